This design comes from an exercise in tuning for a short achievable clock period and few clock cycles on the open sky130 flow, not from production work.
Function was checked by simulation only, so behaviour that the tests miss may differ from the original.
The runs stand in the order in which they began. Some may have run side by side, so a run need not build on the results above it, and the first need not be the original design.
The series may have gaps, and a smaller design here may also do less where the tests do not look.
No activity file was given, so power comes from the tool's default toggle rates.

==> flow/design.v <==
package rv32i_types;
    typedef enum logic [6:0] {
        op_b_lui       = 7'b0110111,  
        op_b_auipc     = 7'b0010111,  
        op_b_jal       = 7'b1101111,  
        op_b_jalr      = 7'b1100111,  
        op_b_br        = 7'b1100011,  
        op_b_load      = 7'b0000011,  
        op_b_store     = 7'b0100011,  
        op_b_imm       = 7'b0010011,  
        op_b_reg       = 7'b0110011   
    } rv32i_opcode;
    typedef enum logic [2:0] {
        arith_f3_add   = 3'b000,  
        arith_f3_sll   = 3'b001,
        arith_f3_slt   = 3'b010,
        arith_f3_sltu  = 3'b011,
        arith_f3_xor   = 3'b100,
        arith_f3_sr    = 3'b101,  
        arith_f3_or    = 3'b110,
        arith_f3_and   = 3'b111
    } arith_f3_t;
    typedef enum logic [2:0] {
        load_f3_lb     = 3'b000,
        load_f3_lh     = 3'b001,
        load_f3_lw     = 3'b010,
        load_f3_lbu    = 3'b100,
        load_f3_lhu    = 3'b101
    } load_f3_t;
    typedef enum logic [2:0] {
        store_f3_sb    = 3'b000,
        store_f3_sh    = 3'b001,
        store_f3_sw    = 3'b010
    } store_f3_t;
    typedef enum logic [2:0] {
        branch_f3_beq  = 3'b000,
        branch_f3_bne  = 3'b001,
        branch_f3_blt  = 3'b100,
        branch_f3_bge  = 3'b101,
        branch_f3_bltu = 3'b110,
        branch_f3_bgeu = 3'b111
    } branch_f3_t;
    typedef enum logic [6:0] {
        base           = 7'b0000000,
        variant        = 7'b0100000
    } funct7_t;
    typedef enum logic [2:0] {
        alu_op_add     = 3'b000,
        alu_op_sll     = 3'b001,
        alu_op_sra     = 3'b010,
        alu_op_sub     = 3'b011,
        alu_op_xor     = 3'b100,
        alu_op_srl     = 3'b101,
        alu_op_or      = 3'b110,
        alu_op_and     = 3'b111
    } alu_ops;
endpackage
module regfile
(
    input   logic           clk,
    input   logic           rst,
    input   logic           regf_we,
    input   logic   [31:0]  rd_v,
    input   logic   [4:0]   rs1_s, rs2_s, rd_s,
    output  logic   [31:0]  rs1_v, rs2_v
);
            logic   [31:0]  data [32];
    always_ff @(posedge clk) begin
        if (rst) begin
            for (int i = 0; i < 32; i++) begin
                data[i] <= '0;
            end
        end else if (regf_we && (rd_s != 5'd0)) begin
            data[rd_s] <= rd_v;
        end
    end
    always_ff @(posedge clk) begin
        if (rst) begin
            rs1_v <= '0;
            rs2_v <= '0;
        end else begin
            rs1_v <= (rs1_s != 5'd0) ? data[rs1_s] : '0;
            rs2_v <= (rs2_s != 5'd0) ? data[rs2_s] : '0;
        end
    end
endmodule
import rv32i_types::*;
module cpu
(
    input   logic           clk,
    input   logic           rst,
    output  logic   [31:0]  mem_addr,
    output  logic   [3:0]   mem_rmask,
    output  logic   [3:0]   mem_wmask,
    input   logic   [31:0]  mem_rdata,
    output  logic   [31:0]  mem_wdata,
    input   logic           mem_resp
);
    enum int unsigned {
        s_reset,
        s_halt,
        s_fetch,
        s_decode,
        s_lui,
        s_aupic,
        s_jal,
        s_jalr,
        s_br,
        s_load,
        s_store,
        s_ri,
        s_rr
    } state, state_next;
            logic   [63:0]  order;
            logic           commit;
            logic   [31:0]  pc;
            logic   [31:0]  pc_next;
            logic           load_ir;
            logic   [31:0]  inst;
            logic   [2:0]   funct3;
            logic   [6:0]   funct7;
            logic   [6:0]   opcode;
            logic   [31:0]  i_imm;
            logic   [31:0]  s_imm;
            logic   [31:0]  b_imm;
            logic   [31:0]  u_imm;
            logic   [31:0]  j_imm;
            logic   [4:0]   rs1_s;
            logic   [4:0]   rs2_s;
            logic   [4:0]   rd_s;
            logic           regf_we;
            logic   [31:0]  rs1_v;
            logic   [31:0]  rs2_v;
            logic   [31:0]  rd_v;
            logic   [31:0]  a;
            logic   [31:0]  b;
            logic   [2:0]   aluop;
            logic   [2:0]   cmpop;
            logic   [31:0]  aluout;
            logic           br_en;
    assign funct3 = inst[14:12];
    assign funct7 = inst[31:25];
    assign opcode = inst[6:0];
    assign i_imm  = {{21{inst[31]}}, inst[30:20]};
    assign s_imm  = {{21{inst[31]}}, inst[30:25], inst[11:7]};
    assign b_imm  = {{20{inst[31]}}, inst[7], inst[30:25], inst[11:8], 1'b0};
    assign u_imm  = {inst[31:12], 12'h000};
    assign j_imm  = {{12{inst[31]}}, inst[19:12], inst[20], inst[30:21], 1'b0};
    assign rs1_s  = inst[19:15];
    assign rs2_s  = inst[24:20];
    assign rd_s   = inst[11:7];
    always_ff @(posedge clk) begin
        if (rst) begin
            inst <= '0;
        end else if (load_ir) begin
            inst <= mem_rdata;
        end
    end
    logic signed   [31:0] as;
    logic signed   [31:0] bs;
    logic unsigned [31:0] au;
    logic unsigned [31:0] bu;
    assign as =   signed'(a);
    assign bs =   signed'(b);
    assign au = unsigned'(a);
    assign bu = unsigned'(b);
    always_comb begin
        unique case (aluop)
            alu_op_add: aluout = au +   bu;
            alu_op_sll: aluout = au <<  bu[4:0];
            alu_op_sra: aluout = unsigned'(as >>> bu[4:0]);
            alu_op_sub: aluout = au -   bu;
            alu_op_xor: aluout = au ^   bu;
            alu_op_srl: aluout = au >>  bu[4:0];
            alu_op_or : aluout = au |   bu;
            alu_op_and: aluout = au &   bu;
            default   : aluout = '0;
        endcase
    end
    always_comb begin
        unique case (cmpop)
            branch_f3_beq : br_en = (au == bu);
            branch_f3_bne : br_en = (au != bu);
            branch_f3_blt : br_en = (as <  bs);
            branch_f3_bge : br_en = (as >=  bs);
            branch_f3_bltu: br_en = (au <  bu);
            branch_f3_bgeu: br_en = (au >=  bu);
            default       : br_en = 1'b0;
        endcase
    end
    regfile regfile(
        .*
    );
    always_ff @(posedge clk) begin
        if (rst) begin
            state <= s_reset;
            pc    <= 32'h1eceb000;
            order <= '0;
        end else begin
            state <= state_next;
            pc    <= pc_next;
            if (commit) begin
                order <= order + 'd1;
            end
        end
    end
    always_comb begin
        state_next = state;
        commit     = 1'b0;
        pc_next    = pc;
        mem_addr   = '0;
        mem_rmask  = '0;
        mem_wmask  = '0;     
        mem_wdata  = '0;
        rd_v       = '0;
        load_ir    = 1'b0;
        regf_we    = 1'b0;
        a          = '0;
        b          = '0;
        aluop      = '0;
        cmpop      = '0;
        unique case (state)
            s_halt: begin
                pc_next = pc;
                commit = 1'b1;
            end
            s_reset: begin
                state_next = s_fetch;
            end
            s_fetch: begin
                mem_addr = pc;
                mem_rmask = '1;
                if (mem_resp) begin
                   load_ir = 1'b1;
                   state_next = s_decode;
                end
            end
            s_decode: begin
                unique case (opcode)
                    op_b_lui  : state_next = s_lui;
                    op_b_auipc: state_next = s_aupic;
                    op_b_jal  : state_next = s_jal;
                    op_b_jalr : state_next = s_jalr;
                    op_b_br   : state_next = s_br;
                    op_b_load : state_next = s_load;
                    op_b_store: state_next = s_store;
                    op_b_imm  : state_next = s_ri;
                    op_b_reg  : state_next = s_rr;
                    default   : state_next = s_halt;
                endcase
            end
            s_lui: begin
                rd_v = u_imm;
                regf_we = 1'b1;
                pc_next = pc + 'd4;
                commit = 1'b1;
                state_next = s_fetch;
            end
            s_aupic: begin
                rd_v = pc + u_imm;
                regf_we = 1'b1;
                pc_next = pc + 'd4;
                commit = 1'b1;
                state_next = s_fetch;
            end
            s_jal: begin
                rd_v = pc + 'd4;
                regf_we = 1'b1;
                pc_next = pc + j_imm;
                commit = 1'b1;
                state_next = s_fetch;
            end
            s_jalr: begin
                rd_v = pc + 'd4;
                regf_we = 1'b1;
                pc_next = (rs1_v + i_imm) & 32'hfffffffe;
                commit = 1'b1;
                state_next = s_fetch;
            end
            s_br: begin
                cmpop = funct3;
                a = rs1_v;
                b = rs2_v;
                if (br_en) begin
                    pc_next = pc + b_imm;
                end else begin
                    pc_next = pc + 'd4;
                end
                commit = 1'b1;
                state_next = s_fetch;
            end
            s_load: begin
                mem_addr = rs1_v + i_imm;    
                unique case (funct3)
                    load_f3_lb, load_f3_lbu: mem_rmask = 4'b0001 << mem_addr[1:0];
                    load_f3_lh, load_f3_lhu: mem_rmask = 4'b0011 << mem_addr[1:0];
                    load_f3_lw             : mem_rmask = 4'b1111;
                    default                : mem_rmask = '0;
                endcase
                if (mem_resp) begin
                    regf_we = 1'b1;
                    unique case (funct3)
                        load_f3_lb : rd_v = {{24{mem_rdata[7 +8 *mem_addr[1:0]]}}, mem_rdata[8 *mem_addr[1:0] +: 8 ]};
                        load_f3_lbu: rd_v = {{24{1'b0}}                          , mem_rdata[8 *mem_addr[1:0] +: 8 ]};
                        load_f3_lh : rd_v = {{16{mem_rdata[15+16*mem_addr[1]  ]}}, mem_rdata[16*mem_addr[1]   +: 16]};
                        load_f3_lhu: rd_v = {{16{1'b0}}                          , mem_rdata[16*mem_addr[1]   +: 16]};
                        load_f3_lw : rd_v = mem_rdata;
                        default    : rd_v = '0;
                    endcase
                    pc_next = pc + 'd4;
                    commit = 1'b1;
                    state_next = s_fetch;
                end
                mem_addr[1:0] = 2'd0;
            end
            s_store: begin
                mem_addr = rs1_v + s_imm;
                unique case (funct3)
                    store_f3_sb: mem_wmask = 4'b0001 << mem_addr[1:0];
                    store_f3_sh: mem_wmask = 4'b0011 << mem_addr[1:0];
                    store_f3_sw: mem_wmask = 4'b1111;
                    default    : mem_wmask = '0;
                endcase
                unique case (funct3)
                    store_f3_sb: mem_wdata[8 *mem_addr[1:0] +: 8 ] = rs2_v[7 :0];
                    store_f3_sh: mem_wdata[16*mem_addr[1]   +: 16] = rs2_v[15:0];
                    store_f3_sw: mem_wdata = rs2_v;
                    default    : mem_wdata = '0;
                endcase
                if (mem_resp) begin
                    pc_next = pc + 'd4;
                    commit = 1'b1;
                    state_next = s_fetch;
                end
                mem_addr[1:0] = 2'd0;
            end
            s_ri: begin
                a = rs1_v;
                b = i_imm;
                unique case (funct3)
                    arith_f3_slt: begin
                        cmpop = branch_f3_blt;
                        rd_v = {31'd0, br_en};
                    end
                    arith_f3_sltu: begin
                        cmpop = branch_f3_bltu;
                        rd_v = {31'd0, br_en};
                    end
                    arith_f3_sr: begin
                        if (funct7[5]) begin
                            aluop = alu_op_sra;
                        end else begin
                            aluop = alu_op_srl;
                        end
                        rd_v = aluout;
                    end
                    default: begin
                        aluop = funct3;
                        rd_v = aluout;
                    end
                endcase
                regf_we = 1'b1;
                pc_next = pc + 'd4;
                commit = 1'b1;
                state_next = s_fetch;
            end
            s_rr: begin
                a = rs1_v;
                b = rs2_v;
                unique case (funct3)
                    arith_f3_slt: begin
                        cmpop = branch_f3_blt;
                        rd_v = {31'd0, br_en};
                    end
                    arith_f3_sltu: begin
                        cmpop = branch_f3_bltu;
                        rd_v = {31'd0, br_en};
                    end
                    arith_f3_sr: begin
                        if (funct7[5]) begin
                            aluop = alu_op_sra;
                        end else begin
                            aluop = alu_op_srl;
                        end
                        rd_v = aluout;
                    end
                    arith_f3_add: begin
                        if (funct7[5]) begin
                            aluop = alu_op_sub;
                        end else begin
                            aluop = alu_op_add;
                        end
                        rd_v = aluout;
                    end
                    default: begin
                        aluop = funct3;
                        rd_v = aluout;
                    end
                endcase
                regf_we = 1'b1;
                pc_next = pc + 'd4;
                commit = 1'b1;
                state_next = s_fetch;
            end
            default: begin
                state_next = s_halt;
            end
        endcase
    end
            logic           monitor_valid;
            logic   [63:0]  monitor_order;
            logic   [31:0]  monitor_inst;
            logic   [4:0]   monitor_rs1_addr;
            logic   [4:0]   monitor_rs2_addr;
            logic   [31:0]  monitor_rs1_rdata;
            logic   [31:0]  monitor_rs2_rdata;
            logic           monitor_regf_we;
            logic   [4:0]   monitor_rd_addr;
            logic   [31:0]  monitor_rd_wdata;
            logic   [31:0]  monitor_pc_rdata;
            logic   [31:0]  monitor_pc_wdata;
            logic   [31:0]  monitor_mem_addr;
            logic   [3:0]   monitor_mem_rmask;
            logic   [3:0]   monitor_mem_wmask;
            logic   [31:0]  monitor_mem_rdata;
            logic   [31:0]  monitor_mem_wdata;
    assign monitor_valid     = commit;
    assign monitor_order     = order;
    assign monitor_inst      = inst;
    assign monitor_rs1_addr  = rs1_s;
    assign monitor_rs2_addr  = rs2_s;
    assign monitor_rs1_rdata = rs1_v;
    assign monitor_rs2_rdata = rs2_v;
    assign monitor_rd_addr   = regf_we ? rd_s : 5'd0;
    assign monitor_rd_wdata  = rd_v;
    assign monitor_pc_rdata  = pc;
    assign monitor_pc_wdata  = pc_next;
    assign monitor_mem_addr  = mem_addr;
    assign monitor_mem_rmask = state != s_fetch ? mem_rmask : 4'd0;
    assign monitor_mem_wmask = mem_wmask;
    assign monitor_mem_rdata = mem_rdata;
    assign monitor_mem_wdata = mem_wdata;
endmodule
==> flow/run.sh <==
#!/bin/bash
# synth_recipe.tcl (not shown) runs the flow's synth.tcl, then flattens the netlist and writes it again
# the make line also repeats each setting of config.mk as NAME=value (left out here)
make -C /OpenROAD-flow-scripts/flow DESIGN_CONFIG=/design/flow/config.mk WORK_HOME=/design/flow/orfs CLKGATE_MAP_FILE= SYNTH_SCRIPT=/design/flow/synth_recipe.tcl finish
==> flow/config.mk <==
export PLATFORM = sky130hd
export DESIGN_NAME = cpu
export DESIGN_NICKNAME = cpu
export VERILOG_FILES = /design/flow/design.v
export SDC_FILE = /design/flow/constraint.sdc
export NUM_CORES = 4
export LEC_CHECK = 0
export CAP_MARGIN = 20
export CORE_MARGIN = 2
export CORE_UTILIZATION = 40
export SLEW_MARGIN = 20
==> flow/constraint.sdc <==
create_clock -name core_clock -period 8.0 [get_ports {clk}]
set_input_delay 1.6000 -clock core_clock [delete_from_list [all_inputs] [get_ports {clk}]]
set_output_delay 1.6000 -clock core_clock [all_outputs]
set_load 0.01 [all_outputs]
==> results of run 1 <==
[cells by family after synthesis]
| group | count (synthesis) | share of synthesized area |
|---|---|---|
| AOI/OAI and AO/OA | 1562 | 0.1393 |
| xor gates and xnor gates | 187 | 0.02175 |
| adders and majority gates | 195 | 0.03310 |
| buffers and inverters | 800 | 0.04169 |
| DFF | 1155 | 0.4432 |
| muxes | 860 | 0.1973 |
| other | 1 | 0.00004980 |
| and+or+nand+nor | 2189 | 0.1235 |
[metal layers]
metal	vias up	share of wire	track usage
met4	4	0.085	0.2552
met5	-	0.000096	0.0002481
met2	4889	0.43	0.5332
li1	26210	-	-
met3	1092	0.12	0.09231
met1	32430	0.36	0.4616
[cells in the mapped netlist, types with 27 or more instances]
cell      instances
nor2_1         1331
edfxtp_1       1024
mux4_2          491
clkbuf_1        468
nand2_1         401
a21oi_1         400
mux2i_1         285
o21ai_0         263
ha_1            188
inv_1           134
dfxtp_1         131
xnor2_1         122
nor3_1           99
buf_2            94
buf_1            93
mux2_2           84
a221oi_1         82
o22ai_1          82
o221ai_1         81
nand3_1          77
a211oi_1         73
xor2_1           65
a21o_1           62
o211ai_1         62
a22oi_1          57
nand4_1          46
a21boi_0         42
a31oi_1          42
a22o_1           31
and2_1           31
o21bai_1         31
and3_1           28
nor2b_1          27
[critical path, delay by kind of cell, from the launching register on]
kind	cells	cell delay (ns)
AND/OR/NAND/NOR	3	2.19
buffers and inverters	2	0.84
flip-flops	1	0.82
adder cells (fa/ha/maj)	2	0.76
AO/OA/AOI/OAI	2	0.22
[layout by cell type (no fill, tap or decap), drive strengths merged, types with 46 or more instances in the layout]
cell	count
ha	188
nand3	77
nor3	99
xor2	65
mux4	491
nor2	1331
a221oi	82
a211oi	74
o22ai	82
mux2i	285
nand4	46
nand2	401
clkbuf	169
clkinv	47
o211ai	62
edfxtp	1024
o221ai	81
mux2	84
buf	290
xnor2	122
a21o	62
dfxtp	131
o21ai	274
a21boi	46
a22oi	57
a21oi	400
inv	149
clkdlybuf4s50	104
[stage by stage]
stage / worst slack, ns / util / area (um2) / hold WS (ns) / cells
finish: 0.7352 / 0.4506 / 84440 / 0.5101 / 9459
global route: 0.7028 / 0.4505 / 84420 / 0.5385 / 9448
CTS: 1.012 / 0.4500 / 84340 / 0.5105 / 9445
detailed placement: 1.504 / 0.4264 / 79910 / 0.4996 / 9210
global placement: 1.342 / 0.4262 / 79880 / 0.4963 / 9208
floorplan: 2.632 / - / 75420 / 0.4591 / 6981
[power groups by stage]
stage / Combinational (mW) / Clock (mW) / Sequential, mW
3_5_place_dp: 1.75 / 0 / 7.12
3_3_place_gp: 1.73 / 0 / 7.10
6_report: 1.81 / 6.29 / 7.01
4_1_cts: 1.75 / 6.31 / 6.99
5_1_grt: 1.85 / 6.54 / 7.02
2_1_floorplan: 1.06 / 0 / 6.98
[how the worst max path moves through the flow]
stage	slack (ns)	to
finish	0.74	mem_wdata[2]
global placement	1.34	regfile.data[21][31]
CTS	1.01	mem_addr[28]
detailed placement	1.50	regfile.data[16][31]
floorplan	2.63	regfile.data[10][26]
global route	0.70	mem_wdata[2]
[sequential cells by signal, summed over array words and instances (netlist names)]
| signal | count |
|---|---|
| pc | 31 |
| regfile.rs2_v | 32 |
| regfile.data | 1024 |
| regfile.rs1_v | 32 |
| state | 4 |
| inst | 32 |
[layout make-up]
| class | count | share of cell area |
|---|---|---|
| Timing Repair Buffer | 395 | 0.03934 |
| Clock buffer | 168 | 0.04252 |
| Multi-Input combinational cell | 5026 | 0.4689 |
| Inverter | 142 | 0.006312 |
| Clock inverter | 67 | 0.009927 |
| Tap cell | 2495 | 0.03697 |
| Sequential cell | 1155 | 0.3957 |
| Antenna cell | 11 | 0.0003260 |
==> impl_metrics.tcl, run 1 <==
set metrics [dict create \
    crit_type "flip-flop to output port" \
    min_to "inst[3]" \
    netlist_instances 6949 \
    fmaxAchievable_ghz 0.1377 \
    dieWidth_um 437.9 \
    core_region_area_um2 187400 \
    p_int_mw 10.99 \
    ys_seq_elements 1155 \
    critPathMaxStageDelay_ns 0.95 \
    ctsResizeCount 0 \
    critPathCaptureType "output port" \
    crit_path_cell_trace "ha_1 > fa_1 > inv_1 > a21boi_0 > nor2_1 > a31oi_1 > nor2_1 > and2_1 > clkdlybuf4s50_1" \
    port_buffers 105 \
    hold_buffers 0 \
    drive_above_1_share 0.1758 \
    critPathSlowestCell "nor2_1" \
    num_rows 159 \
    syn2layout_area_growth_pct 12.15 \
    r2r_slack_ns 1.08 \
    synth-edff-count 1024 \
    hold_depth 2 \
    hold_path.class "flip-flop to flip-flop" \
    yosysUniqueCellTypes 94 \
    vias 64630 \
    maxSlewHeadroom 0.1512 \
    crit_required_ns 6.40 \
    clk_pin_slew_ns 0.07 \
    period_share 0.9081 \
    report.final.hold_viol_count 0 \
    comb_power_share 0.120 \
    worstMarginPinSlew_ns 1.264 \
    ir_worst_vdd_mv 0.2145 \
    synth_flop_cell "edfxtp_1" \
    start_util 0.4018 \
    grt_pass1_wl_mm 487.6 \
    avgRoutedWirePerCell_um 37.46 \
    antenna_found_initial 14 \
    cts_tree "done" \
    path_max_fanout 9 \
    synthArstFlopShare 0 \
    p_per_area_nw_per_um2 179.0 \
    ys_warn_count 2 \
    cpMostUsedCell "nor2_1" \
    cap_violations 0 \
    place_congestion 1.054 \
    die-area_um2 191700 \
    p_leak_nw 28.41 \
    nets 7080 \
    rsz0062_at_grt "no" \
    arrival_ns 5.66 \
    fin_crit_ns 7.265 \
    cp-start-kind "flip-flop" \
    gr-total-overflow 0 \
    p_switching_mw 4.124 \
    setup_tns_ns 0 \
    wirelength_mm 354.3 \
    grt_max_degree 109 \
    finClkSkew_ns 0.05520 \
    rr_startpoint "state[3]" \
    synth-seq-area-share 0.4432 \
    track_usage 0.3607 \
    die_h_um 437.9 \
    reg2reg_depth 16 \
    route.detailed.drc 0 \
    fillers 17370 \
    numCtsBuffers 130 \
    drv_slew 0 \
    register_area_um2 33410 \
    holdCritStartpoint "inst[3]" \
    detail-route-antenna-nets 0 \
    critical_path.startpoint "inst[7]" \
    syn_avg_cell_area_um2 10.84 \
    status "no timing/DRC/antenna violations" \
    clk_path_buf_depth 3 \
    htreeDepth 4 \
    clock-root-buffer "clkbuf_16" \
    setup_viol_count_final 0 \
    multi_input_area_um2 39600 \
    p_seq_frac 0.464 \
    sw_frac_of_total 0.2729 \
    pin_count 107 \
    yosysTopAreaCell "edfxtp_1" \
    yosys.area.top_type_share 0.4084 \
    r2r-end "pc[30]" \
    routed_via_density 6.833 \
    post_cts_buffers 0 \
    drtIter0Drc 10600 \
    grt_pass1_vias 61430 \
    dpl.hpwl_mm 239.7 \
    clock_latency_ns 0.82 \
    synthesis.area_um2 75300 \
    power_mw 15.11 \
    clock_sinks 1155 \
    pwr-share-clk 0.416 \
    synth_area_leaders "edfxtp_1 41%, mux4_2 15%, nor2_1 6.6%" \
    firstDrtPassIters 9 \
]
Testbench counts, summed over its fixed seeds: cycles 152,715.
==> run 2, diff against run 1 <==
==> flow/design.v (replaced) <==
package rv32i_types;
    typedef enum logic [6:0] {
        op_b_lui       = 7'b0110111,  
        op_b_auipc     = 7'b0010111,  
        op_b_jal       = 7'b1101111,  
        op_b_jalr      = 7'b1100111,  
        op_b_br        = 7'b1100011,  
        op_b_load      = 7'b0000011,  
        op_b_store     = 7'b0100011,  
        op_b_imm       = 7'b0010011,  
        op_b_reg       = 7'b0110011   
    } rv32i_opcode;
    typedef enum logic [2:0] {
        arith_f3_add   = 3'b000,  
        arith_f3_sll   = 3'b001,
        arith_f3_slt   = 3'b010,
        arith_f3_sltu  = 3'b011,
        arith_f3_xor   = 3'b100,
        arith_f3_sr    = 3'b101,  
        arith_f3_or    = 3'b110,
        arith_f3_and   = 3'b111
    } arith_f3_t;
    typedef enum logic [2:0] {
        load_f3_lb     = 3'b000,
        load_f3_lh     = 3'b001,
        load_f3_lw     = 3'b010,
        load_f3_lbu    = 3'b100,
        load_f3_lhu    = 3'b101
    } load_f3_t;
    typedef enum logic [2:0] {
        store_f3_sb    = 3'b000,
        store_f3_sh    = 3'b001,
        store_f3_sw    = 3'b010
    } store_f3_t;
    typedef enum logic [2:0] {
        branch_f3_beq  = 3'b000,
        branch_f3_bne  = 3'b001,
        branch_f3_blt  = 3'b100,
        branch_f3_bge  = 3'b101,
        branch_f3_bltu = 3'b110,
        branch_f3_bgeu = 3'b111
    } branch_f3_t;
    typedef enum logic [6:0] {
        base           = 7'b0000000,
        variant        = 7'b0100000
    } funct7_t;
    typedef enum logic [2:0] {
        alu_op_add     = 3'b000,
        alu_op_sll     = 3'b001,
        alu_op_sra     = 3'b010,
        alu_op_sub     = 3'b011,
        alu_op_xor     = 3'b100,
        alu_op_srl     = 3'b101,
        alu_op_or      = 3'b110,
        alu_op_and     = 3'b111
    } alu_ops;
endpackage
module regfile
(
    input   logic           clk,
    input   logic           rst,
    input   logic           regf_we,
    input   logic   [31:0]  rd_v,
    input   logic   [4:0]   rs1_s, rs2_s, rd_s,
    output  logic   [31:0]  rs1_v, rs2_v
);
            logic   [31:0]  data [32];
    always_ff @(posedge clk) begin
        if (rst) begin
            for (int i = 0; i < 32; i++) begin
                data[i] <= '0;
            end
        end else if (regf_we && (rd_s != 5'd0)) begin
            data[rd_s] <= rd_v;
        end
    end
    assign rs1_v = (rs1_s != 5'd0) ? data[rs1_s] : '0;
    assign rs2_v = (rs2_s != 5'd0) ? data[rs2_s] : '0;
endmodule
import rv32i_types::*;
module cpu
(
    input   logic           clk,
    input   logic           rst,
    output  logic   [31:0]  mem_addr,
    output  logic   [3:0]   mem_rmask,
    output  logic   [3:0]   mem_wmask,
    input   logic   [31:0]  mem_rdata,
    output  logic   [31:0]  mem_wdata,
    input   logic           mem_resp
);
    localparam logic [2:0] K_ALU  = 3'd0;
    localparam logic [2:0] K_LD   = 3'd1;
    localparam logic [2:0] K_ST   = 3'd2;
    localparam logic [2:0] K_BR   = 3'd3;
    localparam logic [2:0] K_JAL  = 3'd4;
    localparam logic [2:0] K_JALR = 3'd5;
    localparam logic [2:0] K_PRE  = 3'd6;
    localparam logic [2:0] K_NOP  = 3'd7;
            logic   [29:0]  q_addr;
            logic   [3:0]   q_rmask;
            logic   [3:0]   q_wmask;
            logic   [31:0]  q_wdata;
            logic           q_data;      
            logic   [29:0]  nfpc;        
    assign mem_addr  = {q_addr, 2'b00};
    assign mem_rmask = q_rmask;
    assign mem_wmask = q_wmask;
    assign mem_wdata = q_wdata;
            logic           ir_valid;
            logic   [31:0]  ir;
            logic   [29:0]  ir_pc;
            logic           ex_valid;
            logic   [2:0]   ex_kind;
            logic   [2:0]   ex_f3;
            logic           ex_alt;
            logic   [31:0]  ex_a;
            logic   [31:0]  ex_b;
            logic   [31:0]  ex_sd;
            logic   [31:0]  ex_pre;
            logic   [29:0]  ex_tgt;
            logic   [4:0]   ex_rd;
            logic           ex_wr;
            logic           wb_en;
            logic   [4:0]   wb_rd;
            logic   [31:0]  wb_raw;
            logic           wb_ld;
            logic   [2:0]   wb_f3;
            logic   [1:0]   wb_off;
            logic   [31:0]  wb_val;
            logic   [7:0]   wb_byte;
            logic   [15:0]  wb_half;
    always_comb begin
        unique case (wb_off)
            2'd0: wb_byte = wb_raw[7:0];
            2'd1: wb_byte = wb_raw[15:8];
            2'd2: wb_byte = wb_raw[23:16];
            default: wb_byte = wb_raw[31:24];
        endcase
        wb_half = wb_off[1] ? wb_raw[31:16] : wb_raw[15:0];
        if (!wb_ld) begin
            wb_val = wb_raw;
        end else begin
            unique case (wb_f3)
                load_f3_lb : wb_val = {{24{wb_byte[7]}}, wb_byte};
                load_f3_lbu: wb_val = {24'd0, wb_byte};
                load_f3_lh : wb_val = {{16{wb_half[15]}}, wb_half};
                load_f3_lhu: wb_val = {16'd0, wb_half};
                default    : wb_val = wb_raw;
            endcase
        end
    end
            logic   [6:0]   opcode;
            logic   [2:0]   funct3;
            logic   [4:0]   rs1_s, rs2_s, rd_s;
            logic   [31:0]  i_imm, s_imm, b_imm, u_imm, j_imm;
            logic   [31:0]  rf_rs1, rf_rs2, rs1_v, rs2_v;
            logic   [31:0]  pc_full, pc_imm, pc_sum, pc_4;
    assign opcode = ir[6:0];
    assign funct3 = ir[14:12];
    assign rs1_s  = ir[19:15];
    assign rs2_s  = ir[24:20];
    assign rd_s   = ir[11:7];
    assign i_imm  = {{21{ir[31]}}, ir[30:20]};
    assign s_imm  = {{21{ir[31]}}, ir[30:25], ir[11:7]};
    assign b_imm  = {{20{ir[31]}}, ir[7], ir[30:25], ir[11:8], 1'b0};
    assign u_imm  = {ir[31:12], 12'h000};
    assign j_imm  = {{12{ir[31]}}, ir[19:12], ir[20], ir[30:21], 1'b0};
    regfile regfile (
        .clk    (clk),
        .rst    (rst),
        .regf_we(wb_en),
        .rd_v   (wb_val),
        .rs1_s  (rs1_s),
        .rs2_s  (rs2_s),
        .rd_s   (wb_rd),
        .rs1_v  (rf_rs1),
        .rs2_v  (rf_rs2)
    );
    assign rs1_v = (wb_en && wb_rd == rs1_s) ? wb_val : rf_rs1;
    assign rs2_v = (wb_en && wb_rd == rs2_s) ? wb_val : rf_rs2;
    assign pc_full = {ir_pc, 2'b00};
    assign pc_imm  = (opcode == op_b_jal) ? j_imm : (opcode == op_b_br) ? b_imm : u_imm;
    assign pc_sum  = pc_full + pc_imm;
    assign pc_4    = pc_full + 32'd4;
            logic   [2:0]   d_kind;
            logic           d_alt;
            logic   [31:0]  d_b;
            logic   [31:0]  d_sd;
            logic   [31:0]  d_pre;
            logic           d_wr;
    always_comb begin
        d_kind = K_NOP;
        d_alt  = 1'b0;
        d_b    = i_imm;
        d_pre  = pc_4;
        d_wr   = 1'b0;
        unique case (opcode)
            op_b_lui  : begin d_kind = K_PRE;  d_pre = u_imm;  d_wr = 1'b1; end
            op_b_auipc: begin d_kind = K_PRE;  d_pre = pc_sum; d_wr = 1'b1; end
            op_b_jal  : begin d_kind = K_JAL;  d_wr = 1'b1; end
            op_b_jalr : begin d_kind = K_JALR; d_wr = 1'b1; end
            op_b_br   : begin d_kind = K_BR;   d_b = rs2_v; end
            op_b_load : begin d_kind = K_LD;   d_wr = 1'b1; end
            op_b_store: begin d_kind = K_ST;   d_b = s_imm; end
            op_b_imm  : begin
                d_kind = K_ALU; d_wr = 1'b1;
                d_alt  = (funct3 == arith_f3_sr) && ir[30];
            end
            op_b_reg  : begin
                d_kind = K_ALU; d_wr = 1'b1; d_b = rs2_v;
                d_alt  = ((funct3 == arith_f3_sr) || (funct3 == arith_f3_add)) && ir[30];
            end
            default   : ;
        endcase
        unique case (funct3)
            store_f3_sb: d_sd = {4{rs2_v[7:0]}};
            store_f3_sh: d_sd = {2{rs2_v[15:0]}};
            default    : d_sd = rs2_v;
        endcase
    end
            logic   [31:0]  sum;
            logic   [32:0]  diff;
            logic           eq, lt, ltu, taken;
            logic   [31:0]  alu, result;
            logic           redirect;
            logic   [29:0]  target;
            logic   [3:0]   st_mask;
    assign sum  = ex_a + ex_b;
    assign diff = {1'b0, ex_a} - {1'b0, ex_b};
    assign eq   = (ex_a == ex_b);
    assign ltu  = diff[32];
    assign lt   = (ex_a[31] ^ ex_b[31]) ? ex_a[31] : diff[31];
    always_comb begin
        unique case (ex_f3)
            arith_f3_add : alu = ex_alt ? diff[31:0] : sum;
            arith_f3_sll : alu = ex_a << ex_b[4:0];
            arith_f3_slt : alu = {31'd0, lt};
            arith_f3_sltu: alu = {31'd0, ltu};
            arith_f3_xor : alu = ex_a ^ ex_b;
            arith_f3_sr  : alu = ex_alt ? unsigned'(signed'(ex_a) >>> ex_b[4:0]) : ex_a >> ex_b[4:0];
            arith_f3_or  : alu = ex_a | ex_b;
            default      : alu = ex_a & ex_b;
        endcase
        unique case (ex_f3)
            branch_f3_beq : taken = eq;
            branch_f3_bne : taken = !eq;
            branch_f3_blt : taken = lt;
            branch_f3_bge : taken = !lt;
            branch_f3_bltu: taken = ltu;
            branch_f3_bgeu: taken = !ltu;
            default       : taken = 1'b0;
        endcase
        unique case (ex_f3)
            store_f3_sb: st_mask = 4'b0001 << sum[1:0];
            store_f3_sh: st_mask = sum[1] ? 4'b1100 : 4'b0011;
            default    : st_mask = 4'b1111;
        endcase
    end
    assign result   = (ex_kind == K_ALU) ? alu : ex_pre;
    assign redirect = (ex_kind == K_JAL) || (ex_kind == K_JALR) || ((ex_kind == K_BR) && taken);
    assign target   = (ex_kind == K_JALR) ? sum[31:2] : ex_tgt;
            logic           ex_mem;
    assign ex_mem = (ex_kind == K_LD) || (ex_kind == K_ST);
    always_ff @(posedge clk) begin
        if (rst) begin
            q_addr   <= 30'h1eceb000 >> 2;
            q_rmask  <= 4'b1111;
            q_wmask  <= 4'b0000;
            q_wdata  <= '0;
            q_data   <= 1'b0;
            nfpc     <= '0;
            ir_valid <= 1'b0;
            ir       <= '0;
            ir_pc    <= '0;
            ex_valid <= 1'b0;
            ex_kind  <= K_NOP;
            ex_f3    <= '0;
            ex_alt   <= 1'b0;
            ex_a     <= '0;
            ex_b     <= '0;
            ex_sd    <= '0;
            ex_pre   <= '0;
            ex_tgt   <= '0;
            ex_rd    <= '0;
            ex_wr    <= 1'b0;
            wb_en    <= 1'b0;
            wb_rd    <= '0;
            wb_raw   <= '0;
            wb_ld    <= 1'b0;
            wb_f3    <= '0;
            wb_off   <= '0;
        end else begin
            if (ir_valid && !ex_valid) begin
                ir_valid <= 1'b0;
                ex_valid <= 1'b1;
                ex_kind  <= d_kind;
                ex_f3    <= funct3;
                ex_alt   <= d_alt;
                ex_a     <= rs1_v;
                ex_b     <= d_b;
                ex_sd    <= d_sd;
                ex_pre   <= d_pre;
                ex_tgt   <= pc_sum[31:2];
                ex_rd    <= rd_s;
                ex_wr    <= d_wr && (rd_s != 5'd0);
            end
            if (mem_resp) begin
                if (q_data) begin
                    ex_valid <= 1'b0;
                    if ((ex_kind == K_LD) && ex_wr) begin
                        wb_en  <= 1'b1;
                        wb_rd  <= ex_rd;
                        wb_raw <= mem_rdata;
                        wb_ld  <= 1'b1;
                        wb_f3  <= ex_f3;
                        wb_off <= sum[1:0];
                    end
                    q_addr  <= nfpc;
                    q_rmask <= 4'b1111;
                    q_wmask <= 4'b0000;
                    q_data  <= 1'b0;
                end else if (ex_valid && ex_mem) begin
                    ir       <= mem_rdata;
                    ir_valid <= 1'b1;
                    ir_pc    <= q_addr;
                    nfpc     <= q_addr + 30'd1;
                    q_addr   <= sum[31:2];
                    q_rmask  <= (ex_kind == K_LD) ? 4'b1111 : 4'b0000;
                    q_wmask  <= (ex_kind == K_ST) ? st_mask : 4'b0000;
                    q_wdata  <= ex_sd;
                    q_data   <= 1'b1;
                end else begin
                    ex_valid <= 1'b0;
                    if (ex_valid && ex_wr) begin
                        wb_en  <= 1'b1;
                        wb_rd  <= ex_rd;
                        wb_raw <= result;
                        wb_ld  <= 1'b0;
                    end
                    if (ex_valid && redirect) begin
                        ir_valid <= 1'b0;
                        q_addr   <= target;
                    end else begin
                        ir       <= mem_rdata;
                        ir_valid <= 1'b1;
                        ir_pc    <= q_addr;
                        q_addr   <= q_addr + 30'd1;
                    end
                    q_rmask <= 4'b1111;
                    q_wmask <= 4'b0000;
                    q_data  <= 1'b0;
                end
            end
        end
    end
endmodule
==> run 2 against run 1 <==
Sequential share of layout area grew 3.6 points. Final area grew 5.8%. Setup slack gained 0.97 ns. Core utilization shrank 0.24 points. Non-clock buffer count shrank 104. Cell count grew 1.8%. Largest cell class unchanged. Register-to-register slack gained 0.63 ns. First-iteration DRC count shrank 2.1%.
==> impl_metrics.tcl, run 2 <==
set metrics [dict create \
    status "no timing/DRC/antenna violations" \
    yosysTopAreaCell "edfxtp_1" \
    cp-start-kind "flip-flop" \
    die_h_um 451.3 \
    track_usage 0.3222 \
    setup_tns_ns 0 \
    ctsResizeCount 0 \
    drv_slew 0 \
    htreeDepth 4 \
    rsz0062_at_grt "no" \
    firstDrtPassIters 6 \
    vias 64070 \
    report.final.hold_viol_count 0 \
    cpMostUsedCell "o21ai_0" \
    pin_count 107 \
    dieWidth_um 451.3 \
    top_register "regfile.data" \
    clk_path_buf_depth 3 \
    synth-seq-area-share 0.4807 \
    placed_cell_area_um2 84060 \
    crit_path_cell_trace "inv_1 > ha_1 > o21ba_2 > o41a_1 > nand4_1 > and4_1 > or2_2 > o21ai_0 > o21ai_0 > o21ai_0 > a21oi_1 > nor2_1 > fa_1 > nand2_1 > a21o_1 > a21oi_1 > nor2_1 > a31oi_4 > buf_4 > and2_1 > a22oi_1 > o221ai_1" \
    avgRoutedWirePerCell_um 34.75 \
    grt_pass1_vias 60860 \
    gr-total-overflow 0 \
    final_cell_mix "1336 x nor2_1, 1024 x edfxtp_1, 688 x mux4_2" \
    wirelength_mm 334.7 \
    fin_crit_ns 6.290 \
    fillers 18150 \
    maxSlewHeadroom 0.1790 \
    clock-root-buffer "clkbuf_16" \
    path_max_fanout 39 \
    ys_warn_count 2 \
    antenna_found_initial 8 \
    synth_area_leaders "edfxtp_1 38%, mux4_2 19%, dfxtp_1 9.7%" \
    comb_power_share 0.141 \
    routed_via_density 6.653 \
    drtIter0Drc 10380 \
    ir_worst_vdd_mv 0.2422 \
    yosysUniqueCellTypes 93 \
    setup_viol_count_final 0 \
    synthesis.area_um2 80040 \
    p_leak_nw 28.77 \
    worstMarginPinSlew_ns 1.231 \
    detail-route-antenna-nets 0 \
    grt_max_degree 126 \
    sw_frac_of_total 0.2809 \
    layout.cells.non_filler 9630 \
    netlist_instances 7037 \
    p_seq_frac 0.453 \
    cts_tree "done" \
    crit_required_ns 8.68 \
    critPathSlowestCell "dfxtp_4" \
    largest_reg_flops 1024 \
    core_region_area_um2 199200 \
    grt_pass1_wl_mm 468.0 \
    synth_flop_cell "edfxtp_1" \
    design_area_um2 89310 \
    syn2layout_area_growth_pct 11.58 \
    route.detailed.drc 0 \
    pre_cts_slack_ns 1.984 \
    critPathMaxStageDelay_ns 0.60 \
    hold_buffers 0 \
    critPathCaptureType "flip-flop" \
    path_buf_inv 2 \
    p_int_mw 13.19 \
    place_congestion 1.028 \
    crit_type "flip-flop to flip-flop" \
    whs_ns 0.4533 \
    power_mw 18.34 \
    die-area_um2 203700 \
    final_core_util 0.4482 \
    clock_latency_ns 0.85 \
    numCtsBuffers 158 \
    port_buffers 104 \
    final_common_cell "nor2_1" \
    post_cts_buffers 0 \
    start_util 0.4017 \
    synth.most_common_cell "nor2_1" \
    arrival_ns 6.97 \
    timing.final.ws_setup_ns 1.710 \
    hold_path.class "flip-flop to flip-flop" \
    yosys.area.top_type_share 0.3842 \
    synth_common_cells "1340 x nor2_1, 1024 x edfxtp_1, 688 x mux4_2" \
    p_switching_mw 5.153 \
    nets 7013 \
    cap_violations 0 \
    ys_seq_elements 1410 \
    synthArstFlopShare 0 \
    clk_pin_slew_ns 0.06 \
    syn_avg_cell_area_um2 11.37 \
    fmaxAchievable_ghz 0.1590 \
    critPathTopFamily "compound AO/OA/AOI/OAI gates" \
    p_per_area_nw_per_um2 205.4 \
    finClkSkew_ns 0.06961 \
    dp_cells 9341 \
    num_rows 164 \
    clock_sinks 1410 \
    dpl.hpwl_mm 212.3 \
    period_share 0.7863 \
    synth-edff-count 1024 \
    pwr-share-clk 0.406 \
    drive_above_1_share 0.1865 \
]
-- run 2: power by group through the flow --
stage,logic (mW),clock network (mW),registers [mW]
final,2.58,7.45,8.31
after global routing,2.65,7.78,8.33
after CTS,2.48,7.48,8.30
after detailed placement,2.47,0,8.45
after global placement,2.47,0,8.43
after floorplan,1.56,0,8.33
-- run 2: area by class of cell --
type | instances | area, um2 | area share
Multi-Input combinational cell | 4864 | 39200 | 0.4389
Sequential cell | 1410 | 38520 | 0.4313
Clock buffer | 196 | 4293 | 0.04807
Tap cell | 2656 | 3323 | 0.03721
Timing Repair Buffer | 291 | 2608 | 0.02920
Clock inverter | 89 | 900.9 | 0.01009
Inverter | 121 | 455.4 | 0.005100
Antenna cell | 3 | 7.507 | 0.00008406
-- run 2: worst paths after layout --
| kind | to | slack [ns] | start | cells past startpoint |
|---|---|---|---|---|
| worst min register to register | ex_sd[11] | 0.45 | ex_sd[11] | 2 |
| worst min-delay path | ex_sd[11] | 0.45 | ex_sd[11] | 2 |
| worst max register to register | q_addr[5] | 1.71 | ex_b[1] | 22 |
| worst max-delay path | q_addr[5] | 1.71 | ex_b[1] | 22 |
-- run 2: cells by family (layout without fill, tap and decap cells) --
logic type      count (synthesis)  after routing  share of synthesized area
fa+ha+maj                     132            132                    0.02101
xor+xnor                      144            144                    0.01576
mux                           835            835                     0.2123
flops                        1410           1410                     0.4807
simple gates                 2380           2380                     0.1242
buf+inv                       796            697                    0.03877
other cells                     1             37                 0.00004685
compound gates               1339           1339                     0.1071
-- run 2: metal layers --
metal / up-vias / part of all wire / track usage
met5: - / 0.00032 / 0
met4: 6 / 0.061 / 0.1656
met3: 875 / 0.13 / 0.09738
met2: 4828 / 0.44 / 0.4827
met1: 32400 / 0.36 / 0.4225
li1: 25970 / - / -
-- run 2: tightest hold or removal path, cell delays in order, from the launching register on --
cell	delay, ns
dfxtp_1	0.31
nand2_1	0.05
a21oi_1	0.05
Testbench counts for the RTL of run 2, summed over its fixed seeds: cycles 101,496.
==> run 3, diff against run 2 <==
==> flow/design.v (replaced) <==
package rv32i_types;
    typedef enum logic [6:0] {
        op_b_lui       = 7'b0110111,  
        op_b_auipc     = 7'b0010111,  
        op_b_jal       = 7'b1101111,  
        op_b_jalr      = 7'b1100111,  
        op_b_br        = 7'b1100011,  
        op_b_load      = 7'b0000011,  
        op_b_store     = 7'b0100011,  
        op_b_imm       = 7'b0010011,  
        op_b_reg       = 7'b0110011   
    } rv32i_opcode;
    typedef enum logic [2:0] {
        arith_f3_add   = 3'b000,  
        arith_f3_sll   = 3'b001,
        arith_f3_slt   = 3'b010,
        arith_f3_sltu  = 3'b011,
        arith_f3_xor   = 3'b100,
        arith_f3_sr    = 3'b101,  
        arith_f3_or    = 3'b110,
        arith_f3_and   = 3'b111
    } arith_f3_t;
    typedef enum logic [2:0] {
        load_f3_lb     = 3'b000,
        load_f3_lh     = 3'b001,
        load_f3_lw     = 3'b010,
        load_f3_lbu    = 3'b100,
        load_f3_lhu    = 3'b101
    } load_f3_t;
    typedef enum logic [2:0] {
        store_f3_sb    = 3'b000,
        store_f3_sh    = 3'b001,
        store_f3_sw    = 3'b010
    } store_f3_t;
    typedef enum logic [2:0] {
        branch_f3_beq  = 3'b000,
        branch_f3_bne  = 3'b001,
        branch_f3_blt  = 3'b100,
        branch_f3_bge  = 3'b101,
        branch_f3_bltu = 3'b110,
        branch_f3_bgeu = 3'b111
    } branch_f3_t;
    typedef enum logic [6:0] {
        base           = 7'b0000000,
        variant        = 7'b0100000
    } funct7_t;
    typedef enum logic [2:0] {
        alu_op_add     = 3'b000,
        alu_op_sll     = 3'b001,
        alu_op_sra     = 3'b010,
        alu_op_sub     = 3'b011,
        alu_op_xor     = 3'b100,
        alu_op_srl     = 3'b101,
        alu_op_or      = 3'b110,
        alu_op_and     = 3'b111
    } alu_ops;
endpackage
module regfile
(
    input   logic           clk,
    input   logic           rst,
    input   logic           we_a,
    input   logic   [4:0]   wa_a,
    input   logic   [31:0]  wd_a,
    input   logic           we_b,
    input   logic   [4:0]   wa_b,
    input   logic   [31:0]  wd_b,
    input   logic   [4:0]   rs1_s, rs2_s,
    output  logic   [31:0]  rs1_v, rs2_v
);
            logic   [31:0]  data [32];
    always_ff @(posedge clk) begin
        if (rst) begin
            for (int i = 0; i < 32; i++) begin
                data[i] <= '0;
            end
        end else begin
            for (int i = 1; i < 32; i++) begin
                if (we_a && (wa_a == 5'(i))) begin
                    data[i] <= wd_a;
                end else if (we_b && (wa_b == 5'(i))) begin
                    data[i] <= wd_b;
                end
            end
        end
    end
    assign rs1_v = (rs1_s != 5'd0) ? data[rs1_s] : '0;
    assign rs2_v = (rs2_s != 5'd0) ? data[rs2_s] : '0;
endmodule
import rv32i_types::*;
module cpu
(
    input   logic           clk,
    input   logic           rst,
    output  logic   [31:0]  mem_addr,
    output  logic   [3:0]   mem_rmask,
    output  logic   [3:0]   mem_wmask,
    input   logic   [31:0]  mem_rdata,
    output  logic   [31:0]  mem_wdata,
    input   logic           mem_resp
);
    localparam logic [29:0] RESET_W = 30'h1eceb000 >> 2;
    localparam int          PF_AHEAD = 4;
    localparam int          CB = 4;
    localparam int          NL = 1 << CB;
    localparam logic [2:0] K_ALU  = 3'd0;
    localparam logic [2:0] K_LD   = 3'd1;
    localparam logic [2:0] K_ST   = 3'd2;
    localparam logic [2:0] K_BR   = 3'd3;
    localparam logic [2:0] K_JAL  = 3'd4;
    localparam logic [2:0] K_JALR = 3'd5;
    localparam logic [2:0] K_PRE  = 3'd6;
    localparam logic [2:0] K_NOP  = 3'd7;
    localparam logic [1:0] R_FETCH = 2'd0;
    localparam logic [1:0] R_LOAD  = 2'd1;
    localparam logic [1:0] R_STORE = 2'd2;
            logic           q_pend;
            logic   [29:0]  q_addr;
            logic   [3:0]   q_rmask;
            logic   [3:0]   q_wmask;
            logic   [31:0]  q_wdata;
            logic   [1:0]   q_kind;
            logic           nq_valid;
            logic   [29:0]  nq_addr;
            logic   [3:0]   nq_rmask;
            logic   [3:0]   nq_wmask;
            logic   [31:0]  nq_wdata;
            logic   [1:0]   nq_kind;
    assign mem_addr  = {q_addr, 2'b00};
    assign mem_rmask = q_rmask;
    assign mem_wmask = q_wmask;
    assign mem_wdata = q_wdata;
            logic           port_free;
    assign port_free = !q_pend || mem_resp;
            logic           c_valid [NL];
            logic   [13-CB:0] c_tag [NL];    
            logic   [15:0]  c_hi;                
            logic           f_hi_ok, p_hi_ok;
    assign f_hi_ok = (fpc[29:14] == c_hi);
    assign p_hi_ok = (ppc[29:14] == c_hi);
            logic   [31:0]  c_data  [NL];
            logic           c_pt    [NL];    
            logic   [29:0]  c_pn    [NL];    
            logic   [29:0]  fpc;
            logic   [29:0]  ppc;
            logic           ir_valid;
            logic           ir_fpred;    
            logic   [31:0]  ir;
            logic   [29:0]  ir_pc;
            logic           x_valid;
            logic   [2:0]   x_kind;
            logic   [2:0]   x_f3;
            logic           x_alt;
            logic           x_pred;
            logic   [31:0]  x_a;
            logic   [31:0]  x_b;
            logic   [31:0]  x_sd;
            logic   [31:0]  x_pre;
            logic   [29:0]  x_tgt;
            logic   [29:0]  x_pn;
            logic   [4:0]   x_rd;
            logic           x_wr;
            logic           x_fa, x_fb, x_fs;    
            logic           x_mark;              
            logic   [CB-1:0] x_idx;
            logic   [10:0]  x_sel;               
            logic           wb_en;
            logic   [4:0]   wb_rd;
            logic   [31:0]  wb_val;
            logic           lu_pend;
            logic           lu_wr;
            logic   [4:0]   lu_rd;
            logic   [2:0]   lu_f3;
            logic   [1:0]   lu_off;
            logic           ld_en;
            logic   [4:0]   ld_rd;
            logic   [31:0]  ld_raw;
            logic   [2:0]   ld_f3;
            logic   [1:0]   ld_off;
            logic   [31:0]  ld_val;
            logic   [7:0]   ld_byte;
            logic   [15:0]  ld_half;
    always_comb begin
        unique case (ld_off)
            2'd0: ld_byte = ld_raw[7:0];
            2'd1: ld_byte = ld_raw[15:8];
            2'd2: ld_byte = ld_raw[23:16];
            default: ld_byte = ld_raw[31:24];
        endcase
        ld_half = ld_off[1] ? ld_raw[31:16] : ld_raw[15:0];
        unique case (ld_f3)
            load_f3_lb : ld_val = {{24{ld_byte[7]}}, ld_byte};
            load_f3_lbu: ld_val = {24'd0, ld_byte};
            load_f3_lh : ld_val = {{16{ld_half[15]}}, ld_half};
            load_f3_lhu: ld_val = {16'd0, ld_half};
            default    : ld_val = ld_raw;
        endcase
    end
            logic   [31:0]  sum;
            logic   [32:0]  diff;
            logic           eq, lt, ltu, taken;
            logic   [31:0]  alu, x_res;
            logic   [3:0]   st_mask;
            logic           x_mem;
            logic           x_redir;
            logic           b_redir;     
            logic   [29:0]  b_target;
            logic   [31:0]  x_addr;      
            logic   [29:0]  x_target;
            logic           x_res_wr;    
            logic   [31:0]  xa, xb, xsd;
    assign xa   = x_fa ? wb_val : x_a;
    assign xb   = x_fb ? wb_val : x_b;
    always_comb begin
        if (!x_fs)                    xsd = x_sd;
        else if (x_f3 == store_f3_sb) xsd = {4{wb_val[7:0]}};
        else if (x_f3 == store_f3_sh) xsd = {2{wb_val[15:0]}};
        else                          xsd = wb_val;
    end
    assign sum  = xa + xb;
    assign diff = {1'b0, xa} - {1'b0, xb};
    assign eq   = (xa == xb);
    assign ltu  = diff[32];
    assign lt   = (xa[31] ^ xb[31]) ? xa[31] : diff[31];
    always_comb begin
        alu = ({32{x_sel[0]}}  & sum)
            | ({32{x_sel[1]}}  & diff[31:0])
            | ({32{x_sel[2]}}  & (xa << xb[4:0]))
            | ({32{x_sel[3]}}  & {31'd0, lt})
            | ({32{x_sel[4]}}  & {31'd0, ltu})
            | ({32{x_sel[5]}}  & (xa ^ xb))
            | ({32{x_sel[6]}}  & (xa >> xb[4:0]))
            | ({32{x_sel[7]}}  & unsigned'(signed'(xa) >>> xb[4:0]))
            | ({32{x_sel[8]}}  & (xa | xb))
            | ({32{x_sel[9]}}  & (xa & xb))
            | ({32{x_sel[10]}} & x_pre);
        unique case (x_f3)
            branch_f3_beq : taken = eq;
            branch_f3_bne : taken = !eq;
            branch_f3_blt : taken = lt;
            branch_f3_bge : taken = !lt;
            branch_f3_bltu: taken = ltu;
            branch_f3_bgeu: taken = !ltu;
            default       : taken = 1'b0;
        endcase
        unique case (x_f3)
            store_f3_sb: st_mask = 4'b0001 << x_addr[1:0];
            store_f3_sh: st_mask = x_addr[1] ? 4'b1100 : 4'b0011;
            default    : st_mask = 4'b1111;
        endcase
    end
    assign x_res    = alu;
    assign x_mem    = (x_kind == K_LD) || (x_kind == K_ST);
    assign x_res_wr = x_valid && x_wr && !x_mem && !b_redir;
    assign x_redir  = x_valid && !b_redir && ((x_kind == K_JALR) || ((x_kind == K_BR) && (taken != x_pred)));
    assign x_target = (x_kind == K_JALR) ? sum[31:2] : (taken ? x_tgt : x_pn);
            logic           xr_ok;
            logic           xr_valid;
            logic           x_done;
    assign xr_ok    = (!nq_valid || (nq_kind == R_FETCH)) && ((x_kind != K_LD) || !lu_pend);
    assign xr_valid = x_valid && x_mem && xr_ok && !b_redir;
    assign x_done   = !x_mem || xr_ok;
            logic   [6:0]   opcode;
            logic   [2:0]   funct3;
            logic   [4:0]   rs1_s, rs2_s, rd_s;
            logic   [31:0]  i_imm, s_imm, b_imm, u_imm, j_imm;
            logic   [31:0]  rf_rs1, rf_rs2, rs1_v, rs2_v;
            logic   [31:0]  pc_imm, pc_sum;
            logic   [29:0]  pc_n;
    assign opcode = ir[6:0];
    assign funct3 = ir[14:12];
    assign rs1_s  = ir[19:15];
    assign rs2_s  = ir[24:20];
    assign rd_s   = ir[11:7];
    assign i_imm  = {{21{ir[31]}}, ir[30:20]};
    assign s_imm  = {{21{ir[31]}}, ir[30:25], ir[11:7]};
    assign b_imm  = {{20{ir[31]}}, ir[7], ir[30:25], ir[11:8], 1'b0};
    assign u_imm  = {ir[31:12], 12'h000};
    assign j_imm  = {{12{ir[31]}}, ir[19:12], ir[20], ir[30:21], 1'b0};
    regfile regfile (
        .clk    (clk),
        .rst    (rst),
        .we_a   (wb_en),
        .wa_a   (wb_rd),
        .wd_a   (wb_val),
        .we_b   (ld_en),
        .wa_b   (ld_rd),
        .wd_b   (ld_val),
        .rs1_s  (rs1_s),
        .rs2_s  (rs2_s),
        .rs1_v  (rf_rs1),
        .rs2_v  (rf_rs2)
    );
    always_comb begin
        if (wb_en && (wb_rd == rs1_s))         rs1_v = wb_val;
        else if (ld_en && (ld_rd == rs1_s))    rs1_v = ld_val;
        else                                   rs1_v = rf_rs1;
        if (wb_en && (wb_rd == rs2_s))         rs2_v = wb_val;
        else if (ld_en && (ld_rd == rs2_s))    rs2_v = ld_val;
        else                                   rs2_v = rf_rs2;
    end
            logic   [31:0]  pc_j, pc_b, pc_u;
    assign pc_j   = {ir_pc, 2'b00} + j_imm;
    assign pc_b   = {ir_pc, 2'b00} + b_imm;
    assign pc_u   = {ir_pc, 2'b00} + u_imm;
    assign pc_sum = (opcode == op_b_jal) ? pc_j : pc_b;    
    assign pc_n   = ir_pc + 30'd1;
            logic   [2:0]   d_kind;
            logic           d_alt;
            logic   [31:0]  d_b;
            logic   [31:0]  d_sd;
            logic   [31:0]  d_pre;
            logic           d_wr;
            logic           d_use1, d_use2;
            logic           d_ptaken;
            logic   [10:0]  d_sel;
            logic           d_breg;
    always_comb begin
        d_kind = K_NOP;
        d_alt  = 1'b0;
        d_b    = i_imm;
        d_pre  = {pc_n, 2'b00};
        d_wr   = 1'b0;
        d_use1 = 1'b0;
        d_use2 = 1'b0;
        unique case (opcode)
            op_b_lui  : begin d_kind = K_PRE;  d_pre = u_imm;  d_wr = 1'b1; end
            op_b_auipc: begin d_kind = K_PRE;  d_pre = pc_u;   d_wr = 1'b1; end
            op_b_jal  : begin d_kind = K_JAL;  d_wr = 1'b1; end
            op_b_jalr : begin d_kind = K_JALR; d_wr = 1'b1; d_use1 = 1'b1; end
            op_b_br   : begin d_kind = K_BR;   d_b = rs2_v; d_use1 = 1'b1; d_use2 = 1'b1; end
            op_b_load : begin d_kind = K_LD;   d_wr = 1'b1; d_use1 = 1'b1; end
            op_b_store: begin d_kind = K_ST;   d_b = s_imm; d_use1 = 1'b1; d_use2 = 1'b1; end
            op_b_imm  : begin
                d_kind = K_ALU; d_wr = 1'b1; d_use1 = 1'b1;
                d_alt  = (funct3 == arith_f3_sr) && ir[30];
            end
            op_b_reg  : begin
                d_kind = K_ALU; d_wr = 1'b1; d_b = rs2_v; d_use1 = 1'b1; d_use2 = 1'b1;
                d_alt  = ((funct3 == arith_f3_sr) || (funct3 == arith_f3_add)) && ir[30];
            end
            default   : ;
        endcase
        unique case (funct3)
            store_f3_sb: d_sd = {4{rs2_v[7:0]}};
            store_f3_sh: d_sd = {2{rs2_v[15:0]}};
            default    : d_sd = rs2_v;
        endcase
        d_ptaken = (opcode == op_b_jal) || ((opcode == op_b_br) && ir[31]);
        d_breg   = (opcode == op_b_br) || (opcode == op_b_reg);
        d_sel    = '0;
        if (d_kind == K_ALU) begin
            unique case (funct3)
                arith_f3_add : d_sel[d_alt ? 1 : 0] = 1'b1;
                arith_f3_sll : d_sel[2] = 1'b1;
                arith_f3_slt : d_sel[3] = 1'b1;
                arith_f3_sltu: d_sel[4] = 1'b1;
                arith_f3_xor : d_sel[5] = 1'b1;
                arith_f3_sr  : d_sel[d_alt ? 7 : 6] = 1'b1;
                arith_f3_or  : d_sel[8] = 1'b1;
                default      : d_sel[9] = 1'b1;
            endcase
        end else begin
            d_sel[10] = 1'b1;
        end
    end
            logic           haz_x, haz_l, d_hazard;
    assign haz_x = x_valid && (x_kind == K_LD) && x_wr &&
                   ((d_use1 && (rs1_s == x_rd)) || (d_use2 && (rs2_s == x_rd)) || (d_wr && (rd_s == x_rd)));
    assign haz_l = lu_pend && lu_wr &&
                   ((d_use1 && (rs1_s == lu_rd)) || (d_use2 && (rs2_s == lu_rd)) || (d_wr && (rd_s == lu_rd)));
            logic           haz_a;
    assign haz_a = ((opcode == op_b_load) || (opcode == op_b_store)) && x_res_wr && (x_rd == rs1_s);
    assign d_hazard = haz_x || haz_l || haz_a;
            logic   [31:0]  d_addr;
    assign d_addr = rs1_v + ((opcode == op_b_store) ? s_imm : i_imm);
            logic           d_adv;
    assign d_adv = ir_valid && (!x_valid || x_done) && !d_hazard;
            logic   [CB-1:0] f_idx;
            logic           f_hit_c, f_hit_r, f_avail, f_adv;
            logic   [31:0]  f_inst;
            logic           f_inflight;
    assign f_idx   = fpc[CB-1:0];
    assign f_hit_c = c_valid[f_idx] && (c_tag[f_idx] == fpc[13:CB]) && f_hi_ok;
    assign f_hit_r = mem_resp && (q_kind == R_FETCH) && (q_addr == fpc);
    assign f_inst  = f_hit_r ? mem_rdata : c_data[f_idx];
            logic           f_pt;
    assign f_pt    = f_hit_c && c_pt[f_idx];
    assign f_avail = f_hit_c || f_hit_r;
    assign f_adv   = f_avail && (!ir_valid || d_adv);
    assign f_inflight = (q_pend && (q_kind == R_FETCH) && (q_addr == fpc)) ||
                        (nq_valid && (nq_kind == R_FETCH) && (nq_addr == fpc));
            logic   [29:0]  pdiff;
            logic           p_room, p_behind;
            logic   [CB-1:0] p_idx;
            logic           p_hit, p_inflight, pf_want, pf_valid;
            logic   [2:0]   pd;
    assign pd       = ppc[2:0] - fpc[2:0];
    assign pdiff    = '0;
    assign p_behind = (pd >= 3'd5);
    assign p_room   = (pd < 3'(PF_AHEAD));
    assign p_idx    = ppc[CB-1:0];
    assign p_hit    = c_valid[p_idx] && (c_tag[p_idx] == ppc[13:CB]) && p_hi_ok;
    assign p_inflight = (q_pend && (q_kind == R_FETCH) && (q_addr == ppc)) ||
                        (nq_valid && (nq_kind == R_FETCH) && (nq_addr == ppc));
    assign pf_want  = p_room && !p_hit && !p_inflight;
    assign pf_valid = pf_want && !nq_valid && !xr_valid;
            logic           new_valid;
            logic   [29:0]  new_addr;
            logic   [3:0]   new_rmask, new_wmask;
            logic   [31:0]  new_wdata;
            logic   [1:0]   new_kind;
    always_comb begin
        new_valid = xr_valid || pf_valid;
        if (xr_valid) begin
            new_addr  = x_addr[31:2];
            new_rmask = (x_kind == K_LD) ? 4'b1111 : 4'b0000;
            new_wmask = (x_kind == K_ST) ? st_mask : 4'b0000;
            new_wdata = xsd;
            new_kind  = (x_kind == K_LD) ? R_LOAD : R_STORE;
        end else begin
            new_addr  = ppc;
            new_rmask = 4'b1111;
            new_wmask = 4'b0000;
            new_wdata = xsd;
            new_kind  = R_FETCH;
        end
    end
            logic           pf_drop;
    assign pf_drop = nq_valid && xr_valid;
    always_ff @(posedge clk) begin
        if (rst) begin
            q_pend   <= 1'b0;
            q_addr   <= '0;
            q_rmask  <= '0;
            q_wmask  <= '0;
            q_wdata  <= '0;
            q_kind   <= R_FETCH;
            nq_valid <= 1'b0;
            nq_addr  <= '0;
            nq_rmask <= '0;
            nq_wmask <= '0;
            nq_wdata <= '0;
            nq_kind  <= R_FETCH;
            for (int i = 0; i < NL; i++) c_valid[i] <= 1'b0;
            c_hi     <= '0;
            fpc      <= RESET_W;
            ppc      <= RESET_W;
            ir_valid <= 1'b0;
            ir_fpred <= 1'b0;
            ir       <= '0;
            ir_pc    <= '0;
            x_valid  <= 1'b0;
            b_redir  <= 1'b0;
            b_target <= '0;
            x_addr   <= '0;
            x_kind   <= K_NOP;
            x_f3     <= '0;
            x_alt    <= 1'b0;
            x_pred   <= 1'b0;
            x_a      <= '0;
            x_b      <= '0;
            x_sd     <= '0;
            x_pre    <= '0;
            x_tgt    <= '0;
            x_pn     <= '0;
            x_rd     <= '0;
            x_wr     <= 1'b0;
            x_fa     <= 1'b0;
            x_fb     <= 1'b0;
            x_fs     <= 1'b0;
            x_sel    <= '0;
            x_mark   <= 1'b0;
            x_idx    <= '0;
            wb_en    <= 1'b0;
            wb_rd    <= '0;
            wb_val   <= '0;
            lu_pend  <= 1'b0;
            lu_wr    <= 1'b0;
            lu_rd    <= '0;
            lu_f3    <= '0;
            lu_off   <= '0;
            ld_en    <= 1'b0;
            ld_rd    <= '0;
            ld_raw   <= '0;
            ld_f3    <= '0;
            ld_off   <= '0;
        end else begin
            if (port_free) begin
                if (nq_valid) begin
                    q_pend   <= 1'b1;
                    q_addr   <= nq_addr;
                    q_rmask  <= nq_rmask;
                    q_wmask  <= nq_wmask;
                    q_wdata  <= nq_wdata;
                    q_kind   <= nq_kind;
                    nq_valid <= new_valid;
                end else if (new_valid) begin
                    q_pend   <= 1'b1;
                    q_addr   <= new_addr;
                    q_rmask  <= new_rmask;
                    q_wmask  <= new_wmask;
                    q_wdata  <= new_wdata;
                    q_kind   <= new_kind;
                end else begin
                    q_pend   <= 1'b0;
                    q_rmask  <= 4'b0000;
                    q_wmask  <= 4'b0000;
                end
            end else if (new_valid) begin
                nq_valid <= 1'b1;
            end
            if (new_valid && (nq_valid || !port_free)) begin
                nq_addr  <= new_addr;
                nq_rmask <= new_rmask;
                nq_wmask <= new_wmask;
                nq_wdata <= new_wdata;
                nq_kind  <= new_kind;
            end
            ld_en <= 1'b0;
            if (mem_resp && (q_kind == R_FETCH)) begin
                if (q_addr[29:14] != c_hi) begin
                    for (int i = 0; i < NL; i++) c_valid[i] <= 1'b0;
                    c_hi <= q_addr[29:14];
                end
                c_valid[q_addr[CB-1:0]] <= 1'b1;
                c_tag[q_addr[CB-1:0]]   <= q_addr[13:CB];
                c_data[q_addr[CB-1:0]]  <= mem_rdata;
                c_pt[q_addr[CB-1:0]]    <= 1'b0;
            end
            if (x_valid && x_mark && !b_redir && !(mem_resp && (q_kind == R_FETCH) && (q_addr[CB-1:0] == x_idx))) begin
                c_pt[x_idx]          <= 1'b1;
                c_pn[x_idx]          <= x_tgt;
            end
            if (mem_resp && (q_kind == R_LOAD)) begin
                lu_pend <= 1'b0;
                ld_en   <= lu_wr;
                ld_rd   <= lu_rd;
                ld_raw  <= mem_rdata;
                ld_f3   <= lu_f3;
                ld_off  <= lu_off;
            end
            wb_en  <= x_res_wr;
            if (x_res_wr) begin
                wb_rd  <= x_rd;
                wb_val <= x_res;
            end
            if (xr_valid && (x_kind == K_LD)) begin
                lu_pend <= 1'b1;
                lu_wr   <= x_wr;
                lu_rd   <= x_rd;
                lu_f3   <= x_f3;
                lu_off  <= x_addr[1:0];
            end
            if (d_adv) begin
                x_valid  <= !b_redir;
                x_addr   <= d_addr;
                x_kind   <= d_kind;
                x_sel    <= d_sel;
                x_idx    <= ir_pc[CB-1:0];
                x_mark   <= d_ptaken && !ir_fpred && c_valid[ir_pc[CB-1:0]] && (c_tag[ir_pc[CB-1:0]] == ir_pc[13:CB]) && (ir_pc[29:14] == c_hi) &&
                            !(mem_resp && (q_kind == R_FETCH) && (q_addr[CB-1:0] == ir_pc[CB-1:0]));
                x_fa     <= x_res_wr && (x_rd == rs1_s);
                x_fb     <= x_res_wr && (x_rd == rs2_s) && d_breg;
                x_fs     <= x_res_wr && (x_rd == rs2_s) && (opcode == op_b_store);
                x_f3     <= funct3;
                x_alt    <= d_alt;
                x_pred   <= d_ptaken;
                x_a      <= rs1_v;
                x_b      <= d_b;
                x_sd     <= d_sd;
                x_pre    <= d_pre;
                x_tgt    <= pc_sum[31:2];
                x_pn     <= pc_n;
                x_rd     <= rd_s;
                x_wr     <= d_wr && (rd_s != 5'd0);
            end else if (x_done || b_redir) begin
                x_valid  <= 1'b0;
            end
            if (!ir_valid || d_adv) begin
                ir       <= f_inst;
                ir_pc    <= fpc;
                ir_fpred <= f_pt;
            end
            b_redir  <= x_redir;
            b_target <= x_target;
            if (b_redir) begin
                fpc      <= b_target;
                ppc      <= b_target;
                ir_valid <= 1'b0;
            end else if (d_adv && d_ptaken && !ir_fpred) begin
                fpc      <= pc_sum[31:2];
                ppc      <= pc_sum[31:2];
                ir_valid <= 1'b0;
            end else begin
                if (f_adv) begin
                    ir_valid <= 1'b1;
                    fpc      <= f_pt ? c_pn[f_idx] : fpc + 30'd1;
                end else if (d_adv) begin
                    ir_valid <= 1'b0;
                end
                if (f_adv && f_pt) begin
                    ppc <= c_pn[f_idx];
                end else if (pf_drop) begin
                    ppc <= nq_addr;
                end else if ((p_behind || (!f_hit_c && !f_inflight)) && (ppc != fpc)) begin
                    ppc <= fpc;
                end else if (p_room && (p_hit || p_inflight || pf_valid)) begin
                    ppc <= ppc + 30'd1;
                end
            end
        end
    end
endmodule
==> flow/flow/run.sh (new file) <==
#!/bin/bash
set -euo pipefail
bash standard.sh ADDER_MAP_FILE= synth > synth.log 2>&1
bash standard.sh ADDER_MAP_FILE= finish > layout.log 2>&1
==> flow/standard.sh (new file) <==
#!/bin/bash
# synth_recipe.tcl (not shown) runs the flow's synth.tcl, then flattens the netlist and writes it again
# the make line also repeats each setting of config.mk as NAME=value (left out here)
make -C /OpenROAD-flow-scripts/flow DESIGN_CONFIG=/design/flow/config.mk WORK_HOME=/design/flow/orfs CLKGATE_MAP_FILE= SYNTH_SCRIPT=/design/flow/synth_recipe.tcl "${@:-finish}"
--- a/flow/config.mk
+++ b/flow/config.mk
@@ -5,7 +5,12 @@
 export SDC_FILE = /design/flow/constraint.sdc
 export NUM_CORES = 4
 export LEC_CHECK = 0
+export ABC_CLOCK_PERIOD_IN_PS = 2500
 export CAP_MARGIN = 20
 export CORE_MARGIN = 2
-export CORE_UTILIZATION = 40
+export CORE_UTILIZATION = 30
+export MIN_ROUTING_LAYER = met2
+export PLACE_DENSITY = 0.4
+export SETUP_SLACK_MARGIN = 3.8
 export SLEW_MARGIN = 20
+export TNS_END_PERCENT = 100
removed: flow/run.sh
==> run 3 against run 2 <==
Synthesized cell count increased by 130%. Synthesized area increased by 87%. The flow now stops in global routing.
==> impl_metrics.tcl, run 3 <==
set metrics [dict create \
    status "aborted with a tool error" \
    haltStage "global routing" \
    error "[ERROR GRT-0232] Routing congestion too high. Check the congestion heatmap in the GUI." \
    synth_area_leaders "edfxtp_1 23%, dfxtp_1 23%, mux4_2 7.1%" \
    die_h_um 711.1 \
    hold_buffers 0 \
    gr-total-overflow 4 \
    synth_flop_cell "dfxtp_1" \
    yosys.area.top_type_share 0.2306 \
    synth-seq-area-share 0.4564 \
    netlist_instances 16040 \
    dieWidth_um 711.1 \
    pre_cts_slack_ns 1.442 \
    clock-root-buffer "clkbuf_16" \
    synth-edff-count 1152 \
    dpl.hpwl_mm 644.1 \
    start_util 0.3013 \
    synth_common_cells "2617 x nor2_1, 1691 x dfxtp_1, 1439 x clkbuf_1" \
    synth-compound-area-share 0.2070 \
    clock_sinks 2843 \
    ys_seq_elements 2843 \
    synthSimpleGateAreaFrac 0.1469 \
    port_buffers 104 \
    ys_warn_count 3 \
    grt_max_degree 171 \
    pin_count 107 \
    placed_cell_area_um2 160600 \
    clk_path_buf_depth 4 \
    syn_avg_cell_area_um2 9.350 \
    track_usage 0.6120 \
    place_congestion 1.109 \
    synthMuxAreaShare 0.1047 \
    synth.most_common_cell "nor2_1" \
    synthesis.area_um2 150000 \
    numCtsBuffers 353 \
    yosysTopAreaCell "edfxtp_1" \
    synthXorXnorAreaFrac 0.03648 \
    htreeDepth 5 \
    yosysUniqueCellTypes 103 \
    synth_top_family_by_area "compound AO/OA/AOI/OAI gates" \
    synthArstFlopShare 0 \
    num_rows 259 \
    synth_adder_area_share 0.003746 \
]
## run 3: cell count changes after synthesis, sizes merged, moves of 318 or more
cell,previous run,this run
dfxtp,386,1691
nor2,1340,2617
a211oi,88,1130
clkbuf,526,1440
a21oi,458,1266
nand2,595,1255
a22oi,54,583
o21ai,238,567
xnor2,90,412
mux2i,124,442
## run 3: cell families after synthesis
logic type,after synthesis
xor gates and xnor gates,623
adders and majority gates,56
muxes,972
DFF,2843
and+or+nand+nor,5153
other,1
AOI/OAI and AO/OA,4644
buffers and inverters,1748
## run 3: per-stage QoR
step | hold slack [ns] | instances
CTS | 0.4556 | 22820
detailed placement | 0.4470 | 21810
global placement | 0.4386 | 21800
floorplan | 0.4227 | 16040
## run 3: repair_timing
action | in CTS
pin swaps | 206
cloned | 19
gates resized for setup | 732
buffers inserted | 344
endpoints found under the setup margin | 743
endpoints found under the hold margin | 0
## run 3: power by group through the flow
| stage | clock [mW] | sequential [mW] | combinational [mW] |
|---|---|---|---|
| after floorplan | 0 | 15.7 | 2.35 |
| after global placement | 0 | 16.0 | 3.82 |
| after detailed placement | 0 | 16.0 | 3.82 |
| after CTS | 16.9 | 15.7 | 4.08 |
## run 3: layer usage
layer	track usage	GRT overflow
met1	-	-
met2	0.6124	2
met3	0.7609	2
met4	0.3679	0
met5	0.5958	0
## run 3: worst max-delay path by stage
| stage | startpoint | endpoint | slack [ns] | cells past startpoint |
|---|---|---|---|---|
| 2_1_floorplan | mem_resp | c_data[12][0] | 3.12 | 4 |
| 3_3_place_gp | ir[16] | x_addr[27] | 1.32 | 19 |
| 4_1_cts | ir[17] | x_addr[26] | 2.98 | 18 |
| 3_5_place_dp | ir[18] | x_addr[27] | 1.44 | 15 |
Testbench counts for the RTL of run 3, summed over its fixed seeds: cycles 75,020.
==> run 4, diff against run 3 <==
--- a/flow/design.v
+++ b/flow/design.v
@@ -132,15 +132,15 @@
     assign mem_wdata = q_wdata;
             logic           port_free;
     assign port_free = !q_pend || mem_resp;
-            logic           c_valid [NL];
-            logic   [13-CB:0] c_tag [NL];    
+            logic   [NL-1:0]        c_valid;
+            logic   [NL-1:0][13-CB:0] c_tag;    
             logic   [15:0]  c_hi;                
             logic           f_hi_ok, p_hi_ok;
     assign f_hi_ok = (fpc[29:14] == c_hi);
     assign p_hi_ok = (ppc[29:14] == c_hi);
-            logic   [31:0]  c_data  [NL];
-            logic           c_pt    [NL];    
-            logic   [29:0]  c_pn    [NL];    
+            logic   [NL-1:0][31:0]  c_data;
+            logic   [NL-1:0]        c_pt;    
+            logic   [NL-1:0][9:0]   c_pn;    
             logic   [29:0]  fpc;
             logic   [29:0]  ppc;
             logic           ir_valid;
@@ -205,35 +205,41 @@
             logic           x_redir;
             logic           b_redir;     
             logic   [29:0]  b_target;
+            logic           b_jalr, b_taken;
+            logic   [29:0]  b_sum, b_tgt, b_pn;
+    assign b_target = b_jalr ? b_sum : (b_taken ? b_tgt : b_pn);
             logic   [31:0]  x_addr;      
+            logic   [12:0]  x_alo;       
+            logic   [19:0]  x_ahi;       
+            logic           x_aneg;      
+            logic   [19:0]  x_ahi_p, x_ahi_m;
             logic   [29:0]  x_target;
             logic           x_res_wr;    
-            logic   [31:0]  xa, xb, xsd;
-    assign xa   = x_fa ? wb_val : x_a;
-    assign xb   = x_fb ? wb_val : x_b;
+            logic   [31:0]  xsd;
     always_comb begin
         if (!x_fs)                    xsd = x_sd;
         else if (x_f3 == store_f3_sb) xsd = {4{wb_val[7:0]}};
         else if (x_f3 == store_f3_sh) xsd = {2{wb_val[15:0]}};
         else                          xsd = wb_val;
     end
-    assign sum  = xa + xb;
-    assign diff = {1'b0, xa} - {1'b0, xb};
-    assign eq   = (xa == xb);
-    assign ltu  = diff[32];
-    assign lt   = (xa[31] ^ xb[31]) ? xa[31] : diff[31];
+            logic   [31:0]  res_n, res_a, res_b, sum_n, sum_a, sum_b;
+            logic           eq_n, eq_a, eq_b, lt_n, lt_a, lt_b, ltu_n, ltu_a, ltu_b;
+    xalu alu_n (.a(x_a),    .b(x_b),    .pre(x_pre), .sel(x_sel), .res(res_n), .sum(sum_n), .eq(eq_n), .lt(lt_n), .ltu(ltu_n));
+    xalu alu_a (.a(wb_val), .b(x_b),    .pre(x_pre), .sel(x_sel), .res(res_a), .sum(sum_a), .eq(eq_a), .lt(lt_a), .ltu(ltu_a));
+    xalu alu_b (.a(x_a),    .b(wb_val), .pre(x_pre), .sel(x_sel), .res(res_b), .sum(sum_b), .eq(eq_b), .lt(lt_b), .ltu(ltu_b));
+    always_comb begin
+        if (x_fa && x_fb) begin
+            alu = res_a;  sum = sum_a;  eq = 1'b1; lt = 1'b0; ltu = 1'b0;
+        end else if (x_fa) begin
+            alu = res_a;  sum = sum_a;  eq = eq_a; lt = lt_a; ltu = ltu_a;
+        end else if (x_fb) begin
+            alu = res_b;  sum = sum_b;  eq = eq_b; lt = lt_b; ltu = ltu_b;
+        end else begin
+            alu = res_n;  sum = sum_n;  eq = eq_n; lt = lt_n; ltu = ltu_n;
+        end
+    end
+    assign diff = '0;
     always_comb begin
-        alu = ({32{x_sel[0]}}  & sum)
-            | ({32{x_sel[1]}}  & diff[31:0])
-            | ({32{x_sel[2]}}  & (xa << xb[4:0]))
-            | ({32{x_sel[3]}}  & {31'd0, lt})
-            | ({32{x_sel[4]}}  & {31'd0, ltu})
-            | ({32{x_sel[5]}}  & (xa ^ xb))
-            | ({32{x_sel[6]}}  & (xa >> xb[4:0]))
-            | ({32{x_sel[7]}}  & unsigned'(signed'(xa) >>> xb[4:0]))
-            | ({32{x_sel[8]}}  & (xa | xb))
-            | ({32{x_sel[9]}}  & (xa & xb))
-            | ({32{x_sel[10]}} & x_pre);
         unique case (x_f3)
             branch_f3_beq : taken = eq;
             branch_f3_bne : taken = !eq;
@@ -251,6 +257,14 @@
     end
     assign x_res    = alu;
     assign x_mem    = (x_kind == K_LD) || (x_kind == K_ST);
+    assign x_ahi_p = x_ahi + 20'd1;
+    assign x_ahi_m = x_ahi - 20'd1;
+    always_comb begin
+        x_addr[11:0] = x_alo[11:0];
+        if (x_alo[12] && !x_aneg)      x_addr[31:12] = x_ahi_p;
+        else if (!x_alo[12] && x_aneg) x_addr[31:12] = x_ahi_m;
+        else                           x_addr[31:12] = x_ahi;
+    end
     assign x_res_wr = x_valid && x_wr && !x_mem && !b_redir;
     assign x_redir  = x_valid && !b_redir && ((x_kind == K_JALR) || ((x_kind == K_BR) && (taken != x_pred)));
     assign x_target = (x_kind == K_JALR) ? sum[31:2] : (taken ? x_tgt : x_pn);
@@ -371,11 +385,15 @@
                    ((d_use1 && (rs1_s == lu_rd)) || (d_use2 && (rs2_s == lu_rd)) || (d_wr && (rd_s == lu_rd)));
             logic           haz_a;
     assign haz_a = ((opcode == op_b_load) || (opcode == op_b_store)) && x_res_wr && (x_rd == rs1_s);
-    assign d_hazard = haz_x || haz_l || haz_a;
+            logic           haz_f;
+    assign haz_f = (opcode == op_b_reg) && x_res_wr && (x_rd == rs1_s) && (x_rd == rs2_s);
+    assign d_hazard = haz_x || haz_l || haz_a || haz_f;
             logic   [31:0]  d_addr;
-    assign d_addr = rs1_v + ((opcode == op_b_store) ? s_imm : i_imm);
+    assign d_addr = (opcode == op_b_store) ? s_imm : i_imm;    
             logic           d_adv;
-    assign d_adv = ir_valid && (!x_valid || x_done) && !d_hazard;
+            logic           d_rq;
+            logic   [29:0]  d_rtgt;
+    assign d_adv = ir_valid && (!x_valid || x_done) && !d_hazard && !d_rq;
             logic   [CB-1:0] f_idx;
             logic           f_hit_c, f_hit_r, f_avail, f_adv;
             logic   [31:0]  f_inst;
@@ -404,7 +422,8 @@
     assign p_inflight = (q_pend && (q_kind == R_FETCH) && (q_addr == ppc)) ||
                         (nq_valid && (nq_kind == R_FETCH) && (nq_addr == ppc));
     assign pf_want  = p_room && !p_hit && !p_inflight;
-    assign pf_valid = pf_want && !nq_valid && !xr_valid;
+            logic           fp_q, stuck_q;
+    assign pf_valid = pf_want && !nq_valid && !xr_valid && !fp_q;
             logic           new_valid;
             logic   [29:0]  new_addr;
             logic   [3:0]   new_rmask, new_wmask;
@@ -442,7 +461,13 @@
             nq_wmask <= '0;
             nq_wdata <= '0;
             nq_kind  <= R_FETCH;
-            for (int i = 0; i < NL; i++) c_valid[i] <= 1'b0;
+            for (int i = 0; i < NL; i++) begin
+                c_valid[i] <= 1'b0;
+                c_tag[i]   <= '0;
+                c_data[i]  <= '0;
+                c_pt[i]    <= 1'b0;
+                c_pn[i]    <= '0;
+            end
             c_hi     <= '0;
             fpc      <= RESET_W;
             ppc      <= RESET_W;
@@ -452,8 +477,18 @@
             ir_pc    <= '0;
             x_valid  <= 1'b0;
             b_redir  <= 1'b0;
-            b_target <= '0;
-            x_addr   <= '0;
+            d_rq     <= 1'b0;
+            d_rtgt   <= '0;
+            fp_q     <= 1'b0;
+            stuck_q  <= 1'b0;
+            b_jalr   <= 1'b0;
+            b_taken  <= 1'b0;
+            b_sum    <= '0;
+            b_tgt    <= '0;
+            b_pn     <= '0;
+            x_alo    <= '0;
+            x_ahi    <= '0;
+            x_aneg   <= 1'b0;
             x_kind   <= K_NOP;
             x_f3     <= '0;
             x_alt    <= 1'b0;
@@ -495,22 +530,18 @@
                     q_wdata  <= nq_wdata;
                     q_kind   <= nq_kind;
                     nq_valid <= new_valid;
-                end else if (new_valid) begin
-                    q_pend   <= 1'b1;
+                end else begin
+                    q_pend   <= new_valid;
                     q_addr   <= new_addr;
-                    q_rmask  <= new_rmask;
-                    q_wmask  <= new_wmask;
+                    q_rmask  <= new_valid ? new_rmask : 4'b0000;
+                    q_wmask  <= new_valid ? new_wmask : 4'b0000;
                     q_wdata  <= new_wdata;
                     q_kind   <= new_kind;
-                end else begin
-                    q_pend   <= 1'b0;
-                    q_rmask  <= 4'b0000;
-                    q_wmask  <= 4'b0000;
                 end
             end else if (new_valid) begin
                 nq_valid <= 1'b1;
             end
-            if (new_valid && (nq_valid || !port_free)) begin
+            if ((nq_valid && xr_valid) || (!nq_valid && !port_free)) begin
                 nq_addr  <= new_addr;
                 nq_rmask <= new_rmask;
                 nq_wmask <= new_wmask;
@@ -530,7 +561,7 @@
             end
             if (x_valid && x_mark && !b_redir && !(mem_resp && (q_kind == R_FETCH) && (q_addr[CB-1:0] == x_idx))) begin
                 c_pt[x_idx]          <= 1'b1;
-                c_pn[x_idx]          <= x_tgt;
+                c_pn[x_idx]          <= x_tgt[9:0];
             end
             if (mem_resp && (q_kind == R_LOAD)) begin
                 lu_pend <= 1'b0;
@@ -554,11 +585,13 @@
             end
             if (d_adv) begin
                 x_valid  <= !b_redir;
-                x_addr   <= d_addr;
+                x_alo    <= {1'b0, rs1_v[11:0]} + {1'b0, d_addr[11:0]};
+                x_ahi    <= rs1_v[31:12];
+                x_aneg   <= d_addr[31];
                 x_kind   <= d_kind;
                 x_sel    <= d_sel;
                 x_idx    <= ir_pc[CB-1:0];
-                x_mark   <= d_ptaken && !ir_fpred && c_valid[ir_pc[CB-1:0]] && (c_tag[ir_pc[CB-1:0]] == ir_pc[13:CB]) && (ir_pc[29:14] == c_hi) &&
+                x_mark   <= d_ptaken && !ir_fpred && (pc_sum[31:12] == {ir_pc[29:10]}) && c_valid[ir_pc[CB-1:0]] && (c_tag[ir_pc[CB-1:0]] == ir_pc[13:CB]) && (ir_pc[29:14] == c_hi) &&
                             !(mem_resp && (q_kind == R_FETCH) && (q_addr[CB-1:0] == ir_pc[CB-1:0]));
                 x_fa     <= x_res_wr && (x_rd == rs1_s);
                 x_fb     <= x_res_wr && (x_rd == rs2_s) && d_breg;
@@ -577,33 +610,42 @@
             end else if (x_done || b_redir) begin
                 x_valid  <= 1'b0;
             end
+            fp_q    <= 1'b0;
+            stuck_q <= !f_hit_c && !f_inflight && (ppc != fpc);
             if (!ir_valid || d_adv) begin
                 ir       <= f_inst;
                 ir_pc    <= fpc;
                 ir_fpred <= f_pt;
             end
             b_redir  <= x_redir;
-            b_target <= x_target;
+            b_jalr   <= (x_kind == K_JALR);
+            b_taken  <= taken;
+            b_sum    <= sum[31:2];
+            b_tgt    <= x_tgt;
+            b_pn     <= x_pn;
+            d_rq     <= d_adv && d_ptaken && !ir_fpred && !b_redir;
+            d_rtgt   <= pc_sum[31:2];
             if (b_redir) begin
                 fpc      <= b_target;
                 ppc      <= b_target;
                 ir_valid <= 1'b0;
-            end else if (d_adv && d_ptaken && !ir_fpred) begin
-                fpc      <= pc_sum[31:2];
-                ppc      <= pc_sum[31:2];
+            end else if (d_rq) begin
+                fpc      <= d_rtgt;
+                ppc      <= d_rtgt;
                 ir_valid <= 1'b0;
             end else begin
                 if (f_adv) begin
+                    fp_q     <= f_pt;
                     ir_valid <= 1'b1;
-                    fpc      <= f_pt ? c_pn[f_idx] : fpc + 30'd1;
+                    fpc      <= f_pt ? {fpc[29:10], c_pn[f_idx]} : fpc + 30'd1;
                 end else if (d_adv) begin
                     ir_valid <= 1'b0;
                 end
-                if (f_adv && f_pt) begin
-                    ppc <= c_pn[f_idx];
+                if (fp_q) begin
+                    ppc <= fpc;
                 end else if (pf_drop) begin
                     ppc <= nq_addr;
-                end else if ((p_behind || (!f_hit_c && !f_inflight)) && (ppc != fpc)) begin
+                end else if ((p_behind || stuck_q) && (ppc != fpc)) begin
                     ppc <= fpc;
                 end else if (p_room && (p_hit || p_inflight || pf_valid)) begin
                     ppc <= ppc + 30'd1;
@@ -612,3 +654,35 @@
         end
     end
 endmodule
+module xalu
+(
+    input   logic   [31:0]  a,
+    input   logic   [31:0]  b,
+    input   logic   [31:0]  pre,
+    input   logic   [10:0]  sel,
+    output  logic   [31:0]  res,
+    output  logic   [31:0]  sum,
+    output  logic           eq,
+    output  logic           lt,
+    output  logic           ltu
+);
+            logic   [32:0]  diff;
+    assign sum  = a + b;
+    assign diff = {1'b0, a} - {1'b0, b};
+    assign eq   = (a == b);
+    assign ltu  = diff[32];
+    assign lt   = (a[31] ^ b[31]) ? a[31] : diff[31];
+    always_comb begin
+        res = ({32{sel[0]}}  & sum)
+            | ({32{sel[1]}}  & diff[31:0])
+            | ({32{sel[2]}}  & (a << b[4:0]))
+            | ({32{sel[3]}}  & {31'd0, lt})
+            | ({32{sel[4]}}  & {31'd0, ltu})
+            | ({32{sel[5]}}  & (a ^ b))
+            | ({32{sel[6]}}  & (a >> b[4:0]))
+            | ({32{sel[7]}}  & unsigned'(signed'(a) >>> b[4:0]))
+            | ({32{sel[8]}}  & (a | b))
+            | ({32{sel[9]}}  & (a & b))
+            | ({32{sel[10]}} & pre);
+    end
+endmodule
--- a/flow/config.mk
+++ b/flow/config.mk
@@ -9,8 +9,7 @@
 export CAP_MARGIN = 20
 export CORE_MARGIN = 2
 export CORE_UTILIZATION = 30
-export MIN_ROUTING_LAYER = met2
 export PLACE_DENSITY = 0.4
-export SETUP_SLACK_MARGIN = 3.8
+export SETUP_SLACK_MARGIN = 4.5
 export SLEW_MARGIN = 20
 export TNS_END_PERCENT = 100
==> run 4 against run 3 <==
Now clean on timing, DRC and antenna. Synthesized area increased by 5.6%. Synthesized cell count up 30%.
==> impl_metrics.tcl, run 4 <==
set metrics [dict create \
    drv_slew 0 \
    layout.cells.non_filler 27970 \
    ys_seq_elements 2588 \
    die-area_um2 533800 \
    clk_pin_slew_ns 0.07 \
    synth_area_leaders "dfxtp_1 33%, nor2_1 8.5%, a21oi_1 7.1%" \
    clock-root-buffer "clkbuf_16" \
    ir_worst_vdd_mv 0.1734 \
    top_regs "regfile.data: 992 flops, c_data: 512 flops" \
    antenna_found_initial 88 \
    path_max_fanout 14 \
    dp_cells 26280 \
    rsz0062_at_grt "yes" \
    crit_path_cell_trace "buf_12 > or3_4 > nor2_4 > buf_4 > buf_4 > a22oi_1 > nand4_1 > o31a_1 > o22ai_4 > buf_6 > a211oi_4 > or2_4 > buf_6 > inv_2 > maj3_2 > maj3_2 > xnor2_1 > a211oi_2" \
    status "no timing/DRC/antenna violations" \
    netlist_instances 20900 \
    fmaxAchievable_ghz 0.2367 \
    grt_pass1_wl_mm 1446 \
    arrival_ns 5.08 \
    final_core_util 0.3803 \
    yosysUniqueCellTypes 109 \
    drtIter0Drc 29280 \
    maxSlewHeadroom 0.1481 \
    htreeDepth 5 \
    setup_tns_ns 0 \
    top_register "regfile.data" \
    hold_path.class "flip-flop to flip-flop" \
    synth_flop_cell "dfxtp_1" \
    critPathSlowestCell "buf_4" \
    clk_path_buf_depth 4 \
    grt_max_degree 166 \
    critPathCaptureType "flip-flop" \
    crit_required_ns 8.85 \
    synth_common_cells "3591 x nor2_1, 2588 x dfxtp_1, 2407 x nand2_1" \
    ys_warn_count 4 \
    fin_crit_ns 4.226 \
    firstDrtPassIters 11 \
    placed_cell_area_um2 166600 \
    die_h_um 730.6 \
    vias 180500 \
    synth.most_common_cell "nor2_1" \
    dpl.hpwl_mm 684.3 \
    track_usage 0.3870 \
    synth-edff-count 0 \
    report.final.hold_viol_count 0 \
    avgRoutedWirePerCell_um 39.36 \
    numCtsBuffers 333 \
    final_cell_mix "3382 x nor2_1, 2380 x dfxtp_1, 2337 x nand2_1" \
    core_region_area_um2 525200 \
    hold_buffers 0 \
    place_congestion 1.048 \
    whs_ns 0.4343 \
    port_buffers 104 \
    period_share 0.5282 \
    syn_avg_cell_area_um2 7.579 \
    yosysTopAreaCell "dfxtp_1" \
    synthArstFlopShare 0 \
    design_area_um2 199700 \
    crit_type "flip-flop to flip-flop" \
    start_util 0.3016 \
    cts_tree "done" \
    detail-route-antenna-nets 0 \
    syn2layout_area_growth_pct 26.10 \
    critPathMaxStageDelay_ns 0.49 \
    routed_via_density 6.453 \
    cap_violations 0 \
    synth-seq-area-share 0.3271 \
    setup_viol_count_final 0 \
    yosys.area.top_type_share 0.3271 \
    largest_reg_flops 992 \
    clock_latency_ns 1.04 \
    dieWidth_um 730.6 \
    route.detailed.drc 0 \
    gr-total-overflow 0 \
    pin_count 107 \
    worstMarginPinSlew_ns 1.278 \
    num_rows 266 \
    nets 20700 \
    cp-start-kind "flip-flop" \
    p_leak_nw 65.80 \
    drive_above_1_share 0.2085 \
    synthesis.area_um2 158400 \
    clock_sinks 2588 \
    p_per_area_nw_per_um2 174.3 \
    wirelength_mm 1101 \
    final_common_cell "nor2_1" \
    grt_pass1_vias 161100 \
    finClkSkew_ns 0.08149 \
]
run 4: cell types whose count changed after synthesis, sizes merged, moves of 148 or more:
cell,delta
nor2b,+148
edfxtp,-1152
a211oi,+357
dfxtp,+897
nand2,+1154
nor2,+975
clkbuf,+556
a21oi,+976
a22oi,+196
o211ai,-165
run 4: metal layers:
metal | track usage | vias up | wire [um]
met5 | 0.003684 | - | 1432
met4 | 0.2635 | 83 | 95640
met3 | 0.1170 | 3383 | 128700
met2 | 0.5542 | 12750 | 445000
met1 | 0.4969 | 89270 | 430100
li1 | - | 75000 | -
run 4: kinds of logic after synthesis:
kind of cell	count (synthesis)	share of synthesized area
AOI/OAI and AO/OA	6518	0.2700
DFF	2588	0.3271
and+or+nand+nor	7518	0.1993
buffers and inverters	2511	0.06068
muxes	895	0.09373
other	1	0.00002368
xor gates and xnor gates	735	0.04073
adders and majority gates	132	0.008390
run 4: layout make-up:
class	count	area [um2]
antenna	72	180.2
clock buffer	486	9711
clock inverter	112	1235
fill	54060	325500
inverter	160	752.0
multi-input combinational	15830	106700
sequential	2588	52370
tap	6968	8718
timing repair buffer	1753	20090
run 4: per-stage QoR:
stage / power, mW / setup slack (ns)
after floorplan: 16.07 / 4.226
after global placement: 18.05 / 2.118
after detailed placement: 18.05 / 2.123
after CTS: 34.42 / 3.860
after global routing: 35.52 / 3.716
final: 34.80 / 3.774
run 4: critical path: cells and delay by family, from the launching register on:
family	cells	cell delay, ns
buf+inv	6	1.12
compound gates	5	0.88
fa+ha+maj	2	0.63
flops	1	0.38
xor+xnor	1	0.21
simple gates	4	0.86
run 4: worst paths after layout:
check | start | endpoint | slack [ns] | cells past startpoint
max | ir[18] | x_alo[6] | 3.77 | 18
max reg2reg | ir[18] | x_alo[6] | 3.77 | 18
min reg2reg | x_pn[25] | b_pn[25] | 0.43 | 1
min | x_pn[25] | b_pn[25] | 0.43 | 1
run 4: power by group:
part / switching, mW / internal (mW) / total [mW]
combinational: 3.55 / 1.84 / 5.39
sequential: 0.583 / 13.1 / 13.7
clock: 6.70 / 8.98 / 15.7
total: 10.8 / 24.0 / 34.8
run 4: timing repair:
item / 4_1_cts / 5_1_grt
setup endpoints to repair: 1148 / 764
pin swaps: 381 / 474
gates cloned: 74 / 44
buffers inserted: 575 / 320
resized for setup: 1900 / 940
Testbench counts for the RTL of run 4, summed over its fixed seeds: cycles 76,011.

-- afterwards: timing with drivers on the ports --
In the flow no input, the clock included, has a driving cell. The finished layouts below were timed again as built, in two steps.
Step 1, drivers: a clkbuf_16 drives clk and a buf_2 each remaining input, both assumed.
Step 2 also shifts input and output timing later by t, the mid clock arrival at the registers, as if the neighbouring blocks saw the same clock.
a / b / c = ideal ports / drivers / drivers and shift; a / b = the first two.
| run | t, ns | setup slack, ns | worst setup path at the end | worst register clock-pin slew, ns | worst slew at a driven data input, ns |
|---|---|---|---|---|---|
| run 1 | 0.875 | 0.735 / 0.650 / 1.084 | register to register | 0.07 / 0.07 | 0.05 |
| run 2 | 0.899 | 1.710 / 1.710 / 1.710 | register to register | 0.08 / 0.08 | 0.06 |
| run 4 | 1.125 | 3.774 / 3.774 / 3.493 | input to register | 0.07 / 0.07 | 0.36 |
After both steps setup and hold are still met in every run listed. The setup slack of run 4, which loses most, moves by 0.000 ns with the drivers and by -0.281 ns with both steps.
